From an optimization exercise on the open Yosys and OpenROAD flow, aimed at small area and a short achievable clock period; shortcuts taken in it are not production practice. Where RTL was checked, it was by simulation tests only, not by an equivalence proof against the original. Runs are listed by start time; runs that overlapped did not see each other's results, and the first one shown may already differ from the original design. Not every run is shown, and edits may drop behaviour that the tests do not exercise. No functional check of the RTL was part of run 1. No activity file was given, so power comes from the tool's default toggle rates.

==> flow/design.v <==
`timescale 1ns/1ps
module pe_unit (
  input               pe_weight_in_valid,
  input      [7:0]    pe_weight_in_payload,
  input               pe_ifmap_in_valid,
  input      [7:0]    pe_ifmap_in_payload,
  input               pe_bias_in_valid,
  input      [31:0]   pe_bias_in_payload,
  input               pe_shift_scale_valid,
  input      [7:0]    pe_shift_scale_payload,
  output              pe_ofmap_out_valid,
  output     [7:0]    pe_ofmap_out_payload,
  input               pe_ctrl_ps_back_en,
  input      [6:0]    pe_ctrl_ps_waddr,
  input      [6:0]    pe_ctrl_ps_raddr,
  input               pe_ctrl_ps_wr,
  input               pe_ctrl_ps_rd,
  input               pe_ctrl_ps_allow_rd,
  input               pe_ctrl_ps_pinA_bias_en,
  input               pe_ctrl_ps_pinB_bias_en,
  input               pe_ctrl_byp_mul_en,
  input               pe_ctrl_maxpool_en,
  input               pe_ctrl_bias_mul_en,
  input               pe_ctrl_ps_scale_en,
  output              pe_flags_ps_rd_ready,
  output              pe_flags_ps_wr_ready,
  input               clk,
  input               resetn
);
  wire       [31:0]   Ps_rgfile_wdata;
  wire       [15:0]   Multiplier_dout;
  wire                Multiplier_finish;
  wire                Multiplier_dout_vld;
  wire       [31:0]   Adder_result;
  wire       [31:0]   qnt_quant_data;
  wire       [31:0]   Ps_rgfile_rdata;
  wire       [31:0]   tmp_ps_rf_rdata_payload;
  wire       [31:0]   tmp_ps_rf_rdata_payload_1;
  reg        [7:0]    Mula;
  reg        [7:0]    Mulb;
  wire                MA_AfterMux_valid;
  wire       [7:0]    MA_AfterMux_payload;
  wire                MB_AfterMux_valid;
  wire       [7:0]    MB_AfterMux_payload;
  wire                bias_Mul_valid;
  wire       [7:0]    bias_Mul_payload;
  wire                Mul_out_valid;
  wire       [15:0]   Mul_out_payload;
  wire                Mul_finish;
  reg                 MA_AfterMux_valid_regNext;
  wire                adder_out_valid;
  wire       [31:0]   adder_out_payload;
  wire       [31:0]   mul_out_ext;
  wire       [31:0]   adder_pinB;
  wire       [31:0]   adder_pinA;
  wire                ps_rf_rdata_valid;
  wire       [31:0]   ps_rf_rdata_payload;
  wire                ps_true_rd_en;
  reg                 ps_true_rd_en_regNext;
  assign tmp_ps_rf_rdata_payload = Ps_rgfile_rdata;
  assign tmp_ps_rf_rdata_payload_1 = 32'h0;
  multiplier_wrap Multiplier (
    .dinA     (Mula[7:0]                ),  
    .dinB     (Mulb[7:0]                ),  
    .din_vld  (MA_AfterMux_valid_regNext),  
    .dout     (Multiplier_dout[15:0]    ),  
    .finish   (Multiplier_finish        ),  
    .dout_vld (Multiplier_dout_vld      ),  
    .clk      (clk                      ),  
    .resetn   (resetn                   )   
  );
  adder_unit Adder (
    .pinA       (adder_pinA[31:0]  ),  
    .pinB       (adder_pinB[31:0]  ),  
    .maxpool_en (pe_ctrl_maxpool_en),  
    .result     (Adder_result[31:0])   
  );
  QNT_unit qnt (
    .enable      (pe_ctrl_ps_scale_en        ),  
    .indata      (adder_out_payload[31:0]    ),  
    .shift_scale (pe_shift_scale_payload[7:0]),  
    .quant_data  (qnt_quant_data[31:0]       )   
  );
  Ram1r1w Ps_rgfile (
    .rd     (ps_true_rd_en        ),  
    .wr     (pe_ctrl_ps_wr        ),  
    .waddr  (pe_ctrl_ps_waddr[6:0]),  
    .raddr  (pe_ctrl_ps_raddr[6:0]),  
    .wdata  (Ps_rgfile_wdata[31:0]),  
    .rdata  (Ps_rgfile_rdata[31:0]),  
    .clk    (clk                  ),  
    .resetn (resetn               )   
  );
  assign bias_Mul_valid = pe_bias_in_valid;
  assign bias_Mul_payload = pe_bias_in_payload[7 : 0];
  assign MA_AfterMux_valid = (pe_ctrl_ps_back_en ? pe_ofmap_out_valid : pe_ifmap_in_valid);
  assign MA_AfterMux_payload = (pe_ctrl_ps_back_en ? pe_ofmap_out_payload : pe_ifmap_in_payload);
  assign MB_AfterMux_valid = (pe_ctrl_bias_mul_en ? bias_Mul_valid : pe_weight_in_valid);
  assign MB_AfterMux_payload = (pe_ctrl_bias_mul_en ? bias_Mul_payload : pe_weight_in_payload);
  assign pe_flags_ps_rd_ready = MA_AfterMux_valid;
  assign Mul_finish = Multiplier_finish;
  assign Mul_out_payload = Multiplier_dout;
  assign Mul_out_valid = Multiplier_dout_vld;
  assign pe_flags_ps_wr_ready = Mul_finish;
  assign mul_out_ext = {{16{Mul_out_payload[15]}}, Mul_out_payload};
  assign adder_out_payload = Adder_result;
  assign adder_out_valid = Mul_out_valid;
  assign adder_pinA = (pe_ctrl_ps_pinA_bias_en ? pe_bias_in_payload : mul_out_ext);
  assign ps_true_rd_en = (pe_ctrl_ps_rd && pe_ctrl_ps_allow_rd);
  assign Ps_rgfile_wdata = qnt_quant_data;
  assign ps_rf_rdata_payload = (ps_true_rd_en ? tmp_ps_rf_rdata_payload : tmp_ps_rf_rdata_payload_1);
  assign ps_rf_rdata_valid = ps_true_rd_en_regNext;
  assign adder_pinB = (pe_ctrl_ps_pinB_bias_en ? pe_bias_in_payload : ps_rf_rdata_payload);
  assign pe_ofmap_out_valid = ps_rf_rdata_valid;
  assign pe_ofmap_out_payload = ps_rf_rdata_payload[7 : 0];
  always @(posedge clk or negedge resetn) begin
    if(!resetn) begin
      Mula <= 8'h0;
      Mulb <= 8'h0;
      MA_AfterMux_valid_regNext <= 1'b0;
      ps_true_rd_en_regNext <= 1'b0;
    end else begin
      if(MA_AfterMux_valid) begin
        Mula <= MA_AfterMux_payload;
      end
      if(MB_AfterMux_valid) begin
        Mulb <= MB_AfterMux_payload;
      end
      MA_AfterMux_valid_regNext <= MA_AfterMux_valid;
      ps_true_rd_en_regNext <= ps_true_rd_en;
    end
  end
endmodule
module Ram1r1w (
  input               rd,
  input               wr,
  input      [6:0]    waddr,
  input      [6:0]    raddr,
  input      [31:0]   wdata,
  output     [31:0]   rdata,
  input               clk,
  input               resetn
);
  wire       [31:0]   ram_readData;
  regMem1r1w ram (
    .writeValid (wr                ),  
    .readValid  (rd                ),  
    .waddress   (waddr[6:0]        ),  
    .raddress   (raddr[6:0]        ),  
    .writeData  (wdata[31:0]       ),  
    .readData   (ram_readData[31:0]),  
    .clk        (clk               ),  
    .resetn     (resetn            )   
  );
  assign rdata = ram_readData;
endmodule
module QNT_unit (
  input               enable,
  input      [31:0]   indata,
  input      [7:0]    shift_scale,
  output     [31:0]   quant_data
);
  wire       [31:0]   roundtoinf_indata;
  wire       [7:0]    roundtoinf_roundbits;
  wire       [31:0]   roundtoinf_outdata;
  wire       [7:0]    tmp_scale_abs;
  wire       [7:0]    tmp_scale_abs_1;
  wire       [7:0]    tmp_scale_abs_2;
  wire       [0:0]    tmp_scale_abs_3;
  wire       [31:0]   tmp_indata_after_shift;
  wire       [31:0]   tmp_indata_after_round;
  wire                isSign;
  wire       [7:0]    scale_abs;
  wire       [31:0]   indata_after_shift;
  wire       [31:0]   indata_after_round;
  assign tmp_scale_abs = (shift_scale[7] ? tmp_scale_abs_1 : shift_scale);
  assign tmp_scale_abs_1 = (~ shift_scale);
  assign tmp_scale_abs_3 = shift_scale[7];
  assign tmp_scale_abs_2 = {7'd0, tmp_scale_abs_3};
  assign tmp_indata_after_shift = ($signed(indata) <<< scale_abs);
  assign tmp_indata_after_round = roundtoinf_outdata;
  RoundToInf_unit roundtoinf (
    .indata    (roundtoinf_indata[31:0]  ),  
    .roundbits (roundtoinf_roundbits[7:0]),  
    .outdata   (roundtoinf_outdata[31:0] )   
  );
  assign isSign = shift_scale[7];
  assign scale_abs = (tmp_scale_abs + tmp_scale_abs_2);
  assign indata_after_shift = (isSign ? indata : tmp_indata_after_shift);
  assign roundtoinf_indata = indata_after_shift;
  assign roundtoinf_roundbits = (isSign ? scale_abs : 8'h0);
  assign indata_after_round = (enable ? tmp_indata_after_round : indata);
  assign quant_data = indata_after_round;
endmodule
module adder_unit (
  input      [31:0]   pinA,
  input      [31:0]   pinB,
  input               maxpool_en,
  output     [31:0]   result
);
  wire       [31:0]   tmp_adder_pinA;
  wire       [31:0]   tmp_adder_pinB;
  wire       [31:0]   tmp_comp_pinA;
  wire       [31:0]   tmp_comp_pinB;
  wire       [31:0]   adder_pinA;
  wire       [31:0]   adder_pinB;
  wire       [31:0]   adder_sum;
  wire       [31:0]   comp_pinA;
  wire       [31:0]   comp_pinB;
  wire       [31:0]   comp_res;
  wire                AgtB;
  assign tmp_adder_pinA = 32'h0;
  assign tmp_adder_pinB = 32'h0;
  assign tmp_comp_pinA = 32'h0;
  assign tmp_comp_pinB = 32'h0;
  assign adder_pinA = (maxpool_en ? tmp_adder_pinA : pinA);
  assign adder_pinB = (maxpool_en ? tmp_adder_pinB : pinB);
  assign adder_sum = ($signed(adder_pinA) + $signed(adder_pinB));
  assign AgtB = ($signed(comp_pinB) < $signed(comp_pinA));
  assign comp_pinA = (maxpool_en ? pinA : tmp_comp_pinA);
  assign comp_pinB = (maxpool_en ? pinB : tmp_comp_pinB);
  assign comp_res = (AgtB ? comp_pinA : comp_pinB);
  assign result = (maxpool_en ? comp_res : adder_sum);
endmodule
module multiplier_wrap (
  input      [7:0]    dinA,
  input      [7:0]    dinB,
  input               din_vld,
  output     [15:0]   dout,
  output              finish,
  output              dout_vld,
  input               clk,
  input               resetn
);
  wire       [15:0]   mul_dout;
  wire                mul_dout_vld;
  SimpleSignedMul mul (
    .dinA     (dinA[7:0]     ),  
    .dinB     (dinB[7:0]     ),  
    .din_vld  (din_vld       ),  
    .dout     (mul_dout[15:0]),  
    .dout_vld (mul_dout_vld  ),  
    .clk      (clk           ),  
    .resetn   (resetn        )   
  );
  assign dout = mul_dout;
  assign dout_vld = mul_dout_vld;
  assign finish = din_vld;
endmodule
module regMem1r1w (
  input               writeValid,
  input               readValid,
  input      [6:0]    waddress,
  input      [6:0]    raddress,
  input      [31:0]   writeData,
  output     [31:0]   readData,
  input               clk,
  input               resetn
);
  reg        [31:0]   tmp_mem_port1;
  reg [31:0] mem [0:127];
  always @(posedge clk) begin
    if(writeValid) begin
      mem[waddress] <= writeData;
    end
  end
  always @(posedge clk) begin
    if(readValid) begin
      tmp_mem_port1 <= mem[raddress];
    end
  end
  assign readData = tmp_mem_port1;
endmodule
module RoundToInf_unit (
  input      [31:0]   indata,
  input      [7:0]    roundbits,
  output     [31:0]   outdata
);
  wire       [4:0]    tmp_decide_bit;
  wire       [31:0]   tmp_outdata;
  wire       [31:0]   tmp_outdata_1;
  wire       [31:0]   tmp_outdata_2;
  wire       [31:0]   tmp_outdata_3;
  wire       [4:0]    roundbit;
  wire                isZero;
  wire       [31:0]   decide_bit;
  assign tmp_decide_bit = (roundbit - 5'h01);
  assign tmp_outdata = ($signed(tmp_outdata_1) + $signed(tmp_outdata_3));
  assign tmp_outdata_1 = ($signed(tmp_outdata_2) >>> roundbit);
  assign tmp_outdata_2 = indata;
  assign tmp_outdata_3 = decide_bit;
  assign roundbit = roundbits[4:0];
  assign isZero = (roundbits == 8'h0);
  assign decide_bit = {31'h0,indata[tmp_decide_bit]};
  assign outdata = (isZero ? indata : tmp_outdata);
endmodule
module SimpleSignedMul (
  input      [7:0]    dinA,
  input      [7:0]    dinB,
  input               din_vld,
  output     [15:0]   dout,
  output              dout_vld,
  input               clk,
  input               resetn
);
  wire       [15:0]   mul_io_dout;
  wire                mul_io_dout_vld;
  SignMultiplier mul (
    .io_dinA     (dinA[7:0]        ),  
    .io_dinB     (dinB[7:0]        ),  
    .io_din_vld  (din_vld          ),  
    .io_dout     (mul_io_dout[15:0]),  
    .io_dout_vld (mul_io_dout_vld  ),  
    .clk         (clk              ),  
    .resetn      (resetn           )   
  );
  assign dout = mul_io_dout;
  assign dout_vld = mul_io_dout_vld;
endmodule
module SignMultiplier (
  input      [7:0]    io_dinA,
  input      [7:0]    io_dinB,
  input               io_din_vld,
  output     [15:0]   io_dout,
  output              io_dout_vld,
  input               clk,
  input               resetn
);
  reg        [15:0]   Result;
  reg                 dout_vld_reg;
  assign io_dout = Result;
  assign io_dout_vld = dout_vld_reg;
  always @(posedge clk or negedge resetn) begin
    if(!resetn) begin
      Result <= 16'h0;
      dout_vld_reg <= 1'b0;
    end else begin
      dout_vld_reg <= io_din_vld;
      if(io_din_vld) begin
        Result <= ($signed(io_dinA) * $signed(io_dinB));
      end
    end
  end
endmodule
==> flow/run.sh <==
#!/bin/bash
# synth_recipe.tcl (not shown) runs the flow's synth.tcl, then flattens the netlist and writes it again
# the make line also repeats each setting of config.mk as NAME=value (left out here)
make -C /OpenROAD-flow-scripts/flow DESIGN_CONFIG=/design/flow/config.mk WORK_HOME=/design/flow/orfs CLKGATE_MAP_FILE= SYNTH_SCRIPT=/design/flow/synth_recipe.tcl finish
==> flow/config.mk <==
export PLATFORM = sky130hd
export DESIGN_NAME = pe_unit
export DESIGN_NICKNAME = pe_unit
export VERILOG_FILES = /design/flow/design.v
export SDC_FILE = /design/flow/constraint.sdc
export NUM_CORES = 4
export LEC_CHECK = 0
export CAP_MARGIN = 20
export CORE_MARGIN = 2
export CORE_UTILIZATION = 50
export SLEW_MARGIN = 20
==> flow/constraint.sdc <==
create_clock -name core_clock -period 11.0 [get_ports {clk}]
set_input_delay 2.2000 -clock core_clock [delete_from_list [all_inputs] [get_ports {clk}]]
set_output_delay 2.2000 -clock core_clock [all_outputs]
set_load 0.01 [all_outputs]
==> results of run 1 <==
[sequential cells by signal, summed over array words and instances (netlist names)]
name / count
Ps_rgfile.ram.tmp_mem_port1: 32
MA_AfterMux_valid_regNext: 1
Mula: 8
ps_true_rd_en_regNext: 1
Multiplier.mul.mul.Result: 16
Ps_rgfile.ram.mem: 4096
Mulb: 8
[worst max-delay path, delay by kind of cell]
| family | cells | cell delay [ns] |
|---|---|---|
| AO/OA/AOI/OAI | 12 | 3.86 |
| adder cells (fa/ha/maj) | 2 | 0.62 |
| XOR/XNOR | 2 | 0.44 |
| buffers and inverters | 9 | 2.47 |
| AND/OR/NAND/NOR | 8 | 1.14 |
| multiplexers | 1 | 0.40 |
[final cells by class]
class                   count  area, µm²  share of cell area
diodes                     16       40.0            0.000198
clock buffers             513      11000              0.0543
clock inverters           237       2270              0.0112
inverters                 119        447             0.00221
multi-input cells        3877      48900               0.243
flip-flops and latches   4162     125000               0.618
well taps                4578       5730              0.0284
repair buffers            896       8600              0.0426
[final timing paths]
check	start	endpoint	slack (ns)
worst min register to register	Multiplier.mul.mul.Result[12]	Multiplier.mul.mul.Result[12]	0.51
max in group asynchronous	resetn	Multiplier.mul.mul.Result[11]	8.95
min in group asynchronous	resetn	Mulb[5]	1.65
worst max-delay path	pe_ctrl_ps_pinA_bias_en	Ps_rgfile.ram.mem[55][15]	0.59
worst max register to register	Ps_rgfile.ram.tmp_mem_port1[7]	Ps_rgfile.ram.mem[55][15]	2.09
worst min-delay path	Multiplier.mul.mul.Result[12]	Multiplier.mul.mul.Result[12]	0.51
[logic make-up after synthesis]
group / count (synthesis) / synth area share
compound gates: 900 / 0.0369
xor+xnor: 61 / 0.00306
fa+ha+maj: 155 / 0.0135
buf+inv: 614 / 0.0138
flops: 4162 / 0.715
mux: 1483 / 0.183
simple gates: 1278 / 0.0351
[metal layers]
layer,part of all wire,wire [µm],vias to the layer above,GRT usage
li1,-,-,38128,-
met1,0.41,213000,51378,0.434
met2,0.46,242000,4630,0.453
met3,0.088,45900,819,0.0455
met4,0.040,20900,8,0.105
met5,0.00021,112,-,0
[through the flow]
stage | power, mW | std cells | area, µm² | setup TNS [ns]
6_report | 40.8 | 14398 | 202000 | 0
2_1_floorplan | 23.8 | 8653 | 175000 | -7948.36
3_5_place_dp | 27.3 | 13632 | 189000 | -34.43
5_1_grt | 42.2 | 14384 | 202000 | 0
4_1_cts | 41.0 | 14382 | 202000 | 0
3_3_place_gp | 27.1 | 13632 | 189000 | -1.13
[cells in the final DEF, fill, tap and decap left out, types with 74 or more instances in the layout]
cell type | Yosys | layout
o21ai_0 | 119 | 114
a21oi_1 | 195 | 190
clkbuf_16 | 0 | 425
clkbuf_1 | 358 | 88
nand3_1 | 82 | 78
nor2_4 | 0 | 120
clkinv_2 | 0 | 74
ha_1 | 99 | 96
mux4_2 | 1352 | 1352
inv_1 | 115 | 114
nor3_1 | 93 | 79
buf_12 | 0 | 130
clkdlybuf4s50_1 | 0 | 84
clkinv_1 | 3 | 100
edfxtp_1 | 4128 | 4128
buf_4 | 5 | 674
nand2_1 | 303 | 299
nor2_1 | 464 | 338
[power breakdown]
| part | switching [mW] | internal [mW] |
|---|---|---|
| registers | 0.0656 | 18.9 |
| clock network | 5.91 | 7.89 |
| logic | 5.07 | 2.90 |
==> impl_metrics.env, run 1 <==
export IMPL_cts_tree="done"
export IMPL_fin_nets=9715
export IMPL_synth_area_um2=175000
export IMPL_drv_slew=0
export IMPL_ant_nets=0
export IMPL_grt_total_usage=0.295
export IMPL_avgSynthCellArea_um2=20.2
export IMPL_ys_warnings_count=3
export IMPL_drc=0
export IMPL_postCtsHoldBufs=0
export IMPL_cts_buffers_inserted=418
export IMPL_fin_crit_ns=10.41
export IMPL_totalWireLength_mm=522
export IMPL_hp_class="reg -> reg"
export IMPL_routedWlPerCell_um=36.2
export IMPL_post_cts_repair_setup_buffers=0
export IMPL_grt_pass1_wl_mm=730
export IMPL_clk_path_buf_depth=4
export IMPL_portBuffers=94
export IMPL_fillers=25380
export IMPL_finalCritPeriodShare=0.947
export IMPL_synth_edf_count=4128
export IMPL_hpwlAfterDp_mm=311
export IMPL_crit_fanout=16
export IMPL_min_path_cells=1
export IMPL_post_cts_resize_count=0
export IMPL_ys_flop_type="edfxtp_1"
export IMPL_syn_to_final_growth_pct=15.6
export IMPL_drive_gt1_frac=0.315
export IMPL_startpoint_type="primary input"
export IMPL_r2r_cells=34
export IMPL_outcome="no timing/DRC/antenna violations"
export IMPL_power_density_nw_per_um2=202
export IMPL_crit_arrival_ns=11.18
export IMPL_setup_viol=0
export IMPL_die_area_um2=354000
export IMPL_slowest_delay_ns=0.74
export IMPL_ys_top_cells_by_area="edfxtp_1 (71%), mux4_2 (17%), nor2_1 (1.0%)"
export IMPL_root_buffer="clkbuf_16"
export IMPL_end_kind="flip-flop"
export IMPL_finalHoldViolCount=0
export IMPL_ys_ff_latch=4162
export IMPL_cts_htree_levels=5
export IMPL_netlist_top_cells_count="edfxtp_1 (4128), mux4_2 (1352), nor2_1 (464)"
export IMPL_grt_max_degree=147
export IMPL_slew_headroom=0.176
export IMPL_drtPass1Iterations=7
export IMPL_grt_ovfl_total=0
export IMPL_required_ns=11.77
export IMPL_core_um2=347000
export IMPL_rsz0062_at_grt="no"
export IMPL_crit_top_cell="buf_4"
export IMPL_critPathKind="in -> reg"
export IMPL_die_y_um=595
export IMPL_synth_top_area_frac=0.710
export IMPL_worst_pin_slew_ns=1.22
export IMPL_p_leak_nw=64.6
export IMPL_fin_worst_skew_ns=0.0989
export IMPL_irDropWorstVdd_mv=0.271
export IMPL_drt_initial_drc_count=12778
export IMPL_grt_pass1_vias=94294
export IMPL_post_route_util=0.582
export IMPL_clock_sinks=4162
export IMPL_clk_latency_ns=0.98
export IMPL_synth_cells=8653
export IMPL_path_clk_slew_ns=0.06
export IMPL_antenna_found_initial=49
export IMPL_initial_core_util=0.503
export IMPL_via_count=94963
export IMPL_yosys_area_top_type="edfxtp_1"
export IMPL_pin_count=97
export IMPL_max_cap_violations=0
export IMPL_die_width_um=595
export IMPL_synthArstFlopShare=0.00817
export IMPL_setup_slack_ns=0.588
export IMPL_via_per_inst=6.60
export IMPL_fmax_mhz=96.0
export IMPL_synth_most_common_cell="edfxtp_1"
export IMPL_place_congestion=0.989
export IMPL_hold_ws_ns=0.508
export IMPL_syn_num_nets=8894
export IMPL_ys_seq_area_frac=0.715
export IMPL_preCtsSetupSlack_ns=-0.158
export IMPL_rows=216
export IMPL_ys_types=121
export IMPL_critPathSlowestCell="clkdlybuf4s50_1"
==> run 2: changes to the inputs <==
==> flow/design.v (replaced) <==
`timescale 1ns/1ps
module pe_unit (
  input               pe_weight_in_valid,
  input      [7:0]    pe_weight_in_payload,
  input               pe_ifmap_in_valid,
  input      [7:0]    pe_ifmap_in_payload,
  input               pe_bias_in_valid,
  input      [31:0]   pe_bias_in_payload,
  input               pe_shift_scale_valid,
  input      [7:0]    pe_shift_scale_payload,
  output              pe_ofmap_out_valid,
  output     [7:0]    pe_ofmap_out_payload,
  input               pe_ctrl_ps_back_en,
  input      [6:0]    pe_ctrl_ps_waddr,
  input      [6:0]    pe_ctrl_ps_raddr,
  input               pe_ctrl_ps_wr,
  input               pe_ctrl_ps_rd,
  input               pe_ctrl_ps_allow_rd,
  input               pe_ctrl_ps_pinA_bias_en,
  input               pe_ctrl_ps_pinB_bias_en,
  input               pe_ctrl_byp_mul_en,
  input               pe_ctrl_maxpool_en,
  input               pe_ctrl_bias_mul_en,
  input               pe_ctrl_ps_scale_en,
  output              pe_flags_ps_rd_ready,
  output              pe_flags_ps_wr_ready,
  input               clk,
  input               resetn
);
  reg        [7:0]    A;
  reg        [7:0]    B;
  reg        [15:0]   P;
  reg                 vA;
  reg                 vR;
  reg        [31:0]   R;
  reg        [31:0]   mem [0:127];
  reg        [31:0]   w_sum;
  reg        [6:0]    w_addr;
  reg                 w_en;
  wire                rden = pe_ctrl_ps_rd & pe_ctrl_ps_allow_rd;
  wire       [31:0]   ps = rden ? R : 32'h0;
  assign pe_ofmap_out_valid = vR;
  assign pe_ofmap_out_payload = ps[7:0];
  wire                ma_valid = pe_ctrl_ps_back_en ? vR : pe_ifmap_in_valid;
  wire       [7:0]    ma_data = pe_ctrl_ps_back_en ? ps[7:0] : pe_ifmap_in_payload;
  wire                mb_valid = pe_ctrl_bias_mul_en ? pe_bias_in_valid : pe_weight_in_valid;
  wire       [7:0]    mb_data = pe_ctrl_bias_mul_en ? pe_bias_in_payload[7:0] : pe_weight_in_payload;
  assign pe_flags_ps_rd_ready = ma_valid;
  assign pe_flags_ps_wr_ready = vA;
  wire       [31:0]   pinA = pe_ctrl_ps_pinA_bias_en ? pe_bias_in_payload : {{16{P[15]}}, P};
  wire       [31:0]   pinB = pe_ctrl_ps_pinB_bias_en ? pe_bias_in_payload : ps;
  wire                b_lt_a = $signed(pinB) < $signed(pinA);
  wire       [31:0]   sum = pe_ctrl_maxpool_en ? (b_lt_a ? pinA : pinB) : pinA + pinB;
  wire       [7:0]    s = pe_shift_scale_payload;
  wire                sc = pe_ctrl_ps_scale_en;
  wire       [4:0]    n = 5'd0 - s[4:0];
  reg        [31:0]   mask;
  integer             i;
  always @(*) begin
    for (i = 0; i < 32; i = i + 1) begin
      if (!sc)
        mask[i] = 1'b1;
      else if (s[7])
        mask[i] = (i + n) < 32;
      else
        mask[i] = (s[6:5] == 2'b00) && (i >= s[4:0]);
    end
  end
  reg        [4:0]    w_rot;
  reg        [31:0]   w_mask;
  reg                 w_neg;
  reg        [4:0]    w_bidx;
  wire       [31:0]   rot0 = w_rot[0] ? {w_sum[30:0], w_sum[31]}    : w_sum;
  wire       [31:0]   rot1 = w_rot[1] ? {rot0[29:0], rot0[31:30]}    : rot0;
  wire       [31:0]   rot2 = w_rot[2] ? {rot1[27:0], rot1[31:28]}    : rot1;
  wire       [31:0]   rot3 = w_rot[3] ? {rot2[23:0], rot2[31:24]}    : rot2;
  wire       [31:0]   rot  = w_rot[4] ? {rot3[15:0], rot3[31:16]}    : rot3;
  wire       [31:0]   shifted = (rot & w_mask) | ({32{w_neg & w_sum[31]}} & ~w_mask);
  wire                rbit = w_neg & w_sum[w_bidx];
  wire       [31:0]   wdata = shifted + {31'h0, rbit};
  always @(posedge clk) begin
    w_sum  <= sum;
    w_rot  <= sc ? s[4:0] : 5'd0;
    w_mask <= mask;
    w_neg  <= sc & s[7];
    w_bidx <= ~s[4:0];
    w_addr <= pe_ctrl_ps_waddr;
    w_en   <= pe_ctrl_ps_wr;
    if (w_en)
      mem[w_addr] <= wdata;
    if (rden)
      R <= (w_en && w_addr == pe_ctrl_ps_raddr) ? wdata : mem[pe_ctrl_ps_raddr];
  end
  always @(posedge clk or negedge resetn) begin
    if (!resetn) begin
      A  <= 8'h0;
      B  <= 8'h0;
      P  <= 16'h0;
      vA <= 1'b0;
      vR <= 1'b0;
    end else begin
      if (ma_valid) A <= ma_data;
      if (mb_valid) B <= mb_data;
      vA <= ma_valid;
      vR <= rden;
      if (vA) P <= $signed(A) * $signed(B);
    end
  end
endmodule
--- a/flow/config.mk
+++ b/flow/config.mk
@@ -10,2 +10,3 @@
 export CORE_UTILIZATION = 50
+export SETUP_SLACK_MARGIN = 5
 export SLEW_MARGIN = 20
==> run 2 against run 1 <==
Still clean. Fmax grew 76%. Critical path depth decreased by 30. Final cell count is 11% lower. Critical endpoint is now pe_flags_ps_rd_ready. Largest cell class unchanged.
==> impl_metrics.env, run 2 <==
export IMPL_outcome="no timing/DRC/antenna violations"
export IMPL_fin_nets=8221
export IMPL_fin_crit_ns=5.92
export IMPL_place_area_um2=179000
export IMPL_via_count=80852
export IMPL_finalHoldViolCount=0
export IMPL_portBuffers=94
export IMPL_crit_top_cell="clkdlybuf4s50_1"
export IMPL_crit_fanout=10
export IMPL_pin_count=97
export IMPL_layout_cells_most_common="edfxtp_1"
export IMPL_synth_most_common_cell="edfxtp_1"
export IMPL_routedWlPerCell_um=33.3
export IMPL_initial_core_util=0.501
export IMPL_critPathSlowestCell="clkdlybuf4s50_1"
export IMPL_crit_arrival_ns=3.72
export IMPL_avgSynthCellArea_um2=22.3
export IMPL_synth_edf_count=4128
export IMPL_regMostFlops="mem"
export IMPL_grt_pass1_wl_mm=607
export IMPL_hp_class="reg -> reg"
export IMPL_ys_types=86
export IMPL_die_width_um=587
export IMPL_clk_path_buf_depth=4
export IMPL_setup_viol=0
export IMPL_drive_gt1_frac=0.300
export IMPL_p_leak_nw=60.6
export IMPL_hold_ws_ns=0.503
export IMPL_ys_ff_latch=4245
export IMPL_totalWireLength_mm=429
export IMPL_setup_slack_ns=5.08
export IMPL_syn_num_nets=7852
export IMPL_critPathKind="in -> out"
export IMPL_stdcell_count=12883
export IMPL_fmax_mhz=169
export IMPL_drv_slew=0
export IMPL_drt_initial_drc_count=9564
export IMPL_post_route_util=0.567
export IMPL_synth_compound_area_frac=0.0131
export IMPL_grt_ovfl_total=0
export IMPL_slew_headroom=0.282
export IMPL_synthMuxAreaShare=0.193
export IMPL_rows=214
export IMPL_fin_tns_setup_ns=0
export IMPL_combPwrFrac=0.150
export IMPL_p_int_mw=29.4
export IMPL_antenna_found_initial=42
export IMPL_startpoint_type="primary input"
export IMPL_synth_xor_area_frac=0.00405
export IMPL_largest_reg_flops=4096
export IMPL_post_cts_repair_setup_buffers=0
export IMPL_fin_worst_skew_ns=0.0442
export IMPL_synth_top_family_by_area="multiplexers"
export IMPL_cts_buffers_inserted=425
export IMPL_synth_cells=7612
export IMPL_die_area_um2=345000
export IMPL_cp_cell_sequence="clkdlybuf4s50_1, nand2b_1, nand2_4, clkdlybuf4s50_1"
export IMPL_drtPass1Iterations=5
export IMPL_synth_fa_ha_area_frac=0.0138
export IMPL_grt_pass1_vias=81846
export IMPL_switching_share=0.259
export IMPL_preCtsSetupSlack_ns=3.50
export IMPL_grt_total_usage=0.248
export IMPL_ys_top_cells_by_area="edfxtp_1 (73%), mux4_2 (19%), dfxtp_1 (0.98%)"
export IMPL_clock_sinks=4245
export IMPL_pwr_share_clk=0.356
export IMPL_end_kind="primary output"
export IMPL_die_y_um=587
export IMPL_core_um2=339000
export IMPL_via_per_inst=6.28
export IMPL_power_density_nw_per_um2=206
export IMPL_rsz0062_at_grt="yes"
export IMPL_p_seq_frac=0.494
export IMPL_total_power_mw=39.7
export IMPL_slowest_delay_ns=0.57
export IMPL_postLayoutCellArea_um2=192000
export IMPL_p_sw_mw=10.3
export IMPL_ant_nets=0
export IMPL_hpwlAfterDp_mm=242
export IMPL_most_common_layout_cells="edfxtp_1 (4128), mux4_2 (1410), clkbuf_16 (434)"
export IMPL_path_clk_slew_ns=0.06
export IMPL_synth_simple_area_share=0.0199
export IMPL_yosys_area_top_type="edfxtp_1"
export IMPL_required_ns=8.80
export IMPL_place_inst=12089
export IMPL_synth_area_um2=170000
export IMPL_postCtsHoldBufs=0
export IMPL_ys_warnings_count=1
export IMPL_clk_latency_ns=0.98
export IMPL_max_cap_violations=0
export IMPL_worst_pin_slew_ns=1.07
export IMPL_drc=0
export IMPL_root_buffer="clkbuf_16"
export IMPL_synthArstFlopShare=0.00801
export IMPL_cts_htree_levels=5
export IMPL_netlist_top_cells_count="edfxtp_1 (4128), mux4_2 (1410), clkbuf_1 (282)"
export IMPL_ys_seq_area_frac=0.743
export IMPL_synth_top_area_frac=0.729
export IMPL_place_congestion=0.858
export IMPL_finalCritPeriodShare=0.538
export IMPL_irDropWorstVdd_mv=0.156
export IMPL_grt_max_degree=140
export IMPL_syn_to_final_growth_pct=13.2
export IMPL_cts_tree="done"
export IMPL_ys_flop_type="edfxtp_1"
[run 2: what timing repair did]
| action | in CTS | in global routing |
|---|---|---|
| gates resized for setup | 5 | 22 |
| endpoints found under the setup margin | 227 | 197 |
| gates cloned | 0 | 1 |
[run 2: layout make-up]
cell class | count | area (µm²)
Tap cell | 4536 | 5680
Sequential cell | 4245 | 126000
Timing Repair Buffer | 348 | 3200
Clock buffer | 516 | 11200
Fill cell | 24823 | 147000
Multi-Input combinational cell | 2817 | 43000
Clock inverter | 260 | 2350
Antenna cell | 17 | 42.5
Inverter | 144 | 541
[run 2: worst paths after layout]
| path | startpoint | to | slack [ns] | cells past startpoint |
|---|---|---|---|---|
| max | pe_ctrl_ps_back_en | pe_flags_ps_rd_ready | 5.08 | 4 |
| min | P[10] | P[10] | 0.50 | 1 |
| max reg2reg | w_rot[3] | R[12] | 5.43 | 17 |
| min reg2reg | P[10] | P[10] | 0.50 | 1 |
| max in group asynchronous | resetn | B[4] | 9.04 | 2 |
| min in group asynchronous | resetn | A[0] | 1.65 | 2 |
[run 2: worst max-delay path: cells and delay by family]
family,cells,cell delay (ns)
AND/OR/NAND/NOR,2,0.51
buffers and inverters,2,1.01
[run 2: logic make-up after synthesis]
family | after synthesis
mux | 1500
flops | 4245
compound gates | 351
simple gates | 736
fa+ha+maj | 154
buf+inv | 550
xor+xnor | 76
[run 2: per-layer routing]
metal  track usage  vias up  wire, µm  part of all wire
met5             0        -        13          0.000030
met2         0.395     3193    207000              0.48
li1              -    32849         -                 -
met1         0.362    44313    179000              0.42
met3        0.0428      495     33300             0.078
met4        0.0581        2      9870             0.023
[run 2: power by group through the flow]
stage / Combinational, mW / Sequential, mW / Clock (mW)
6_report: 5.96 / 19.6 / 14.1
3_5_place_dp: 5.96 / 19.9 / 0
2_1_floorplan: 3.67 / 20.0 / 0
3_3_place_gp: 5.76 / 19.9 / 0
4_1_cts: 5.99 / 19.6 / 14.4
5_1_grt: 6.52 / 19.6 / 15.0
==> run 3: changes to the inputs <==
==> flow/flow/run.sh (new file) <==
#!/bin/bash
set -o pipefail
cp standard.sh standard.sh.txt 2>/dev/null
export SETUP_SLACK_MARGIN=6.4
bash standard.sh > standard.log 2>&1
status=$?
# keep ORFS's per-step logs next to the flow's own log
if [ -d orfs/logs ]; then cp -r orfs/logs flow_logs 2>/dev/null; fi
exit $status
==> flow/standard.sh (new file) <==
#!/bin/bash
# synth_recipe.tcl (not shown) runs the flow's synth.tcl, then flattens the netlist and writes it again
# the make line also repeats each setting of config.mk as NAME=value (left out here)
make -C /OpenROAD-flow-scripts/flow DESIGN_CONFIG=/design/flow/config.mk WORK_HOME=/design/flow/orfs CLKGATE_MAP_FILE= SYNTH_SCRIPT=/design/flow/synth_recipe.tcl "${@:-finish}"
--- a/flow/config.mk
+++ b/flow/config.mk
@@ -9,4 +9,6 @@
 export CORE_MARGIN = 2
-export CORE_UTILIZATION = 50
-export SETUP_SLACK_MARGIN = 5
+export CORE_UTILIZATION = 60
+export CTS_BUF_LIST = sky130_fd_sc_hd__clkbuf_16
+export CTS_CLUSTER_DIAMETER = 100
+export CTS_CLUSTER_SIZE = 30
 export SLEW_MARGIN = 20
removed: flow/run.sh
==> run 3 against run 2 <==
Non-clock buffer count grew 247. Sequential power is essentially flat. Critical path depth is the same. Final cell count shrank 8.7%. Clock power shrank 46%. Total power shrank 14%. Critical path type unchanged. Still clean on timing, DRC and antenna. Largest cell class unchanged. Core utilization grew 10 points.
==> impl_metrics.env, run 3 <==
export IMPL_max_cap_violations=0
export IMPL_slowest_delay_ns=0.16
export IMPL_yosys_area_top_type="edfxtp_1"
export IMPL_crit_fanout=4
export IMPL_routedWlPerCell_um=37.1
export IMPL_crit_top_cell="buf_6"
export IMPL_ant_nets=0
export IMPL_drtPass1Iterations=6
export IMPL_synth_area_um2=170000
export IMPL_synth_top_area_frac=0.729
export IMPL_ys_seq_area_frac=0.743
export IMPL_cts_buffers_inserted=167
export IMPL_stdcell_count=11768
export IMPL_die_y_um=536
export IMPL_required_ns=8.80
export IMPL_setup_viol=0
export IMPL_grt_ovfl_total=0
export IMPL_cts_htree_levels=4
export IMPL_critPathKind="in -> out"
export IMPL_ys_flop_type="edfxtp_1"
export IMPL_fin_nets=8216
export IMPL_netlist_top_cells_count="edfxtp_1 (4128), mux4_2 (1410), clkbuf_1 (282)"
export IMPL_grt_pass1_wl_mm=607
export IMPL_core_um2=282000
export IMPL_avgSynthCellArea_um2=22.3
export IMPL_initial_core_util=0.603
export IMPL_die_area_um2=288000
export IMPL_most_common_layout_cells="edfxtp_1 (4128), mux4_2 (1411), buf_4 (302)"
export IMPL_via_count=81260
export IMPL_slew_headroom=0.298
export IMPL_finalHoldViolCount=0
export IMPL_crit_arrival_ns=2.69
export IMPL_p_leak_nw=58.8
export IMPL_regMostFlops="mem"
export IMPL_drv_slew=0
export IMPL_via_per_inst=6.91
export IMPL_drc=0
export IMPL_worst_pin_slew_ns=1.05
export IMPL_end_kind="primary output"
export IMPL_ys_ff_latch=4245
export IMPL_drive_gt1_frac=0.322
export IMPL_fillers=17805
export IMPL_cp_startpoint="pe_ctrl_ps_allow_rd"
export IMPL_place_inst=11298
export IMPL_path_clk_slew_ns=0.11
export IMPL_ys_warnings_count=1
export IMPL_fmax_mhz=204
export IMPL_grt_total_usage=0.304
export IMPL_irDropWorstVdd_mv=0.273
export IMPL_die_width_um=536
export IMPL_cp_cell_sequence="buf_8, buf_6, and3_4, buf_6"
export IMPL_layout_cells_most_common="edfxtp_1"
export IMPL_post_route_util=0.668
export IMPL_grt_max_degree=121
export IMPL_critPathSlowestCell="and3_4"
export IMPL_hp_class="reg -> reg"
export IMPL_rsz0062_at_grt="yes"
export IMPL_postCtsHoldBufs=0
export IMPL_hp_start="P[10]"
export IMPL_syn_to_final_growth_pct=10.8
export IMPL_grt_pass1_vias=80054
export IMPL_cts_tree="done"
export IMPL_fin_crit_ns=4.89
export IMPL_outcome="no timing/DRC/antenna violations"
export IMPL_syn_num_nets=7852
export IMPL_synth_most_common_cell="edfxtp_1"
export IMPL_r2r_start="w_rot[3]"
export IMPL_multi_input_area_um2=44500
export IMPL_ys_top_cells_by_area="edfxtp_1 (73%), mux4_2 (19%), dfxtp_1 (0.98%)"
export IMPL_seqCellArea_um2=126000
export IMPL_root_buffer="clkbuf_16"
export IMPL_rows=195
export IMPL_synthArstFlopShare=0.00801
export IMPL_place_congestion=0.836
export IMPL_fin_tns_setup_ns=0
export IMPL_clock_sinks=4245
export IMPL_startpoint_type="primary input"
export IMPL_totalWireLength_mm=437
export IMPL_antenna_found_initial=23
export IMPL_finalCritPeriodShare=0.445
export IMPL_portBuffers=94
export IMPL_clk_path_buf_depth=4
export IMPL_power_density_nw_per_um2=181
export IMPL_clk_latency_ns=0.92
export IMPL_pin_count=97
export IMPL_synth_cells=7612
export IMPL_drt_initial_drc_count=10993
export IMPL_ys_types=86
export IMPL_largest_reg_flops=4096
export IMPL_hpwlAfterDp_mm=240
export IMPL_synth_edf_count=4128
export IMPL_fin_worst_skew_ns=0.0693
## run 3: cell types whose count changed in the layout (fill, tap and decap cells not counted), sizes merged, moves of 12 or more
cell	before	now
bufinv	34	1
clkinv	193	11
buf	262	482
clkdlybuf4s50	84	59
dlygate4sd2	0	12
clkbuf	517	197
bufbuf	0	16
clkinvlp	18	0
## run 3: worst paths after layout
kind / to / slack [ns] / cells past startpoint
min in group asynchronous: A[0] / 1.73 / 2
max: pe_ofmap_out_payload[6] / 6.11 / 4
max in group asynchronous: B[1] / 8.93 / 2
min: P[10] / 0.52 / 1
min reg2reg: P[10] / 0.52 / 1
max reg2reg: R[24] / 6.45 / 17
## run 3: cells by family after synthesis
kind of cell,synth area share
flip-flops,0.743
multiplexers,0.193
AND/OR/NAND/NOR,0.0199
buffers and inverters,0.0128
AO/OA/AOI/OAI,0.0131
adder cells (fa/ha/maj),0.0138
XOR/XNOR,0.00405
## run 3: cell type report
class,instances,share of cell area
clock inverter,32,0.00171
sequential,4245,0.671
multi-input combinational,2823,0.236
inverter,144,0.00287
antenna,15,0.000199
clock buffer,171,0.0227
timing repair buffer,595,0.0405
tap,3743,0.0248
## run 3: routing by layer
metal / wire, µm / up-vias / track usage
met5: 13 / - / 0
met4: 10700 / 2 / 0.0671
met3: 40100 / 433 / 0.0507
met2: 212000 / 3618 / 0.483
met1: 175000 / 44733 / 0.455
li1: - / 32474 / -
## run 3: repair_timing
action                     in CTS  in global routing
gates resized for setup       466                207
pin swaps                      72                 72
setup buffers                 117                 66
setup endpoints to repair    3250                570
hold endpoints to repair        0                  0
cloned                         45                 23
## run 3: report_power, final
group / total [mW] / internal [mW] / switching (mW)
Clock: 7.61 / 2.89 / 4.72
Combinational: 6.89 / 2.55 / 4.34
Sequential: 19.6 / 19.4 / 0.207
## run 3: through the flow
stage	hold WS, ns	setup WS, ns	total power, mW	area [µm²]
after detailed placement	0.502	3.64	25.9	178000
final	0.519	6.11	34.1	189000
after CTS	0.528	6.07	33.8	187000
after floorplan	0.446	5.60	23.7	172000
after global routing	0.553	6.10	35.2	188000
after global placement	0.499	3.36	25.6	178000
## run 3: worst max-delay path: cells and delay by family
family | cells | cell delay [ns]
buffers and inverters | 3 | 0.33
AND/OR/NAND/NOR | 1 | 0.16
==> run 4: changes to the inputs <==
--- a/flow/design.v
+++ b/flow/design.v
@@ -55,3 +55,5 @@
   wire                sc = pe_ctrl_ps_scale_en;
-  wire       [4:0]    n = 5'd0 - s[4:0];
+  reg        [4:0]    w_rot;
+  reg                 w_neg;
+  reg                 w_zero;
   reg        [31:0]   mask;
@@ -60,14 +62,10 @@
     for (i = 0; i < 32; i = i + 1) begin
-      if (!sc)
-        mask[i] = 1'b1;
-      else if (s[7])
-        mask[i] = (i + n) < 32;
+      if (w_zero)
+        mask[i] = 1'b0;
+      else if (w_neg)
+        mask[i] = (w_rot == 5'd0) || (i < w_rot);
       else
-        mask[i] = (s[6:5] == 2'b00) && (i >= s[4:0]);
+        mask[i] = (i >= w_rot);
     end
   end
-  reg        [4:0]    w_rot;
-  reg        [31:0]   w_mask;
-  reg                 w_neg;
-  reg        [4:0]    w_bidx;
   wire       [31:0]   rot0 = w_rot[0] ? {w_sum[30:0], w_sum[31]}    : w_sum;
@@ -77,4 +75,4 @@
   wire       [31:0]   rot  = w_rot[4] ? {rot3[15:0], rot3[31:16]}    : rot3;
-  wire       [31:0]   shifted = (rot & w_mask) | ({32{w_neg & w_sum[31]}} & ~w_mask);
-  wire                rbit = w_neg & w_sum[w_bidx];
+  wire       [31:0]   shifted = (rot & mask) | ({32{w_neg & w_sum[31]}} & ~mask);
+  wire                rbit = w_neg & w_sum[~w_rot];
   wire       [31:0]   wdata = shifted + {31'h0, rbit};
@@ -83,5 +81,4 @@
     w_rot  <= sc ? s[4:0] : 5'd0;
-    w_mask <= mask;
     w_neg  <= sc & s[7];
-    w_bidx <= ~s[4:0];
+    w_zero <= sc & ~s[7] & (s[6:5] != 2'b00);
     w_addr <= pe_ctrl_ps_waddr;
==> run 4 against run 3 <==
Clock skew increased by 0.0016 ns. Fmax about the same. Largest cell class unchanged. Still clean on timing, DRC and antenna. Final cell count decreased by 0.92%. Count of clock-buffer cells in the layout decreased by 2. Sequential share of layout area increased by 0.15 points. Non-clock buffer count decreased by 22. First-iteration DRC count increased by 2.5%. Die area decreased by 0.46%. Worst hold slack improved by 0.025 ns.
==> impl_metrics.env, run 4 <==
export IMPL_synth_area_um2=169000
export IMPL_p_int_mw=25.0
export IMPL_synthArstFlopShare=0.00808
export IMPL_synth_cells=7534
export IMPL_root_buffer="clkbuf_16"
export IMPL_fin_tns_setup_ns=0
export IMPL_routedWlPerCell_um=37.2
export IMPL_cts_buffers_inserted=165
export IMPL_pwr_share_clk=0.216
export IMPL_syn_num_nets=7770
export IMPL_worstSetupEndpoint="pe_ofmap_out_payload[6]"
export IMPL_initial_core_util=0.601
export IMPL_layout_cells_most_common="edfxtp_1"
export IMPL_switching_share=0.276
export IMPL_finalHoldViolCount=0
export IMPL_rsz0062_at_grt="yes"
export IMPL_crit_fanout=7
export IMPL_clk_latency_ns=0.94
export IMPL_netlist_top_cells_count="edfxtp_1 (4128), mux4_2 (1405), clkbuf_1 (272)"
export IMPL_place_congestion=0.887
export IMPL_preCtsSetupSlack_ns=4.05
export IMPL_cts_tree="done"
export IMPL_core_um2=282000
export IMPL_ys_seq_area_frac=0.743
export IMPL_ys_flop_type="edfxtp_1"
export IMPL_ys_types=87
export IMPL_ys_ff_latch=4209
export IMPL_irDropWorstVdd_mv=0.198
export IMPL_yosys_area_top_type="edfxtp_1"
export IMPL_avgSynthCellArea_um2=22.5
export IMPL_drc=0
export IMPL_required_ns=8.80
export IMPL_antenna_found_initial=39
export IMPL_fillers=18078
export IMPL_die_area_um2=286000
export IMPL_path_clk_slew_ns=0.11
export IMPL_clk_path_buf_depth=4
export IMPL_cp_startpoint="pe_ctrl_ps_rd"
export IMPL_p_sw_mw=9.53
export IMPL_r2r_cells=17
export IMPL_crit_arrival_ns=2.69
export IMPL_grt_total_usage=0.301
export IMPL_setup_slack_ns=6.11
export IMPL_cts_htree_levels=4
export IMPL_r2r_start="A[3]"
export IMPL_syn_to_final_growth_pct=10.5
export IMPL_drt_initial_drc_count=11270
export IMPL_most_common_layout_cells="edfxtp_1 (4128), mux4_2 (1405), buf_4 (296)"
export IMPL_startpoint_type="primary input"
export IMPL_synth_edf_count=4128
export IMPL_p_seq_frac=0.566
export IMPL_r2r_end="P[15]"
export IMPL_hp_class="reg -> reg"
export IMPL_drv_slew=0
export IMPL_worst_pin_slew_ns=1.13
export IMPL_ys_warnings_count=1
export IMPL_regMostFlops="mem"
export IMPL_portBuffers=94
export IMPL_grt_pass1_wl_mm=597
export IMPL_synth_most_common_cell="edfxtp_1"
export IMPL_ys_top_cells_by_area="edfxtp_1 (73%), mux4_2 (19%), ha_1 (0.69%)"
export IMPL_fin_crit_ns=4.89
export IMPL_via_count=80657
export IMPL_rows=195
export IMPL_fin_nets=8091
export IMPL_outcome="no timing/DRC/antenna violations"
export IMPL_top_regs="mem x4096, R x32, w_sum x32"
export IMPL_end_kind="primary output"
export IMPL_grt_ovfl_total=0
export IMPL_ant_nets=0
export IMPL_worst_r2r_setup_slack_ns=6.38
export IMPL_power_density_nw_per_um2=185
export IMPL_die_width_um=535
export IMPL_slew_headroom=0.248
export IMPL_p_leak_nw=58.6
export IMPL_synth_top_area_frac=0.732
export IMPL_hpwlAfterDp_mm=236
export IMPL_fmax_mhz=204
export IMPL_largest_reg_flops=4096
export IMPL_setup_viol=0
export IMPL_via_per_inst=6.92
export IMPL_totalWireLength_mm=434
export IMPL_combPwrFrac=0.218
export IMPL_drive_gt1_frac=0.321
export IMPL_grt_pass1_vias=79267
export IMPL_max_cap_violations=0
export IMPL_clock_sinks=4209
export IMPL_fin_worst_skew_ns=0.0709
export IMPL_die_y_um=535
export IMPL_critPathKind="in -> out"
export IMPL_grt_max_degree=113
export IMPL_drtPass1Iterations=6
export IMPL_finalCritPeriodShare=0.445
export IMPL_pin_count=97
## run 4: layout make-up
cell class / count / area, µm² / area share
Multi-Input combinational cell: 2766 / 44300 / 0.237
Clock inverter: 47 / 323 / 0.00173
Timing Repair Buffer: 573 / 7210 / 0.0386
Antenna cell: 13 / 32.5 / 0.000174
Sequential cell: 4209 / 126000 / 0.672
Clock buffer: 169 / 4230 / 0.0226
Tap cell: 3743 / 4680 / 0.0250
Inverter: 139 / 536 / 0.00286
Timing Repair inverter: 1 / 7.51 / 0.0000401
## run 4: worst min-delay path by stage
stage | depth (start not counted) | slack [ns] | endpoint | start
finish | 1 | 0.54 | P[15] | P[15]
detailed placement | 1 | 0.51 | P[15] | P[15]
floorplan | 1 | 0.47 | P[15] | P[15]
global placement | 1 | 0.50 | P[15] | P[15]
CTS | 1 | 0.53 | P[15] | P[15]
global route | 1 | 0.56 | P[15] | P[15]
## run 4: routing by layer
layer  vias to the layer above  part of all wire  global-route usage
li1                      32150                 -                   -
met1                     44356              0.39               0.442
met2                      3709              0.48               0.479
met3                       442             0.098              0.0569
met4                         0             0.026              0.0695
met5                         -                 0                   0
## run 4: repair_timing
item	4_1_cts	5_1_grt
gates cloned	36	20
setup endpoints to repair	3392	1666
hold buffers	0	0
pin swaps	36	71
endpoints found under the hold margin	0	0
gates resized for setup	360	236
buffers inserted	72	90
## run 4: critical path: stages
cell,delay (ns)
buf_12,0.11
buf_6,0.11
and3_4,0.15
buf_6,0.12
## run 4: cells by family after synthesis
logic type,Yosys count,synth area share
compound gates,349,0.0127
simple gates,646,0.0179
flops,4209,0.743
mux,1536,0.195
fa+ha+maj,150,0.0136
xor+xnor,84,0.00466
buf+inv,560,0.0133
## run 4: metrics by stage
stage	instance area (µm²)	hold WS (ns)	utilization	cells	power, mW
4_1_cts	185000	0.534	0.656	11537	34.2
2_1_floorplan	172000	0.473	-	7534	24.0
6_report	187000	0.543	0.664	11660	34.5
3_5_place_dp	177000	0.508	0.630	11213	26.4
5_1_grt	187000	0.561	0.664	11648	35.8
3_3_place_gp	177000	0.501	0.630	11212	26.2
## run 4: power by group through the flow
stage | Clock, mW | Combinational (mW) | Sequential, mW
detailed placement | 0 | 6.44 | 20.0
finish | 7.47 | 7.52 | 19.6
global route | 8.09 | 8.11 | 19.6
global placement | 0 | 6.23 | 19.9
floorplan | 0 | 4.07 | 19.9
CTS | 7.62 | 7.05 | 19.6
==> run 5: changes to the inputs <==
--- a/flow/config.mk
+++ b/flow/config.mk
@@ -9,3 +9,3 @@
 export CORE_MARGIN = 2
-export CORE_UTILIZATION = 60
+export CORE_UTILIZATION = 65
 export CTS_BUF_LIST = sky130_fd_sc_hd__clkbuf_16
==> run 5 against run 4 <==
Still clean. Fmax rose by 1.6%. Synthesized cell count unchanged. Sequential cell count stayed put. Total power rose by 0.62%. Worst hold slack better by 0.0025 ns. Critical path type unchanged. Critical endpoint is now pe_ofmap_out_payload[0]. Highest routed layer is now met5.
==> impl_metrics.env, run 5 <==
export IMPL_outcome="no timing/DRC/antenna violations"
export IMPL_crit_fanout=4
export IMPL_path_clk_slew_ns=0.09
export IMPL_drv_slew=0
export IMPL_ys_types=87
export IMPL_core_um2=259000
export IMPL_cp_cell_sequence="clkbuf_16, and3_4, buf_6"
export IMPL_cp_top_family="buffers and inverters"
export IMPL_clk_latency_ns=0.88
export IMPL_clk_path_buf_depth=3
export IMPL_worst_pin_slew_ns=1.12
export IMPL_largest_reg_flops=4096
export IMPL_critPathSlowestCell="and3_4"
export IMPL_critPathKind="in -> out"
export IMPL_yosys_area_top_type="edfxtp_1"
export IMPL_required_ns=8.80
export IMPL_hp_class="reg -> reg"
export IMPL_slowest_delay_ns=0.20
export IMPL_ys_warnings_count=1
export IMPL_top_regs="mem x4096, R x32, w_sum x32"
export IMPL_finalHoldViolCount=0
export IMPL_die_area_um2=265000
export IMPL_drc=0
export IMPL_via_per_inst=7.17
export IMPL_fin_nets=8061
export IMPL_ys_top_cells_by_area="edfxtp_1 (73%), mux4_2 (19%), ha_1 (0.69%)"
export IMPL_synth_edf_count=4128
export IMPL_synth_top_area_frac=0.732
export IMPL_grt_pass1_vias=80430
export IMPL_hold_ws_ns=0.546
export IMPL_crit_arrival_ns=2.62
export IMPL_grt_pass1_wl_mm=594
export IMPL_place_congestion=0.898
export IMPL_ys_ff_latch=4209
export IMPL_cts_htree_levels=4
export IMPL_syn_to_final_growth_pct=10.1
export IMPL_drtPass1Iterations=5
export IMPL_critPathBufInv=2
export IMPL_synth_cells=7534
export IMPL_ant_nets=0
export IMPL_rsz0062_at_grt="yes"
export IMPL_synth_most_common_cell="edfxtp_1"
export IMPL_cts_tree="done"
export IMPL_grt_ovfl_total=0
export IMPL_ys_seq_area_frac=0.743
export IMPL_die_y_um=514
export IMPL_most_common_layout_cells="edfxtp_1 (4128), mux4_2 (1407), buf_4 (279)"
export IMPL_rows=187
export IMPL_drt_initial_drc_count=11250
export IMPL_initial_core_util=0.653
export IMPL_cts_buffers_inserted=164
export IMPL_p_leak_nw=58.5
export IMPL_grt_max_degree=122
export IMPL_via_count=81013
export IMPL_fin_worst_skew_ns=0.0494
export IMPL_synth_area_um2=169000
export IMPL_fin_tns_setup_ns=0
export IMPL_postCtsHoldBufs=0
export IMPL_synthArstFlopShare=0.00808
export IMPL_power_density_nw_per_um2=186
export IMPL_regMostFlops="mem"
export IMPL_root_buffer="clkbuf_16"
export IMPL_end_kind="primary output"
export IMPL_setup_viol=0
export IMPL_avgSynthCellArea_um2=22.5
export IMPL_hpwlAfterDp_mm=233
export IMPL_clock_sinks=4209
export IMPL_layout_cells_most_common="edfxtp_1"
export IMPL_portBuffers=94
export IMPL_antenna_found_initial=29
export IMPL_syn_num_nets=7770
export IMPL_finalCritPeriodShare=0.438
export IMPL_irDropWorstVdd_mv=0.268
export IMPL_die_width_um=514
export IMPL_slew_headroom=0.249
export IMPL_fin_crit_ns=4.82
export IMPL_drive_gt1_frac=0.316
export IMPL_grt_total_usage=0.324
export IMPL_ys_flop_type="edfxtp_1"
export IMPL_netlist_top_cells_count="edfxtp_1 (4128), mux4_2 (1405), clkbuf_1 (272)"
export IMPL_routedWlPerCell_um=38.1
export IMPL_max_cap_violations=0
export IMPL_totalWireLength_mm=430
export IMPL_fmax_mhz=208
export IMPL_pin_count=97
export IMPL_startpoint_type="primary input"
[run 5: cell types whose count changed in the layout (fill, tap and decap cells not counted), sizes merged]
cell           change
buf               -36
bufbuf             -4
bufinv             +1
clkbuf            +10
clkdlybuf4s50      -2
clkinv             +3
clkinvlp           +1
diode              -1
dlygate4sd2        +1
dlymetal6s2s       +1
xnor2              +1
xor2               +1
[run 5: through the flow]
step	instances	util	power, mW	setup slack [ns]	cell area [µm²]
floorplan	7534	-	24.0	5.68	172000
global placement	10863	0.682	26.1	4.19	177000
detailed placement	10866	0.683	26.3	4.10	177000
CTS	11206	0.712	34.3	6.17	185000
global route	11286	0.719	35.9	6.18	186000
finish	11295	0.719	34.8	6.18	186000
[run 5: area by class of cell]
cell class / count / area [µm²]
Fill cell: 14894 / 72800
Clock inverter: 52 / 515
Antenna cell: 12 / 30.0
Timing Repair inverter: 1 / 5.00
Clock buffer: 170 / 4250
Sequential cell: 4209 / 126000
Inverter: 139 / 533
Multi-Input combinational cell: 2768 / 44100
Tap cell: 3402 / 4260
Timing Repair Buffer: 542 / 6990
[run 5: repair_timing]
item,CTS,global route
gates cloned,36,30
endpoints found under the hold margin,0,0
setup endpoints to repair,3621,1710
pin swaps,51,52
resized for setup,372,155
setup buffers,82,47
[run 5: kinds of logic after synthesis]
logic type,after synthesis,synth area share
simple gates,646,0.0179
fa+ha+maj,150,0.0136
mux,1536,0.195
compound gates,349,0.0127
xor+xnor,84,0.00466
flops,4209,0.743
buf+inv,560,0.0133
[run 5: routing by layer]
metal | part of all wire | global-route usage | vias up
met5 | 0.000063 | 0 | -
met4 | 0.031 | 0.0880 | 4
met3 | 0.12 | 0.0864 | 534
met2 | 0.47 | 0.500 | 4193
met1 | 0.38 | 0.469 | 44164
li1 | - | - | 32118
[run 5: worst paths after layout]
path,from,endpoint,slack (ns),depth (start not counted)
setup reg to reg,B[1],P[15],6.35,17
hold reg to reg,P[9],P[9],0.55,1
setup / recovery,pe_ctrl_ps_rd,pe_ofmap_out_payload[0],6.18,3
hold / removal,P[9],P[9],0.55,1
max in group asynchronous,resetn,B[6],8.89,2
min in group asynchronous,resetn,A[3],1.77,2
[run 5: worst register-to-register path: cells and delay by family (launching register included)]
family,cells,cell delay [ns]
compound gates,5,1.00
fa+ha+maj,5,2.28
buf+inv,3,0.25
simple gates,2,0.11
xor+xnor,1,0.15
mux,1,0.27
flops,1,0.46
[run 5: power breakdown]
group	internal (mW)	switching [mW]	total (mW)
clock network	2.90	4.66	7.55
logic	2.84	4.78	7.62
registers	19.4	0.174	19.6
total	25.1	9.61	34.8
==> run 6: changes to the inputs <==
--- a/flow/flow/run.sh
+++ b/flow/flow/run.sh
@@ -3,3 +3,3 @@
 cp standard.sh standard.sh.txt 2>/dev/null
-export SETUP_SLACK_MARGIN=6.4
+export SETUP_SLACK_MARGIN=6.2
 bash standard.sh > standard.log 2>&1
==> run 6 against run 5 <==
Final cell count down 0.86%. Sequential cell count did not move. Total power shrank 2.3%. Still clean on timing, DRC and antenna. Die area unchanged. Critical path type is now in -> reg. First-iteration DRC count increased by 8.5%. Worst hold slack worse by 0.013 ns. Combinational power is 8.0% lower. Highest routed layer unchanged. Synthesized cell count stayed put. Sequential share of layout area up 0.81 points. Clock skew down 0.0047 ns. Clock power is 2% lower. Critical path depth increased by 4.
==> impl_metrics.env, run 6 <==
export IMPL_finalHoldViolCount=0
export IMPL_syn_to_final_growth_pct=8.79
export IMPL_postLayoutCellArea_um2=184000
export IMPL_most_common_layout_cells="edfxtp_1 (4128), mux4_2 (1405), buf_4 (235)"
export IMPL_portBuffers=94
export IMPL_hold_ws_ns=0.533
export IMPL_grt_pass1_vias=78645
export IMPL_hp_class="reg -> reg"
export IMPL_ys_types=87
export IMPL_ant_nets=0
export IMPL_grt_pass1_wl_mm=587
export IMPL_postCtsHoldBufs=0
export IMPL_p_seq_frac=0.576
export IMPL_irDropWorstVdd_mv=0.187
export IMPL_r2r_start="w_rot[4]"
export IMPL_post_route_util=0.711
export IMPL_finalCritPeriodShare=0.443
export IMPL_root_buffer="clkbuf_16"
export IMPL_fin_nets=7967
export IMPL_cp_top_family="multiplexers"
export IMPL_p_leak_nw=57.5
export IMPL_drc=0
export IMPL_ys_top_cells_by_area="edfxtp_1 (73%), mux4_2 (19%), ha_1 (0.69%)"
export IMPL_hpwlAfterDp_mm=234
export IMPL_startpoint_type="primary input"
export IMPL_clock_sinks=4209
export IMPL_cts_htree_levels=4
export IMPL_synth_most_common_cell="edfxtp_1"
export IMPL_worst_pin_slew_ns=1.03
export IMPL_top_layer="met5"
export IMPL_combPwrFrac=0.206
export IMPL_p_int_mw=24.7
export IMPL_synth_area_um2=169000
export IMPL_cts_tree="done"
export IMPL_required_ns=11.61
export IMPL_end_kind="flip-flop"
export IMPL_synth_cells=7534
export IMPL_worst_r2r_setup_slack_ns=6.29
export IMPL_die_area_um2=265000
export IMPL_grt_total_usage=0.320
export IMPL_setup_slack_ns=6.12
export IMPL_grt_max_degree=128
export IMPL_m1WireLength_mm=165
export IMPL_ys_flop_type="edfxtp_1"
export IMPL_pwr_share_clk=0.217
export IMPL_path_clk_slew_ns=0.11
export IMPL_regMostFlops="mem"
export IMPL_drv_slew=0
export IMPL_routedWlPerCell_um=37.5
export IMPL_fin_tns_setup_ns=0
export IMPL_largest_reg_flops=4096
export IMPL_hp_start="P[15]"
export IMPL_outcome="no timing/DRC/antenna violations"
export IMPL_min_path_cells=1
export IMPL_syn_num_nets=7770
export IMPL_crit_arrival_ns=5.48
export IMPL_drive_gt1_frac=0.302
export IMPL_clk_path_buf_depth=3
export IMPL_crit_fanout=24
export IMPL_synth_top_area_frac=0.732
export IMPL_critPathBufInv=2
export IMPL_cp_depth=7
export IMPL_clk_latency_ns=0.90
export IMPL_r2r_cells=13
export IMPL_total_power_mw=34.0
export IMPL_power_density_nw_per_um2=184
export IMPL_cts_buffers_inserted=161
export IMPL_via_per_inst=7.20
export IMPL_synth_edf_count=4128
export IMPL_die_width_um=514
export IMPL_avgSynthCellArea_um2=22.5
export IMPL_stdcell_count=11198
export IMPL_fillers=15151
export IMPL_setup_viol=0
export IMPL_p_sw_mw=9.29
export IMPL_place_area_um2=177000
export IMPL_crit_top_cell="mux4_2"
export IMPL_place_inst=10867
export IMPL_synthArstFlopShare=0.00808
export IMPL_preCtsSetupSlack_ns=4.27
export IMPL_critPathSlowestCell="mux4_2"
export IMPL_pin_count=97
export IMPL_grt_ovfl_total=0
export IMPL_core_um2=259000
export IMPL_drtPass1Iterations=6
export IMPL_r2r_end="R[30]"
export IMPL_ys_ff_latch=4209
export IMPL_dr_wl_met3_mm=42.8
export IMPL_cp_cell_sequence="bufbuf_16, bufbuf_16, mux4_2, mux4_2, mux4_2, mux2i_1, o21ai_0"
export IMPL_antenna_found_initial=38
export IMPL_critPathKind="in -> reg"
export IMPL_via_count=80632
export IMPL_yosys_area_top_type="edfxtp_1"
export IMPL_layout_cells_most_common="edfxtp_1"
export IMPL_totalWireLength_mm=420
export IMPL_slowest_delay_ns=0.61
export IMPL_slew_headroom=0.309
export IMPL_wl_met2_mm=201
export IMPL_die_y_um=514
export IMPL_max_cap_violations=0
export IMPL_top_regs="mem x4096, R x32, w_sum x32"
export IMPL_ys_warnings_count=1
export IMPL_fmax_mhz=205
export IMPL_netlist_top_cells_count="edfxtp_1 (4128), mux4_2 (1405), clkbuf_1 (272)"
export IMPL_rsz0062_at_grt="yes"
export IMPL_place_congestion=0.903
export IMPL_switching_share=0.274
export IMPL_fin_crit_ns=4.88
export IMPL_ys_seq_area_frac=0.743
export IMPL_fin_worst_skew_ns=0.0447
export IMPL_drt_initial_drc_count=12201
export IMPL_initial_core_util=0.653
export IMPL_min_to="P[15]"
export IMPL_rows=187
[run 6: cell counts after synthesis]
Identical to the previous run, type by type.
[run 6: worst max-delay path by stage]
stage | endpoint | slack (ns) | from
after floorplan | w_sum[30] | 5.68 | pe_ctrl_ps_pinB_bias_en
after global placement | R[12] | 4.28 | pe_ctrl_ps_raddr[1]
after detailed placement | R[12] | 4.27 | pe_ctrl_ps_raddr[1]
after CTS | w_sum[30] | 6.15 | pe_ctrl_ps_pinB_bias_en
after global routing | R[27] | 6.10 | pe_ctrl_ps_raddr[0]
final | R[18] | 6.12 | pe_ctrl_ps_raddr[0]
[run 6: area by class of cell]
cell class,instances,area (µm²),area share
antenna,8,20.0,0.000109
tap,3402,4260,0.0231
timing repair inverter,1,5.00,0.0000272
sequential,4209,126000,0.683
multi-input combinational,2766,43700,0.237
inverter,139,532,0.00289
clock inverter,59,529,0.00287
clock buffer,161,4030,0.0219
timing repair buffer,453,5360,0.0291
[run 6: layer usage]
metal  vias to the layer above  track usage
li1                      31893            -
met1                     43981        0.489
met2                      4250        0.496
met3                       496       0.0554
met4                        12       0.0795
met5                         -            0
[run 6: what timing repair did]
item / 4_1_cts / 5_1_grt
pin swaps: 19 / 47
setup buffers: 25 / 42
gates cloned: 25 / 11
endpoints found under the setup margin: 2896 / 1901
gates resized for setup: 246 / 156
[run 6: kinds of logic (layout without fill, tap and decap cells)]
family | count (synthesis) | after routing | synth area share
XOR/XNOR | 84 | 85 | 0.00466
adder cells (fa/ha/maj) | 150 | 150 | 0.0136
multiplexers | 1536 | 1536 | 0.195
AND/OR/NAND/NOR | 646 | 646 | 0.0179
other | 0 | 8 | 0
flip-flops | 4209 | 4209 | 0.743
AO/OA/AOI/OAI | 349 | 349 | 0.0127
buffers and inverters | 560 | 813 | 0.0133
[run 6: power by group through the flow]
| stage | combinational (mW) | sequential, mW | clock, mW |
|---|---|---|---|
| 2_1_floorplan | 4.03 | 19.9 | 0 |
| 3_3_place_gp | 6.09 | 19.9 | 0 |
| 3_5_place_dp | 6.32 | 20.0 | 0 |
| 4_1_cts | 6.57 | 19.6 | 7.49 |
| 5_1_grt | 7.57 | 19.6 | 7.96 |
| 6_report | 7.01 | 19.6 | 7.37 |
==> run 7: changes to the inputs <==
--- a/flow/flow/run.sh
+++ b/flow/flow/run.sh
@@ -3,3 +3,3 @@
 cp standard.sh standard.sh.txt 2>/dev/null
-export SETUP_SLACK_MARGIN=6.2
+export SETUP_SLACK_MARGIN=6.4
 bash standard.sh > standard.log 2>&1
--- a/flow/config.mk
+++ b/flow/config.mk
@@ -9,3 +9,3 @@
 export CORE_MARGIN = 2
-export CORE_UTILIZATION = 65
+export CORE_UTILIZATION = 70
 export CTS_BUF_LIST = sky130_fd_sc_hd__clkbuf_16
==> run 7 against run 6 <==
Still clean on timing, DRC and antenna. Sequential share of layout area decreased by 0.62 points. Final cell count shrank 1.2%. Combinational power grew 7.6%. Die area shrank 7.1%. Clock power is 1% higher.
==> impl_metrics.env, run 7 <==
export IMPL_setup_viol=0
export IMPL_ys_top_cells_by_area="edfxtp_1 (73%), mux4_2 (19%), ha_1 (0.69%)"
export IMPL_post_route_util=0.773
export IMPL_hp_class="reg -> reg"
export IMPL_core_um2=241000
export IMPL_fin_tns_setup_ns=0
export IMPL_clock_sinks=4209
export IMPL_largest_reg_flops=4096
export IMPL_p_leak_nw=58.4
export IMPL_combPwrFrac=0.218
export IMPL_setup_slack_ns=6.18
export IMPL_drv_slew=0
export IMPL_postLayoutCellArea_um2=186000
export IMPL_pin_count=97
export IMPL_most_common_layout_cells="edfxtp_1 (4128), mux4_2 (1406), buf_4 (285)"
export IMPL_end_kind="primary output"
export IMPL_syn_to_final_growth_pct=9.80
export IMPL_fillers=12036
export IMPL_ys_types=87
export IMPL_preCtsSetupSlack_ns=3.81
export IMPL_total_power_mw=34.6
export IMPL_place_congestion=0.924
export IMPL_grt_total_usage=0.356
export IMPL_synth_top_area_frac=0.732
export IMPL_finalHoldViolCount=0
export IMPL_synthArstFlopShare=0.00808
export IMPL_netlist_top_cells_count="edfxtp_1 (4128), mux4_2 (1405), clkbuf_1 (272)"
export IMPL_hold_ws_ns=0.540
export IMPL_antenna_found_initial=48
export IMPL_switching_share=0.277
export IMPL_avgSynthCellArea_um2=22.5
export IMPL_multi_input_area_um2=44100
export IMPL_via_per_inst=7.48
export IMPL_rsz0062_at_grt="yes"
export IMPL_ys_seq_area_frac=0.743
export IMPL_worst_r2r_setup_slack_ns=6.42
export IMPL_synth_edf_count=4128
export IMPL_r2r_end="P[15]"
export IMPL_die_area_um2=246000
export IMPL_postCtsHoldBufs=0
export IMPL_drive_gt1_frac=0.317
export IMPL_routedWlPerCell_um=40.1
export IMPL_layout_cells_most_common="edfxtp_1"
export IMPL_top_regs="mem x4096, R x32, w_sum x32"
export IMPL_hpwlAfterDp_mm=231
export IMPL_fin_crit_ns=4.82
export IMPL_totalWireLength_mm=443
export IMPL_syn_num_nets=7770
export IMPL_power_density_nw_per_um2=186
export IMPL_regMostFlops="mem"
export IMPL_grt_pass1_vias=81217
export IMPL_cts_htree_levels=4
export IMPL_ys_ff_latch=4209
export IMPL_synth_area_um2=169000
export IMPL_grt_ovfl_total=0
export IMPL_slew_headroom=0.183
export IMPL_cts_tree="done"
export IMPL_drc=0
export IMPL_portBuffers=94
export IMPL_finalCritPeriodShare=0.438
export IMPL_die_y_um=496
export IMPL_crit_fanout=5
export IMPL_cp_startpoint="pe_ctrl_ps_allow_rd"
export IMPL_grt_max_degree=130
export IMPL_ys_warnings_count=1
export IMPL_irDropWorstVdd_mv=0.277
export IMPL_worstSetupEndpoint="pe_ofmap_out_payload[7]"
export IMPL_ant_nets=0
export IMPL_crit_arrival_ns=2.62
export IMPL_required_ns=8.80
export IMPL_max_cap_violations=0
export IMPL_synth_cells=7534
export IMPL_outcome="no timing/DRC/antenna violations"
export IMPL_yosys_area_top_type="edfxtp_1"
export IMPL_rows=180
export IMPL_clk_path_buf_depth=3
export IMPL_worst_pin_slew_ns=1.23
export IMPL_startpoint_type="primary input"
export IMPL_fmax_mhz=207
export IMPL_seqCellArea_um2=126000
export IMPL_clk_latency_ns=0.88
export IMPL_synth_most_common_cell="edfxtp_1"
export IMPL_p_seq_frac=0.566
export IMPL_p_int_mw=25.0
export IMPL_p_sw_mw=9.57
export IMPL_drtPass1Iterations=6
export IMPL_via_count=82771
export IMPL_path_clk_slew_ns=0.11
export IMPL_ys_flop_type="edfxtp_1"
export IMPL_r2r_start="A[3]"
export IMPL_drt_initial_drc_count=14042
export IMPL_place_area_um2=177000
export IMPL_die_width_um=496
export IMPL_grt_pass1_wl_mm=604
export IMPL_fin_nets=8056
export IMPL_critPathKind="in -> out"
export IMPL_pwr_share_clk=0.216
export IMPL_stdcell_count=11069
export IMPL_fin_worst_skew_ns=0.0490
export IMPL_initial_core_util=0.704
export IMPL_r2r_cells=15
export IMPL_cts_buffers_inserted=162
export IMPL_root_buffer="clkbuf_16"
export IMPL_place_inst=10643
run 7: cells by family (layout without fill, tap and decap cells):
logic type | after synthesis | count (layout) | synth area share
adders and majority gates | 150 | 150 | 0.0136
xor gates and xnor gates | 84 | 84 | 0.00466
other | 0 | 6 | 0
muxes | 1536 | 1536 | 0.195
DFF | 4209 | 4209 | 0.743
AOI/OAI and AO/OA | 349 | 349 | 0.0127
and+or+nand+nor | 646 | 646 | 0.0179
buffers and inverters | 560 | 904 | 0.0133
run 7: metal layers:
| metal | routed length (µm) | up-vias | part of all wire | GRT usage |
|---|---|---|---|---|
| met1 | 153000 | 43756 | 0.35 | 0.514 |
| li1 | - | 32075 | - | - |
| met4 | 15500 | 12 | 0.035 | 0.101 |
| met2 | 215000 | 6147 | 0.48 | 0.562 |
| met5 | 77 | - | 0.00017 | 0 |
| met3 | 59900 | 781 | 0.14 | 0.0863 |
run 7: worst min-delay path by stage:
stage | startpoint | endpoint | slack, ns | depth (start not counted)
global placement | P[15] | P[15] | 0.50 | 1
finish | P[15] | P[15] | 0.54 | 1
detailed placement | P[15] | P[15] | 0.50 | 1
floorplan | P[15] | P[15] | 0.47 | 1
global route | P[5] | P[5] | 0.57 | 1
CTS | P[15] | P[15] | 0.54 | 1
run 7: repair_timing:
action                     in CTS  in global routing
gates cloned                   34                 22
gates resized for setup       366                173
setup endpoints to repair    3373               1756
buffers inserted               85                 57
pin swaps                      50                 52
run 7: critical path, stage by stage:
cell and delay [ns]:
buf_12 0.11, and3_4 0.18, buf_6 0.12
run 7: layout make-up:
class	count	share of cell area
sequential	4209	0.677
inverter	139	0.00284
multi-input combinational	2765	0.237
timing repair inverter	1	0.0000269
timing repair buffer	542	0.0367
tap	3185	0.0214
clock buffer	166	0.0223
antenna	6	0.0000808
clock inverter	56	0.00250
run 7: power by group through the flow:
| stage | combinational (mW) | clock (mW) | sequential (mW) |
|---|---|---|---|
| after global routing | 8.02 | 7.97 | 19.6 |
| after CTS | 7.00 | 7.48 | 19.6 |
| after global placement | 6.06 | 0 | 20.0 |
| after detailed placement | 6.30 | 0 | 20.0 |
| after floorplan | 4.07 | 0 | 19.9 |
| final | 7.54 | 7.46 | 19.6 |
==> run 8: changes to the inputs <==
--- a/flow/flow/run.sh
+++ b/flow/flow/run.sh
@@ -3,3 +3,3 @@
 cp standard.sh standard.sh.txt 2>/dev/null
-export SETUP_SLACK_MARGIN=6.4
+export SETUP_SLACK_MARGIN=6.6
 bash standard.sh > standard.log 2>&1
--- a/flow/config.mk
+++ b/flow/config.mk
@@ -9,3 +9,3 @@
 export CORE_MARGIN = 2
-export CORE_UTILIZATION = 70
+export CORE_UTILIZATION = 65
 export CTS_BUF_LIST = sky130_fd_sc_hd__clkbuf_16
==> run 8 against run 7 <==
Synthesized area did not move. Largest power group unchanged. Critical path type unchanged. Final cell count rose by 3.9%. Combinational power rose by 13%. Wire length rose by 3.1%. First-iteration DRC count fell by 6.1%. Total power rose by 3.1%. Via count rose by 1.2%. Clock power rose by 0.9%. Sequential share of layout area fell by 1.9 points.
==> impl_metrics.env, run 8 <==
export IMPL_outcome="no timing/DRC/antenna violations"
export IMPL_drtPass1Iterations=5
export IMPL_max_cap_violations=0
export IMPL_place_inst=10860
export IMPL_rsz0062_at_grt="yes"
export IMPL_grt_pass1_vias=80901
export IMPL_grt_ovfl_total=0
export IMPL_clk_path_buf_depth=3
export IMPL_ys_ff_latch=4209
export IMPL_grt_max_degree=118
export IMPL_rows=187
export IMPL_avgSynthCellArea_um2=22.5
export IMPL_min_to="P[7]"
export IMPL_ys_types=87
export IMPL_grt_pass1_wl_mm=622
export IMPL_fin_worst_skew_ns=0.0459
export IMPL_fillers=14290
export IMPL_power_density_nw_per_um2=186
export IMPL_clk_latency_ns=0.89
export IMPL_die_y_um=514
export IMPL_preCtsSetupSlack_ns=4.08
export IMPL_crit_arrival_ns=2.62
export IMPL_fin_tns_setup_ns=0
export IMPL_required_ns=8.80
export IMPL_postLayoutCellArea_um2=191000
export IMPL_finalCritPeriodShare=0.438
export IMPL_syn_to_final_growth_pct=13.0
export IMPL_root_buffer="clkbuf_16"
export IMPL_most_common_layout_cells="edfxtp_1 (4128), mux4_2 (1406), buf_4 (328)"
export IMPL_irDropWorstVdd_mv=0.195
export IMPL_clock_sinks=4209
export IMPL_end_kind="primary output"
export IMPL_hp_start="P[7]"
export IMPL_min_path_cells=1
export IMPL_synth_edf_count=4128
export IMPL_largest_reg_flops=4096
export IMPL_cp_startpoint="pe_ctrl_ps_rd"
export IMPL_die_area_um2=265000
export IMPL_worst_r2r_setup_slack_ns=6.42
export IMPL_yosys_area_top_type="edfxtp_1"
export IMPL_crit_fanout=9
export IMPL_via_count=83792
export IMPL_hpwlAfterDp_mm=232
export IMPL_finalHoldViolCount=0
export IMPL_drt_initial_drc_count=13185
export IMPL_regMostFlops="mem"
export IMPL_netlist_top_cells_count="edfxtp_1 (4128), mux4_2 (1405), clkbuf_1 (272)"
export IMPL_fin_nets=8273
export IMPL_total_power_mw=35.6
export IMPL_fmax_mhz=208
export IMPL_cts_htree_levels=4
export IMPL_path_clk_slew_ns=0.10
export IMPL_die_width_um=514
export IMPL_syn_num_nets=7770
export IMPL_setup_viol=0
export IMPL_r2r_cells=17
export IMPL_totalWireLength_mm=457
export IMPL_cts_tree="done"
export IMPL_ant_nets=0
export IMPL_layout_cells_most_common="edfxtp_1"
export IMPL_place_congestion=0.898
export IMPL_hp_class="reg -> reg"
export IMPL_core_um2=259000
export IMPL_grt_total_usage=0.344
export IMPL_cts_buffers_inserted=164
export IMPL_ys_top_cells_by_area="edfxtp_1 (73%), mux4_2 (19%), ha_1 (0.69%)"
export IMPL_setup_slack_ns=6.18
export IMPL_via_per_inst=7.29
export IMPL_initial_core_util=0.653
export IMPL_portBuffers=94
export IMPL_synth_cells=7534
export IMPL_drv_slew=0
export IMPL_worst_pin_slew_ns=1.29
export IMPL_startpoint_type="primary input"
export IMPL_synth_top_area_frac=0.732
export IMPL_routedWlPerCell_um=39.8
export IMPL_antenna_found_initial=43
export IMPL_synthArstFlopShare=0.00808
export IMPL_place_area_um2=177000
export IMPL_p_leak_nw=60.6
export IMPL_pin_count=97
export IMPL_r2r_start="B[3]"
export IMPL_ys_warnings_count=1
export IMPL_synth_most_common_cell="edfxtp_1"
export IMPL_ys_flop_type="edfxtp_1"
export IMPL_drc=0
export IMPL_synth_area_um2=169000
export IMPL_drive_gt1_frac=0.349
export IMPL_critPathKind="in -> out"
export IMPL_slew_headroom=0.133
export IMPL_ys_seq_area_frac=0.743
export IMPL_r2r_end="P[15]"
export IMPL_stdcell_count=11496
export IMPL_fin_crit_ns=4.82
export IMPL_top_regs="mem x4096, R x32, w_sum x32"
[run 8: cell counts after synthesis]
No cell type changed its count.
[run 8: worst max-delay path: stages]
cell,delay [ns]
buf_12,0.09
and3_4,0.21
buf_6,0.11
[run 8: cells by family (layout without fill, tap and decap cells)]
group	after synthesis	count (layout)	synth area share
simple gates	646	646	0.0179
buf+inv	560	1100	0.0133
mux	1536	1536	0.195
other cells	0	18	0
fa+ha+maj	150	150	0.0136
flops	4209	4209	0.743
compound gates	349	349	0.0127
xor+xnor	84	86	0.00466
[run 8: how the worst max path moves through the flow]
| stage | to | cells after the start |
|---|---|---|
| 6_report | pe_ofmap_out_payload[0] | 3 |
| 5_1_grt | pe_flags_ps_rd_ready | 4 |
| 2_1_floorplan | w_sum[30] | 16 |
| 3_3_place_gp | w_sum[31] | 15 |
| 3_5_place_dp | w_sum[31] | 15 |
| 4_1_cts | pe_flags_ps_rd_ready | 4 |
[run 8: final cells by class]
class,instances,area (µm²),area share
inverter,139,536,0.00280
clock inverter,40,524,0.00274
antenna,18,45.0,0.000235
multi-input combinational,2767,45000,0.235
timing repair buffer,755,11100,0.0582
timing repair inverter,1,7.51,0.0000392
clock buffer,165,4130,0.0216
sequential,4209,126000,0.657
tap,3402,4260,0.0222
[run 8: stage by stage]
| step | hold slack [ns] | utilization |
|---|---|---|
| final | 0.561 | 0.738 |
| after global routing | 0.597 | 0.738 |
| after CTS | 0.576 | 0.725 |
| after detailed placement | 0.552 | 0.682 |
| after global placement | 0.542 | 0.682 |
| after floorplan | 0.473 | - |
[run 8: report_power, final]
group / switching (mW) / internal [mW]
combinational: 5.13 / 3.41
sequential: 0.181 / 19.4
clock: 4.70 / 2.83
total: 10.0 / 25.6
[run 8: per-layer routing]
layer | up-vias | track usage | part of all wire
met4 | 6 | 0.0826 | 0.030
li1 | 32593 | - | -
met2 | 5313 | 0.537 | 0.48
met1 | 45337 | 0.507 | 0.37
met5 | - | 0 | 0.000092
met3 | 543 | 0.0784 | 0.13
[run 8: timing repair]
action / in CTS / in global routing
setup endpoints to repair: 3698 / 1570
pin swaps: 67 / 116
setup buffers: 138 / 128
resized for setup: 526 / 380
cloned: 114 / 33
hold buffers: 0 / 0
==> run 9: changes to the inputs <==
--- a/flow/flow/run.sh
+++ b/flow/flow/run.sh
@@ -3,3 +3,3 @@
 cp standard.sh standard.sh.txt 2>/dev/null
-export SETUP_SLACK_MARGIN=6.6
+export SETUP_SLACK_MARGIN=6.4
 bash standard.sh > standard.log 2>&1
--- a/flow/config.mk
+++ b/flow/config.mk
@@ -10,3 +10,3 @@
 export CORE_UTILIZATION = 65
-export CTS_BUF_LIST = sky130_fd_sc_hd__clkbuf_16
+export CTS_BUF_LIST = sky130_fd_sc_hd__clkbuf_8 sky130_fd_sc_hd__clkbuf_16
 export CTS_CLUSTER_DIAMETER = 100
==> run 9 against run 8 <==
Critical endpoint unchanged. Clock skew increased by 0.0035 ns. Synthesized area unchanged. Core utilization decreased by 1.9 points.
==> impl_metrics.env, run 9 <==
export IMPL_outcome="no timing/DRC/antenna violations"
export IMPL_fillers=14894
export IMPL_syn_to_final_growth_pct=10.1
export IMPL_routedWlPerCell_um=38.1
export IMPL_setup_viol=0
export IMPL_die_y_um=514
export IMPL_ys_warnings_count=1
export IMPL_rows=187
export IMPL_initial_core_util=0.653
export IMPL_startpoint_type="primary input"
export IMPL_die_width_um=514
export IMPL_drc=0
export IMPL_fmax_mhz=208
export IMPL_hpwlAfterDp_mm=233
export IMPL_synth_xor_area_frac=0.00466
export IMPL_rsz0062_at_grt="yes"
export IMPL_die_area_um2=265000
export IMPL_grt_ovfl_total=0
export IMPL_core_um2=259000
export IMPL_antenna_found_initial=29
export IMPL_finalHoldViolCount=0
export IMPL_via_per_inst=7.17
export IMPL_use_met3=0.0864
export IMPL_slowest_delay_ns=0.20
export IMPL_max_cap_violations=0
export IMPL_portBuffers=94
export IMPL_hp_class="reg -> reg"
export IMPL_ys_ff_latch=4209
export IMPL_cts_buffers_inserted=164
export IMPL_totalWireLength_mm=430
export IMPL_p_leak_nw=58.5
export IMPL_synth_cells=7534
export IMPL_layout_cells_most_common="edfxtp_1"
export IMPL_root_buffer="clkbuf_16"
export IMPL_syn_num_nets=7770
export IMPL_gr_max_usage_layer="met2"
export IMPL_irDropWorstVdd_mv=0.268
export IMPL_grt_max_degree=122
export IMPL_fin_nets=8061
export IMPL_fin_crit_ns=4.82
export IMPL_clk_latency_ns=0.88
export IMPL_synthMuxAreaShare=0.195
export IMPL_finalCritPeriodShare=0.438
export IMPL_synth_most_common_cell="edfxtp_1"
export IMPL_synthArstFlopShare=0.00808
export IMPL_avgSynthCellArea_um2=22.5
export IMPL_grt_pass1_wl_mm=594
export IMPL_gr_usage_met2=0.500
export IMPL_fin_worst_skew_ns=0.0494
export IMPL_yosys_area_top_type="edfxtp_1"
export IMPL_regMostFlops="mem"
export IMPL_largest_reg_flops=4096
export IMPL_grt_pass1_vias=80430
export IMPL_synth_top_family_by_area="multiplexers"
export IMPL_fin_tns_setup_ns=0
export IMPL_clock_sinks=4209
export IMPL_drt_initial_drc_count=11250
export IMPL_ys_flop_type="edfxtp_1"
export IMPL_ys_top_cells_by_area="edfxtp_1 (73%), mux4_2 (19%), ha_1 (0.69%)"
export IMPL_cts_tree="done"
export IMPL_via_count=81013
export IMPL_top_regs="mem x4096, R x32, w_sum x32"
export IMPL_synth_simple_area_share=0.0179
export IMPL_crit_arrival_ns=2.62
export IMPL_crit_fanout=4
export IMPL_path_clk_slew_ns=0.09
export IMPL_cts_htree_levels=4
export IMPL_grt_util_met1=0.469
export IMPL_pin_count=97
export IMPL_synth_area_um2=169000
export IMPL_most_common_layout_cells="edfxtp_1 (4128), mux4_2 (1407), buf_4 (279)"
export IMPL_place_congestion=0.898
export IMPL_slew_headroom=0.249
export IMPL_synth_compound_area_frac=0.0127
export IMPL_cp_top_family="buffers and inverters"
export IMPL_power_density_nw_per_um2=186
export IMPL_ys_seq_area_frac=0.743
export IMPL_total_power_mw=34.8
export IMPL_critPathBufInv=2
export IMPL_cp_cell_sequence="clkbuf_16, and3_4, buf_6"
export IMPL_synth_top_area_frac=0.732
export IMPL_synth_fa_ha_area_frac=0.0136
export IMPL_netlist_top_cells_count="edfxtp_1 (4128), mux4_2 (1405), clkbuf_1 (272)"
export IMPL_clk_path_buf_depth=3
export IMPL_ys_types=87
export IMPL_critPathSlowestCell="and3_4"
export IMPL_required_ns=8.80
export IMPL_drv_slew=0
export IMPL_grt_total_usage=0.324
export IMPL_ant_nets=0
export IMPL_drtPass1Iterations=5
export IMPL_worst_pin_slew_ns=1.12
export IMPL_critPathKind="in -> out"
export IMPL_synth_edf_count=4128
export IMPL_drive_gt1_frac=0.316
export IMPL_end_kind="primary output"
export IMPL_worst_r2r_setup_slack_ns=6.35
[run 9: cell counts after synthesis]
Identical to the previous run, type by type.
[run 9: layout make-up]
cell class,count,area [µm²],share of cell area
antenna,12,30.0,0.000161
clock buffer,170,4250,0.0228
clock inverter,52,515,0.00277
inverter,139,533,0.00286
multi-input combinational,2768,44100,0.236
sequential,4209,126000,0.675
tap,3402,4260,0.0228
timing repair buffer,542,6990,0.0375
timing repair inverter,1,5.00,0.0000268
[run 9: metal layers]
layer | share of wire | routed length (µm) | vias to the layer above
li1 | - | - | 32118
met1 | 0.38 | 163000 | 44164
met2 | 0.47 | 204000 | 4193
met3 | 0.12 | 49800 | 534
met4 | 0.031 | 13400 | 4
met5 | 0.000063 | 27 | -
[run 9: cells by family (layout without fill, tap and decap cells)]
logic type,Yosys count,after routing
flip-flops,4209,4209
multiplexers,1536,1536
AND/OR/NAND/NOR,646,646
buffers and inverters,560,904
AO/OA/AOI/OAI,349,349
adder cells (fa/ha/maj),150,150
XOR/XNOR,84,87
other,0,12
[run 9: through the flow]
step	cells	utilization	area (µm²)	worst slack, ns	hold slack, ns
after floorplan	7534	-	172000	5.68	0.473
after global placement	10863	0.682	177000	4.19	0.534
after detailed placement	10866	0.683	177000	4.10	0.531
after CTS	11206	0.712	185000	6.17	0.553
after global routing	11286	0.719	186000	6.18	0.569
final	11295	0.719	186000	6.18	0.546
[run 9: timing repair]
action | CTS | global route
gates resized for setup | 372 | 155
setup buffers | 82 | 47
pin swaps | 51 | 52
gates cloned | 36 | 30
setup endpoints to repair | 3621 | 1710
hold endpoints to repair | 0 | 0
hold buffers | 0 | 0
[run 9: power by group]
| group | internal (mW) | total, mW | switching (mW) | leakage [nW] |
|---|---|---|---|---|
| sequential | 19.4 | 19.6 | 0.174 | 38.3 |
| clock | 2.90 | 7.55 | 4.66 | 2.43 |
| combinational | 2.84 | 7.62 | 4.78 | 17.8 |
[run 9: worst paths after layout]
check	start	endpoint	cells past startpoint
max	pe_ctrl_ps_rd	pe_ofmap_out_payload[0]	3
min	P[9]	P[9]	1
max reg2reg	B[1]	P[15]	17
min reg2reg	P[9]	P[9]	1
max in group asynchronous	resetn	B[6]	2
min in group asynchronous	resetn	A[3]	2

[what the ideal ports hide]
The results above use ideal ports. As a check the final layouts listed here were re-extracted and re-timed, cells and wires unchanged.
Step 1: set_driving_cell puts a clkbuf_16 on clk and a buf_2 on each other input, an assumption about the parent block.
Step 2 adds t to the input delays and takes it off the output delays; t is the mean of the earliest and latest rising clock arrival at the registers after step 1. Input paths then give back, and output paths get back, about the clock's delay inside the block.
Slacks: ideal / step 1 / step 2; pairs: ideal / step 1.
run | shift t [ns] | slack for setup (ns) | worst slew at a driven data input, ns
run 1 | 1.030 | 0.588 / 0.667 / -0.363 | 0.22
run 2 | 1.067 | 5.084 / 5.058 / 4.112 | 0.08
run 3 | 0.988 | 6.109 / 5.947 / 4.978 | 0.44
run 4 | 1.005 | 6.106 / 6.037 / 5.154 | 0.37
run 5 | 0.961 | 6.181 / 6.036 / 5.199 | 0.35
run 6 | 0.980 | 6.124 / 5.766 / 4.786 | 0.49
run 7 | 0.960 | 6.181 / 6.039 / 5.236 | 0.37
run 8 | 0.970 | 6.182 / 6.030 / 5.095 | 0.40
run 9 | 0.961 | 6.181 / 6.036 / 5.199 | 0.35
With both steps, setup timing fails in run 1, where it was met with ideal ports. For run 6, which loses most, drivers alone change the setup slack by -0.358 ns; drivers and shift together by -1.338 ns.
